This is an optimization exercise on Yosys and OpenROAD, whose aim is small area, not a production implementation. Where RTL was checked, it was by simulation tests only, not by an equivalence proof against the original. The runs stand in the order in which they began. Some may have run side by side, so a run need not build on the results above it, and the first need not be the original design. The series may have gaps, and a smaller design here may also do less where the tests do not look. The RTL of run 2 was laid out without a check of its function. No activity file was given, so power comes from the tool's default toggle rates.

### run.sh
#!/bin/bash
# synth_recipe.tcl (not shown) runs the flow's synth.tcl, then flattens the netlist and writes it again
# the make line also repeats each setting of config.mk as NAME=value (left out here)
make -C /OpenROAD-flow-scripts/flow DESIGN_CONFIG=/design/flow/config.mk WORK_HOME=/design/flow/orfs CLKGATE_MAP_FILE= SYNTH_SCRIPT=/design/flow/synth_recipe.tcl finish
### config.mk
export PLATFORM = sky130hd
export DESIGN_NAME = ChordMachine2
export DESIGN_NICKNAME = ChordMachine2
export VERILOG_FILES = /design/flow/design.v
export SDC_FILE = /design/flow/constraint.sdc
export NUM_CORES = 4
export LEC_CHECK = 0
export CAP_MARGIN = 20
export CORE_MARGIN = 2
export CORE_UTILIZATION = 40
export SLEW_MARGIN = 20
### constraint.sdc
create_clock -name core_clock -period 20.0 [get_ports {CLOCK_50}]
set_input_delay 4.0000 -clock core_clock [delete_from_list [all_inputs] [get_ports {CLOCK_50}]]
set_output_delay 4.0000 -clock core_clock [all_outputs]
set_load 0.01 [all_outputs]
### design.v
module ChordMachine2 (
	input         CLOCK_50,
	input         reset,
	input  [3:0]  KEY,
	input  [9:0]  SW,
	input  [17:0] keyBus,
	output [31:0] mix_out,
	output [5:0]  LEDR
);
	localparam integer clock = 50000000;
	localparam [20:0] C3  = clock/131;
	localparam [20:0] Eb3 = clock/156;
	localparam [20:0] F3  = clock/175;
	localparam [20:0] G3  = clock/196;
	localparam [20:0] C5  = clock/523;
	localparam [20:0] Eb5 = clock/622;
	localparam [20:0] F5  = clock/698;
	localparam [20:0] Gb5 = clock/740;
	localparam [20:0] G5  = clock/784;
	localparam [20:0] Bb5 = clock/932;
	localparam [20:0] C6  = clock/1047;
	localparam [20:0] Eb6 = clock/1244;
	localparam [20:0] F6  = clock/1397;
	wire squareEn = SW[9];
	wire triEn    = SW[8];
	wire sawEn    = SW[7];
	wire phaseEn  = SW[6];
	wire loopEn   = SW[5];
	reg sawEn_d, sawPEn_d, triEn_d, triPEn_d;
	always @(posedge CLOCK_50) begin
		if (reset) begin
			sawEn_d <= 1'b0; sawPEn_d <= 1'b0; triEn_d <= 1'b0; triPEn_d <= 1'b0;
		end else begin
			sawEn_d <= sawEn; sawPEn_d <= sawEn & phaseEn;
			triEn_d <= triEn; triPEn_d <= triEn & phaseEn;
		end
	end
	wire sqPEn = squareEn & phaseEn;
	wire [31:0] v0, v1, v2, v3, v0k, v1k, v2k, v3k, v4k, v5k, v6k, v7k, v8k;
	noteVoice #(C3)  n0 (CLOCK_50, reset, squareEn, sqPEn, sawEn_d, sawPEn_d, triEn_d, triPEn_d, v0);
	noteVoice #(Eb3) n1 (CLOCK_50, reset, squareEn, sqPEn, sawEn_d, sawPEn_d, triEn_d, triPEn_d, v1);
	noteVoice #(F3)  n2 (CLOCK_50, reset, squareEn, sqPEn, sawEn_d, sawPEn_d, triEn_d, triPEn_d, v2);
	noteVoice #(G3)  n3 (CLOCK_50, reset, squareEn, sqPEn, sawEn_d, sawPEn_d, triEn_d, triPEn_d, v3);
	noteVoice #(C5)  k0 (CLOCK_50, reset, squareEn, sqPEn, sawEn_d, sawPEn_d, triEn_d, triPEn_d, v0k);
	noteVoice #(Eb5) k1 (CLOCK_50, reset, squareEn, sqPEn, sawEn_d, sawPEn_d, triEn_d, triPEn_d, v1k);
	noteVoice #(F5)  k2 (CLOCK_50, reset, squareEn, sqPEn, sawEn_d, sawPEn_d, triEn_d, triPEn_d, v2k);
	noteVoice #(Gb5) k3 (CLOCK_50, reset, squareEn, sqPEn, sawEn_d, sawPEn_d, triEn_d, triPEn_d, v3k);
	noteVoice #(G5)  k4 (CLOCK_50, reset, squareEn, sqPEn, sawEn_d, sawPEn_d, triEn_d, triPEn_d, v4k);
	noteVoice #(Bb5) k5 (CLOCK_50, reset, squareEn, sqPEn, sawEn_d, sawPEn_d, triEn_d, triPEn_d, v5k);
	noteVoice #(C6)  k6 (CLOCK_50, reset, squareEn, sqPEn, sawEn_d, sawPEn_d, triEn_d, triPEn_d, v6k);
	noteVoice #(Eb6) k7 (CLOCK_50, reset, squareEn, sqPEn, sawEn_d, sawPEn_d, triEn_d, triPEn_d, v7k);
	noteVoice #(F6)  k8 (CLOCK_50, reset, squareEn, sqPEn, sawEn_d, sawPEn_d, triEn_d, triPEn_d, v8k);
	wire [3:0] finalOutBus;
	wire [31:0] o0  = finalOutBus[0] ? v0 : 32'd0;
	wire [31:0] o1  = finalOutBus[1] ? v1 : 32'd0;
	wire [31:0] o2  = finalOutBus[2] ? v2 : 32'd0;
	wire [31:0] o3  = finalOutBus[3] ? v3 : 32'd0;
	wire [31:0] o0k = keyBus[0]  ? v0k : 32'd0;
	wire [31:0] o1k = keyBus[3]  ? v1k : 32'd0;
	wire [31:0] o2k = keyBus[5]  ? v2k : 32'd0;
	wire [31:0] o3k = keyBus[6]  ? v3k : 32'd0;
	wire [31:0] o4k = keyBus[7]  ? v4k : 32'd0;
	wire [31:0] o5k = keyBus[10] ? v5k : 32'd0;
	wire [31:0] o6k = keyBus[12] ? v6k : 32'd0;
	wire [31:0] o7k = keyBus[15] ? v7k : 32'd0;
	wire [31:0] o8k = keyBus[17] ? v8k : 32'd0;
	assign mix_out = o0+o1+o2+o3+o0k+o1k+o2k+o3k+o4k+o5k+o6k+o7k+o8k;
	wire [3:0] noteKeys = SW[3:0];
	wire writeEn = (noteKeys != 0) & !loopEn;
	wire [3:0] nkey = ~KEY;
	reg [3:0] qbus0, qbus1, qbus2, qbus3;        
	reg [3:0] Dstatic0, Dstatic1, Dstatic2, Dstatic3;  
	reg [3:0] loopbus0, loopbus1, loopbus2, loopbus3;  
	reg [3:0] LEDPos;
	reg       DstaticLED;
	reg [15:0] rateOut;
	reg [2:0] startOfBar;
	reg [3:0] ledShiftSel;
	wire start = (startOfBar == 3'd0);
	wire BPMShiftEn = (rateOut == 16'd0);
	always @(posedge CLOCK_50) begin
		if (reset) begin
			qbus0 <= 0; qbus1 <= 0; qbus2 <= 0; qbus3 <= 0;
		end else begin
			if (nkey[0] & writeEn) qbus0 <= noteKeys;
			if (nkey[1] & writeEn) qbus1 <= noteKeys;
			if (nkey[2] & writeEn) qbus2 <= noteKeys;
			if (nkey[3] & writeEn) qbus3 <= noteKeys;
		end
	end
	always @(posedge CLOCK_50) begin
		if (reset) begin
			Dstatic0 <= 0; Dstatic1 <= 0; Dstatic2 <= 0; Dstatic3 <= 0;
			DstaticLED <= 1'b0;
		end else begin
			if (nkey[0] & loopEn) Dstatic0 <= noteKeys;
			if (nkey[1] & loopEn) Dstatic1 <= noteKeys;
			if (nkey[2] & loopEn) Dstatic2 <= noteKeys;
			if (nkey[3] & loopEn) Dstatic3 <= noteKeys;
			if (loopEn) DstaticLED <= 1'b1;
		end
	end
	always @(posedge CLOCK_50) begin
		if (reset | !loopEn) begin
			loopbus0 <= 0; loopbus1 <= 0; loopbus2 <= 0; loopbus3 <= 0; LEDPos <= 0;
		end else begin
			if (nkey[0]) begin if (start) loopbus0 <= Dstatic0; end
			else if (BPMShiftEn) loopbus0 <= {loopbus0[0], loopbus0[3:1]};
			else if (start) loopbus0 <= Dstatic0;
			if (nkey[1]) begin if (start) loopbus1 <= Dstatic1; end
			else if (BPMShiftEn) loopbus1 <= {loopbus1[0], loopbus1[3:1]};
			else if (start) loopbus1 <= Dstatic1;
			if (nkey[2]) begin if (start) loopbus2 <= Dstatic2; end
			else if (BPMShiftEn) loopbus2 <= {loopbus2[0], loopbus2[3:1]};
			else if (start) loopbus2 <= Dstatic2;
			if (nkey[3]) begin if (start) loopbus3 <= Dstatic3; end
			else if (BPMShiftEn) loopbus3 <= {loopbus3[0], loopbus3[3:1]};
			else if (start) loopbus3 <= Dstatic3;
			if (BPMShiftEn) LEDPos <= {LEDPos[0], LEDPos[3:1]};
			else if (start) LEDPos <= {DstaticLED, 3'b000};
		end
	end
	always @(posedge CLOCK_50) begin
		if (reset) begin
			rateOut <= 0;
			startOfBar <= 0;
		end else begin
			if (startOfBar == 3'd4) startOfBar <= 0;
			if (BPMShiftEn) begin
				rateOut <= 16'd49999;
				startOfBar <= startOfBar + 3'd1;
			end else if (loopEn)
				rateOut <= rateOut - 16'd1;
		end
	end
	always @(posedge CLOCK_50) begin
		if (reset) ledShiftSel <= 0;
		else if (loopEn) begin
			if (nkey[3]) ledShiftSel <= 4'b1000;
			else if (nkey[2]) ledShiftSel <= 4'b0100;
			else if (nkey[1]) ledShiftSel <= 4'b0010;
			else if (nkey[0]) ledShiftSel <= 4'b0001;
		end
	end
	wire [3:0] qbus0pt = (nkey[0] | loopbus0[3]) ? qbus0 : 4'd0;
	wire [3:0] qbus1pt = (nkey[1] | loopbus1[3]) ? qbus1 : 4'd0;
	wire [3:0] qbus2pt = (nkey[2] | loopbus2[3]) ? qbus2 : 4'd0;
	wire [3:0] qbus3pt = (nkey[3] | loopbus3[3]) ? qbus3 : 4'd0;
	assign finalOutBus = qbus0pt | qbus1pt | qbus2pt | qbus3pt;
	assign LEDR[5] = loopEn ? start : |keyBus;
	assign LEDR[4] = loopEn & BPMShiftEn;
	assign LEDR[3:0] = loopEn ? (LEDPos | (ledShiftSel[3] ? Dstatic3 : 4'd0) | (ledShiftSel[2] ? Dstatic2 : 4'd0)
	                                    | (ledShiftSel[1] ? Dstatic1 : 4'd0) | (ledShiftSel[0] ? Dstatic0 : 4'd0))
	                          : (writeEn ? noteKeys : finalOutBus);
endmodule
module noteVoice #(parameter [20:0] N = 1) (
	input clk, input rst,
	input sqEn, input sqPEn, input sawEn_d, input sawPEn_d, input triEn_d, input triPEn_d,
	output [31:0] v
);
	localparam [20:0] P = N + N/2;
	localparam [31:0] SQ_HI = 32'd20000000;
	localparam [31:0] SQ_LO = -32'd20000000;
	wire snd, sndP;
	wire [31:0] saw, sawP, triV, triVP;
	sawGen #(N) sa (clk, rst, saw, snd);
	sawGen #(P) sp (clk, rst, sawP, sndP);
	triGen #(N) ta (clk, rst, triV);
	triGen #(P) tp (clk, rst, triVP);
	assign v = (sqEn ? (snd ? SQ_HI : SQ_LO) : 32'd0)
	         | (sqPEn ? (sndP ? SQ_HI : SQ_LO) : 32'd0)
	         | (sawEn_d ? saw : 32'd0) | (sawPEn_d ? sawP : 32'd0)
	         | (triEn_d ? triV : 32'd0) | (triPEn_d ? triVP : 32'd0);
endmodule
module sawGen #(parameter [20:0] N = 1) (input clk, input rst, output [31:0] val, output snd);
	function integer BITS(input integer x);
		integer i;
		begin
			BITS = 1;
			for (i = 1; i < 27; i = i + 1)
				if (x >= (1 << i)) BITS = i + 1;
		end
	endfunction
	localparam integer Q  = 20000000 / N;
	localparam integer TZ = (Q % 2 != 0) ? 0 : (Q % 4 != 0) ? 1 : (Q % 8 != 0) ? 2 : (Q % 16 != 0) ? 3 : 4;
	localparam integer QH = Q >> TZ;
	localparam integer NQH = N * QH;
	localparam integer W  = BITS(NQH);
	reg [W-1:0] R;
	reg sndd;
	wire [W-1:0] nq = NQH;
	wire wrap = &(R | ~nq);  
	always @(posedge clk) begin
		if (rst) begin
			R <= nq;
			sndd <= 1'b1;
		end else begin
			R <= wrap ? {W{1'b0}} : R + QH[W-1:0];
			sndd <= sndd ^ wrap;
		end
	end
	assign snd = sndd ^ wrap;
	assign val = {{(31-W-TZ){1'b0}}, R, {(TZ+1){1'b0}}};
endmodule
module triGen #(parameter [20:0] N = 1) (input clk, input rst, output [31:0] val);
	function integer BITS(input integer x);
		integer i;
		begin
			BITS = 1;
			for (i = 1; i < 27; i = i + 1)
				if (x >= (1 << i)) BITS = i + 1;
		end
	endfunction
	localparam integer Q  = 20000000 / N;
	localparam integer TZ = (Q % 2 != 0) ? 0 : (Q % 4 != 0) ? 1 : (Q % 8 != 0) ? 2 : (Q % 16 != 0) ? 3 : 4;
	localparam integer QH = Q >> TZ;
	localparam integer NQH = N * QH;
	localparam integer W  = BITS((N + 1) * QH);
	localparam [31:0] SPIKE = 32'h1FFFFF * (2 * Q);
	reg [W-1:0] R;
	reg up, spk;
	wire [W-1:0] nq = NQH;
	wire [W-1:0] qh = QH;
	wire isN = &(R | ~nq);                   
	wire [W:0] sum = {1'b0, R} + {1'b0, (up ? qh : -qh)};
	wire zero = ~sum[W];                     
	always @(posedge clk) begin
		if (rst) begin
			R <= {W{1'b0}};
			up <= 1'b1;
			spk <= 1'b1;
		end else begin
			R <= (spk | (~up & zero)) ? {W{1'b0}} : sum[W-1:0];
			up <= up ? ~isN : zero;
			spk <= ~up & zero;
		end
	end
	assign val = {{(31-W-TZ){1'b0}}, R, {(TZ+1){1'b0}}} | (spk ? SPIKE : 32'd0);
endmodule
==> results of run 1 <==
## worst max-delay path, cell delays in order
cell and delay, ns:
clkdlybuf4s50_1 0.60, nand2b_1 0.38, a22oi_1 0.13, nand2_1 0.10, buf_4 0.25, nand2_1 0.08, nor2_1 0.81, a21oi_1 0.14
fa_1 0.59, inv_1 0.08, fa_1 0.61, fa_1 0.46, fa_1 0.49, inv_1 0.05, fa_1 0.49, inv_1 0.06
ha_1 0.31, o21ai_0 0.39, a21oi_1 0.15, o211ai_1 0.17, nand3_1 0.18, a221oi_1 0.43, o21bai_1 0.10, a21oi_1 0.39
o21ai_0 0.19, a41oi_1 0.27, xnor2_1 0.26, clkdlybuf4s50_1 0.62
## logic make-up (layout without fill, tap and decap cells)
kind of cell    Yosys count  in the layout  synth area share [%]
simple gates           3568           3568                  18.1
compound gates         3069           3069                  21.3
buf+inv                 982           1008                  4.09
fa+ha+maj              1004           1004                  16.3
mux                      39             39                 0.422
other cells               1              9               0.00404
flops                  1408           1408                  30.4
xor+xnor                993            993                  9.38
## stage by stage
step / instance area, um^2 / cells / hold WS (ns) / setup slack, ns / utilization [%]
2_1_floorplan: 92700 / 11100 / 0.394 / 5.85 / -
3_3_place_gp: 96200 / 13800 / 0.435 / 3.32 / 41.8
3_5_place_dp: 96200 / 13800 / 0.442 / 3.27 / 41.8
4_1_cts: 102000 / 14100 / 0.456 / 3.21 / 44.3
5_1_grt: 102000 / 14100 / 0.467 / 2.62 / 44.3
6_report: 102000 / 14100 / 0.450 / 3.19 / 44.3
## cell usage after synthesis, drive strengths merged, types with 105 or more instances
master and instances:
xnor2 449, nor2b 138, nor3 270, nand4 170, a31oi 105, a222oi 154, xor2 544, inv 561
ha 662, nand2 763, nor2 1254, o21a 119, dfxtp 1408, a21oi 610, a22oi 218, and3 115
fa 342, nand2b 147, o21ai 1049, nand3 340, clkbuf 353, a21o 242
## layer usage
metal  GRT usage, %  up-vias  wire, um
met1           32.8    39400    131000
met4           10.1        0     13000
met2           39.2     2551    134000
met3           4.03      524     20400
met5              0        -         0
li1               -    39200         -
## area by class of cell
| cell class | count | area share, % |
|---|---|---|
| well taps | 3026 | 3.71 |
| multi-input cells | 8674 | 59.6 |
| repair buffers | 135 | 1.20 |
| flip-flops and latches | 1408 | 27.6 |
| clock inverters | 59 | 0.842 |
| inverters | 563 | 2.08 |
| clock buffers | 251 | 4.95 |
| diodes | 8 | 0.0196 |
## cell usage in the layout (no fill, tap or decap), types with 28 or more instances in the layout
| master | count |
|---|---|
| nand4_1 | 170 |
| clkbuf_16 | 172 |
| clkbuf_8 | 45 |
| a22oi_1 | 218 |
| nand2_1 | 763 |
| or3_1 | 81 |
| clkdlybuf4s50_1 | 66 |
| nor3b_1 | 42 |
| o31ai_1 | 31 |
| nor2_1 | 1254 |
| a41oi_1 | 50 |
| ha_1 | 662 |
| nor4_1 | 39 |
| o21bai_1 | 73 |
| a31o_2 | 28 |
| a21o_1 | 242 |
| inv_1 | 561 |
| o21ai_0 | 1036 |
| a31oi_1 | 105 |
| xor2_1 | 544 |
| o21a_1 | 119 |
| or2_2 | 72 |
| fa_1 | 342 |
| nor3_1 | 268 |
| dfxtp_1 | 1404 |
| a211oi_1 | 100 |
| buf_4 | 62 |
| clkinv_2 | 28 |
| nand3_1 | 340 |
| clkbuf_1 | 34 |
| and4_1 | 28 |
| a222oi_1 | 154 |
| mux2i_1 | 38 |
| nand2b_1 | 147 |
| xnor2_1 | 449 |
| and3_1 | 115 |
| a21oi_1 | 609 |
| nor2b_1 | 137 |
| and2_1 | 49 |
## how the worst max path moves through the flow
stage	startpoint	to	cells after the start
final	KEY[1]	mix_out[30]	28
after global routing	KEY[1]	mix_out[30]	28
after CTS	KEY[1]	mix_out[30]	28
after detailed placement	KEY[0]	mix_out[30]	28
after global placement	KEY[1]	mix_out[30]	28
after floorplan	SW[9]	mix_out[30]	26
==> out/metrics.cfg, run 1 <==
[clock_network]
cts_made_buffers = 170
cts_max_level = 4
postCtsResizedCells = 0
cts-root-buf = clkbuf_16
cts.sinks = 1408
clock_latency_ns = 0.87
tritoncts = done
cts_setup_buffers = 0
clk_pin_slew_worst_paths_ns = 0.06
clock_path_buffers = 3
postCtsHoldBufs = 0

[synth]
synthTopCellsByArea = dfxtp_1 30%, ha_1 8.9%, fa_1 7.4%
synth_area_mm2 = 0.0927
ys.flop_type = dfxtp_1
yosysSeqAreaShare_pct = 30.4
syn_avg_cell_area_um2 = 8.38
yosys_warnings = 53
syn_inst = 11100
synth_edf_count = 0
synth_cell_types = 102
yosysTopAreaCell = dfxtp_1
yosys.area.top_type_share_pct = 30.4
synth_seq_cells = 1408
synthArstFlopShare_pct = 0

[global_route]
grt_max_degree = 147
grt_pass1_wl_mm = 458
grt_pass1_vias = 78300
grt_usage_pct = 24.5
antenna_found_initial = 8
overflow = 0

[floorplan]
die_y_um = 486
pin_count = 72
fp.dieArea_mm2 = 0.236
die_width_um = 486
coreArea_mm2 = 0.230
num_rows = 176
start_util_pct = 40.3

[worst_setup_path]
crit_fanout = 18
timing.rr.start = k8.ta.up
timing.rr.end = k8.ta.R[4]
cp_data_arrival_time_ns = 12.81
reg2reg_slack_ns = 15.13
start_kind = input pin
setup.worst_path.class = input pin to output port
reg2regPathDepth = 12
crit_required_ns = 16.00
cp-end-kind = output port

[detailed_routing]
drc = 0
drtIter0Drc = 7421
first_pass_iters = 11
wirelength_mm = 298
via_count = 81800
wire_per_inst_um = 21.1
avgViaCountPerCell = 5.79
ant_nets = 0

[final_layout]
fillers = 22600
layout-drive-gt1-share_pct = 4.57
fin_nets = 12000
multi_input_area_mm2 = 0.0609
syn2layout_area_growth_pct = 10.1
register_area_mm2 = 0.0282

[worst_hold_path]
hold_end = n3.sp.R[0]
min_from = n3.sp.R[0]
hold_depth = 1
hold_class = register to register

[sta]
setup_viol = 0
fin_crit_sh_pct = 84.1
tns_ns = 0
fmax_mhz = 59.5
hold_viol = 0
rsz0062_at_grt = no
fin_crit_ns = 16.81
worstMarginPinSlew_ns = 1.15
slew_violations = 0
finClkSkew_ns = 0.0387
slew_headroom_pct = 22.9

[job]
maxCapViolations = 0

[placed_design]
gp_congestion = 0.965
io_buffers = 69
place_hpwl_mm = 228

[outcome]
status = no timing/DRC/antenna violations

Power of run 1 is not shown: the default activity estimate is doubtful for this run.
==> run 2: changes to the inputs <==
--- a/design.v
+++ b/design.v
@@ -186,18 +186,28 @@
 	localparam integer QH = Q >> TZ;
 	localparam integer NQH = N * QH;
 	localparam integer W  = BITS(NQH);
-	reg [W-1:0] R;
+	wire [W-1:0] pm = QH;
+	wire [W-1:0] nq = NQH;
+	reg [W-1:0] X;
 	reg sndd;
-	wire [W-1:0] nq = NQH;
+	wire [W-1:0] R = X ^ pm;
 	wire wrap = &(R | ~nq);  
+	wire clr = rst | wrap;
+	wire [W:0] co;           
+	wire [W-1:0] ci, s;
+	genvar i;
+	generate for (i = 0; i < W; i = i + 1) begin : add
+		if (i == 0) begin : b0
+			assign ci[i] = pm[0];
+		end else begin : bn
+			assign ci[i] = co[i] ^ (pm[i] ^ pm[i-1]);
+		end
+		assign s[i] = X[i] ^ ci[i];
+		assign co[i+1] = X[i] & ci[i];
+	end endgenerate
 	always @(posedge clk) begin
-		if (rst) begin
-			R <= nq;
-			sndd <= 1'b1;
-		end else begin
-			R <= wrap ? {W{1'b0}} : R + QH[W-1:0];
-			sndd <= sndd ^ wrap;
-		end
+		X <= rst ? (nq ^ pm) : wrap ? pm : s;
+		sndd <= rst | (sndd ^ wrap);
 	end
 	assign snd = sndd ^ wrap;
 	assign val = {{(31-W-TZ){1'b0}}, R, {(TZ+1){1'b0}}};
@@ -218,22 +228,32 @@
 	localparam integer W  = BITS((N + 1) * QH);
 	localparam [31:0] SPIKE = 32'h1FFFFF * (2 * Q);
 	reg [W-1:0] R;
-	reg up, spk;
+	reg up, dn, spk;    
 	wire [W-1:0] nq = NQH;
 	wire [W-1:0] qh = QH;
-	wire isN = &(R | ~nq);                   
-	wire [W:0] sum = {1'b0, R} + {1'b0, (up ? qh : -qh)};
-	wire zero = ~sum[W];                     
+	wire isN = &(R | ~nq);   
+	wire [W:0] c;
+	wire [W-1:0] s;
+	assign c[0] = 1'b0;
+	genvar i;
+	generate for (i = 0; i < W; i = i + 1) begin : add
+		wire b;
+		if (i == 0) begin : b0
+			assign b = 1'b1;
+		end else begin : bn
+			assign b = qh[i] ? up : dn;
+		end
+		assign s[i] = R[i] ^ b ^ c[i];
+		assign c[i+1] = (R[i] & b) | (R[i] & c[i]) | (b & c[i]);
+	end endgenerate
+	wire zero = ~c[W];       
+	wire clr = rst | spk | (dn & zero);
+	wire nup = up ? ~isN : zero;
 	always @(posedge clk) begin
-		if (rst) begin
-			R <= {W{1'b0}};
-			up <= 1'b1;
-			spk <= 1'b1;
-		end else begin
-			R <= (spk | (~up & zero)) ? {W{1'b0}} : sum[W-1:0];
-			up <= up ? ~isN : zero;
-			spk <= ~up & zero;
-		end
+		R <= clr ? {W{1'b0}} : s;
+		up <= rst | nup;
+		dn <= ~rst & ~nup;
+		spk <= rst | (dn & zero);
 	end
 	assign val = {{(31-W-TZ){1'b0}}, R, {(TZ+1){1'b0}}} | (spk ? SPIKE : 32'd0);
 endmodule
--- a/config.mk
+++ b/config.mk
@@ -7,5 +7,6 @@
 export LEC_CHECK = 0
 export CAP_MARGIN = 20
 export CORE_MARGIN = 2
-export CORE_UTILIZATION = 40
+export CORE_UTILIZATION = 70
+export PLACE_DENSITY = 0.78
 export SLEW_MARGIN = 20
==> out/metrics.cfg, run 2 <==
[outcome]
status = no timing/DRC/antenna violations

[synth]
yosys_warnings = 53
yosys.area.top_type_share_pct = 35.8
synth_most_common_cell = dfxtp_1
synth_fa_ha_area_share_pct = 32.3
synth_cell_types = 80
synth_area_mm2 = 0.0803
yosys-top-cells-count = 1434 x dfxtp_1, 915 x fa_1, 869 x and2_1
yosysTopAreaCell = dfxtp_1
synthSimpleGateAreaFrac_pct = 13.2
syn_avg_cell_area_um2 = 10.7
synth_xor_area_share_pct = 1.17
synth_top_family_by_area = adder cells
ys.flop_type = dfxtp_1
muxShareOfSynthArea_pct = 0.411
yosysSeqAreaShare_pct = 35.8
synth_seq_cells = 1434
syn_inst = 7530
synthArstFlopShare_pct = 0
synth-compound-area-share_pct = 12.6
synthTopCellsByArea = dfxtp_1 36%, fa_1 23%, ha_1 9.5%
synth_edf_count = 0

[sta]
fin_ws_ns = 3.47
hold_viol = 0
tns_ns = 0
rsz0062_at_grt = no
worstMarginPinSlew_ns = 1.12
setup_viol = 0
finClkSkew_ns = 0.0353
slew_headroom_pct = 24.8
fin_crit_sh_pct = 82.6
slew_violations = 0
fmax_mhz = 60.5
fin_crit_ns = 16.53

[detailed_routing]
wirelength_mm = 222
via_count = 56400
drtIter0Drc = 6591
wire_per_inst_um = 24.5
drc = 0
first_pass_iters = 10
ant_nets = 0
avgViaCountPerCell = 6.24

[global_route]
met3_usage_pct = 8.62
grt_max_degree = 157
grt.met1_usage_pct = 54.2
grt_usage_pct = 38.5
grt_pass1_wl_mm = 341
met2_usage_pct = 57.8
overflow = 0
busiest_layer = met2
grt_pass1_vias = 56800
antenna_found_initial = 4

[clock_network]
clock_path_buffers = 3
cts-root-buf = clkbuf_16
clk_pin_slew_worst_paths_ns = 0.06
postCtsResizedCells = 0
tritoncts = done
cts_setup_buffers = 0
cts_max_level = 4
cts_made_buffers = 153
postCtsHoldBufs = 0
cts.sinks = 1434
clock_latency_ns = 0.76

[final_layout]
mostFrequentLayoutCells = 1430 x dfxtp_1, 915 x fa_1, 869 x and2_1
n_antenna_cell = 0
fin_nets = 8971
fillers = 7696
instances_no_fill = 9040
syn2layout_area_growth_pct = 8.43
layout-drive-gt1-share_pct = 5.05
multi_input_area_mm2 = 0.0480
final_common_cell = dfxtp_1
register_area_mm2 = 0.0287
fin_area_mm2 = 0.0870

[worst_setup_path]
timing.rr.start = n1.tp.dn
cp-end-kind = output port
start_kind = input pin
setup.worst_path.class = input pin to output port
reg2reg_slack_ns = 7.42
cp_data_arrival_time_ns = 12.53
reg2regPathDepth = 30
crit_required_ns = 16.00
timing.rr.end = n1.tp.R[16]
crit_fanout = 28

[worst_hold_path]
hold_depth = 1
hold_end = k4.sp.X[0]
hold_class = register to register
min_from = k4.sp.X[0]

[placed_design]
dp.cells = 8767
dp_slack_ns = 3.50
gp_congestion = 1.03
place_hpwl_mm = 168
placedInstanceArea_mm2 = 0.0819
io_buffers = 69

[floorplan]
fp.dieArea_mm2 = 0.117
num_rows = 124
die_y_um = 343
start_util_pct = 70.4
coreArea_mm2 = 0.114
pin_count = 72
die_width_um = 343

[job]
maxCapViolations = 0

## run 2: logic make-up (layout without fill, tap and decap cells)
group / after synthesis / after routing
simple gates: 1911 / 1911
other cells: 1 / 1
compound gates: 1562 / 1562
buf+inv: 965 / 963
fa+ha+maj: 1524 / 1524
flops: 1434 / 1434
mux: 33 / 33
xor+xnor: 100 / 100
## run 2: worst max path at each step
stage	slack (ns)	startpoint	cells after the start	to
detailed placement	3.50	KEY[2]	22	mix_out[31]
CTS	3.49	KEY[2]	22	mix_out[31]
finish	3.47	KEY[2]	22	mix_out[31]
global route	3.02	KEY[2]	22	mix_out[31]
global placement	3.55	KEY[2]	22	mix_out[31]
floorplan	5.70	KEY[1]	19	mix_out[31]
## run 2: cell type report
cell class | count | share of cell area, %
multi-input cells | 5131 | 55.2
flip-flops and latches | 1434 | 33.0
clock buffers | 234 | 5.36
clock inverters | 36 | 0.484
inverters | 557 | 2.40
repair buffers | 136 | 1.42
well taps | 1512 | 2.17
## run 2: metrics by stage
step	utilization, %	hold WS [ns]
2_1_floorplan	-	0.358
3_3_place_gp	71.8	0.366
3_5_place_dp	71.8	0.369
4_1_cts	76.3	0.382
5_1_grt	76.3	0.410
6_report	76.3	0.385
## run 2: routing by layer
| metal | part of all wire [%] | up-vias | routed length (um) |
|---|---|---|---|
| li1 | - | 25200 | - |
| met1 | 41 | 28100 | 90700 |
| met2 | 44 | 2596 | 98600 |
| met3 | 10 | 483 | 22100 |
| met4 | 4.7 | 6 | 10500 |
| met5 | 0.018 | - | 40 |
## run 2: critical path: stages
cell             delay, ns
clkdlybuf4s50_1       0.72
nand2b_1              0.19
a22o_1                0.29
a221oi_4              0.18
buf_4                 0.38
or3_1                 0.42
o21ai_0               0.27
fa_1                  0.66
fa_1                  0.49
fa_1                  0.53
fa_1                  0.52
fa_1                  0.49
ha_1                  0.35
o21ai_0               0.22
nor2_1                0.13
a311oi_2              0.40
nor3_1                0.13
a311o_1               0.38
a31oi_1               0.37
o21ai_0               0.28
xnor3_1               0.44
clkdlybuf4s50_1       0.64
Power of run 2 is not shown: the default activity estimate is doubtful for this run.
==> run 3: changes to the inputs <==
--- a/design.v
+++ b/design.v
@@ -36,35 +36,25 @@
 		end
 	end
 	wire sqPEn = squareEn & phaseEn;
+	reg rst_d;
+	always @(posedge CLOCK_50) rst_d <= reset;
+	wire rstSaw = reset | rst_d;
+	wire [3:0] finalOutBus;
 	wire [31:0] v0, v1, v2, v3, v0k, v1k, v2k, v3k, v4k, v5k, v6k, v7k, v8k;
-	noteVoice #(C3)  n0 (CLOCK_50, reset, squareEn, sqPEn, sawEn_d, sawPEn_d, triEn_d, triPEn_d, v0);
-	noteVoice #(Eb3) n1 (CLOCK_50, reset, squareEn, sqPEn, sawEn_d, sawPEn_d, triEn_d, triPEn_d, v1);
-	noteVoice #(F3)  n2 (CLOCK_50, reset, squareEn, sqPEn, sawEn_d, sawPEn_d, triEn_d, triPEn_d, v2);
-	noteVoice #(G3)  n3 (CLOCK_50, reset, squareEn, sqPEn, sawEn_d, sawPEn_d, triEn_d, triPEn_d, v3);
-	noteVoice #(C5)  k0 (CLOCK_50, reset, squareEn, sqPEn, sawEn_d, sawPEn_d, triEn_d, triPEn_d, v0k);
-	noteVoice #(Eb5) k1 (CLOCK_50, reset, squareEn, sqPEn, sawEn_d, sawPEn_d, triEn_d, triPEn_d, v1k);
-	noteVoice #(F5)  k2 (CLOCK_50, reset, squareEn, sqPEn, sawEn_d, sawPEn_d, triEn_d, triPEn_d, v2k);
-	noteVoice #(Gb5) k3 (CLOCK_50, reset, squareEn, sqPEn, sawEn_d, sawPEn_d, triEn_d, triPEn_d, v3k);
-	noteVoice #(G5)  k4 (CLOCK_50, reset, squareEn, sqPEn, sawEn_d, sawPEn_d, triEn_d, triPEn_d, v4k);
-	noteVoice #(Bb5) k5 (CLOCK_50, reset, squareEn, sqPEn, sawEn_d, sawPEn_d, triEn_d, triPEn_d, v5k);
-	noteVoice #(C6)  k6 (CLOCK_50, reset, squareEn, sqPEn, sawEn_d, sawPEn_d, triEn_d, triPEn_d, v6k);
-	noteVoice #(Eb6) k7 (CLOCK_50, reset, squareEn, sqPEn, sawEn_d, sawPEn_d, triEn_d, triPEn_d, v7k);
-	noteVoice #(F6)  k8 (CLOCK_50, reset, squareEn, sqPEn, sawEn_d, sawPEn_d, triEn_d, triPEn_d, v8k);
-	wire [3:0] finalOutBus;
-	wire [31:0] o0  = finalOutBus[0] ? v0 : 32'd0;
-	wire [31:0] o1  = finalOutBus[1] ? v1 : 32'd0;
-	wire [31:0] o2  = finalOutBus[2] ? v2 : 32'd0;
-	wire [31:0] o3  = finalOutBus[3] ? v3 : 32'd0;
-	wire [31:0] o0k = keyBus[0]  ? v0k : 32'd0;
-	wire [31:0] o1k = keyBus[3]  ? v1k : 32'd0;
-	wire [31:0] o2k = keyBus[5]  ? v2k : 32'd0;
-	wire [31:0] o3k = keyBus[6]  ? v3k : 32'd0;
-	wire [31:0] o4k = keyBus[7]  ? v4k : 32'd0;
-	wire [31:0] o5k = keyBus[10] ? v5k : 32'd0;
-	wire [31:0] o6k = keyBus[12] ? v6k : 32'd0;
-	wire [31:0] o7k = keyBus[15] ? v7k : 32'd0;
-	wire [31:0] o8k = keyBus[17] ? v8k : 32'd0;
-	assign mix_out = o0+o1+o2+o3+o0k+o1k+o2k+o3k+o4k+o5k+o6k+o7k+o8k;
+	noteVoice #(C3)  n0 (CLOCK_50, rstSaw, reset, finalOutBus[0], squareEn, sqPEn, sawEn_d, sawPEn_d, triEn_d, triPEn_d, v0);
+	noteVoice #(Eb3) n1 (CLOCK_50, rstSaw, reset, finalOutBus[1], squareEn, sqPEn, sawEn_d, sawPEn_d, triEn_d, triPEn_d, v1);
+	noteVoice #(F3)  n2 (CLOCK_50, rstSaw, reset, finalOutBus[2], squareEn, sqPEn, sawEn_d, sawPEn_d, triEn_d, triPEn_d, v2);
+	noteVoice #(G3)  n3 (CLOCK_50, rstSaw, reset, finalOutBus[3], squareEn, sqPEn, sawEn_d, sawPEn_d, triEn_d, triPEn_d, v3);
+	noteVoice #(C5)  k0 (CLOCK_50, rstSaw, reset, keyBus[0], squareEn, sqPEn, sawEn_d, sawPEn_d, triEn_d, triPEn_d, v0k);
+	noteVoice #(Eb5) k1 (CLOCK_50, rstSaw, reset, keyBus[3], squareEn, sqPEn, sawEn_d, sawPEn_d, triEn_d, triPEn_d, v1k);
+	noteVoice #(F5)  k2 (CLOCK_50, rstSaw, reset, keyBus[5], squareEn, sqPEn, sawEn_d, sawPEn_d, triEn_d, triPEn_d, v2k);
+	noteVoice #(Gb5) k3 (CLOCK_50, rstSaw, reset, keyBus[6], squareEn, sqPEn, sawEn_d, sawPEn_d, triEn_d, triPEn_d, v3k);
+	noteVoice #(G5)  k4 (CLOCK_50, rstSaw, reset, keyBus[7], squareEn, sqPEn, sawEn_d, sawPEn_d, triEn_d, triPEn_d, v4k);
+	noteVoice #(Bb5) k5 (CLOCK_50, rstSaw, reset, keyBus[10], squareEn, sqPEn, sawEn_d, sawPEn_d, triEn_d, triPEn_d, v5k);
+	noteVoice #(C6)  k6 (CLOCK_50, rstSaw, reset, keyBus[12], squareEn, sqPEn, sawEn_d, sawPEn_d, triEn_d, triPEn_d, v6k);
+	noteVoice #(Eb6) k7 (CLOCK_50, rstSaw, reset, keyBus[15], squareEn, sqPEn, sawEn_d, sawPEn_d, triEn_d, triPEn_d, v7k);
+	noteVoice #(F6)  k8 (CLOCK_50, rstSaw, reset, keyBus[17], squareEn, sqPEn, sawEn_d, sawPEn_d, triEn_d, triPEn_d, v8k);
+	assign mix_out = v0+v1+v2+v3+v0k+v1k+v2k+v3k+v4k+v5k+v6k+v7k+v8k;
 	wire [3:0] noteKeys = SW[3:0];
 	wire writeEn = (noteKeys != 0) & !loopEn;
 	wire [3:0] nkey = ~KEY;
@@ -77,7 +67,7 @@
 	reg [2:0] startOfBar;
 	reg [3:0] ledShiftSel;
 	wire start = (startOfBar == 3'd0);
-	wire BPMShiftEn = (rateOut == 16'd0);
+	wire BPMShiftEn = (rateOut == 16'h0001);
 	always @(posedge CLOCK_50) begin
 		if (reset) begin
 			qbus0 <= 0; qbus1 <= 0; qbus2 <= 0; qbus3 <= 0;
@@ -122,15 +112,15 @@
 	end
 	always @(posedge CLOCK_50) begin
 		if (reset) begin
-			rateOut <= 0;
+			rateOut <= 16'h0001;
 			startOfBar <= 0;
 		end else begin
 			if (startOfBar == 3'd4) startOfBar <= 0;
 			if (BPMShiftEn) begin
-				rateOut <= 16'd49999;
+				rateOut <= 16'he856;
 				startOfBar <= startOfBar + 3'd1;
 			end else if (loopEn)
-				rateOut <= rateOut - 16'd1;
+				rateOut <= {1'b0, rateOut[15:1]} ^ (rateOut[0] ? 16'hb400 : 16'h0000);
 		end
 	end
 	always @(posedge CLOCK_50) begin
@@ -154,7 +144,7 @@
 	                          : (writeEn ? noteKeys : finalOutBus);
 endmodule
 module noteVoice #(parameter [20:0] N = 1) (
-	input clk, input rst,
+	input clk, input rstSaw, input rstTri, input g,
 	input sqEn, input sqPEn, input sawEn_d, input sawPEn_d, input triEn_d, input triPEn_d,
 	output [31:0] v
 );
@@ -163,14 +153,16 @@
 	localparam [31:0] SQ_LO = -32'd20000000;
 	wire snd, sndP;
 	wire [31:0] saw, sawP, triV, triVP;
-	sawGen #(N) sa (clk, rst, saw, snd);
-	sawGen #(P) sp (clk, rst, sawP, sndP);
-	triGen #(N) ta (clk, rst, triV);
-	triGen #(P) tp (clk, rst, triVP);
-	assign v = (sqEn ? (snd ? SQ_HI : SQ_LO) : 32'd0)
-	         | (sqPEn ? (sndP ? SQ_HI : SQ_LO) : 32'd0)
-	         | (sawEn_d ? saw : 32'd0) | (sawPEn_d ? sawP : 32'd0)
-	         | (triEn_d ? triV : 32'd0) | (triPEn_d ? triVP : 32'd0);
+	sawGen #(N) sa (clk, rstSaw, saw, snd);
+	sawGen #(P) sp (clk, rstSaw, sawP, sndP);
+	triGen #(N) ta (clk, rstTri, triV);
+	triGen #(P) tp (clk, rstTri, triVP);
+	wire sqHi = g & ((sqEn & snd) | (sqPEn & sndP));
+	wire sqLo = g & ((sqEn & ~snd) | (sqPEn & ~sndP));
+	wire eSaw = g & sawEn_d, eSawP = g & sawPEn_d, eTri = g & triEn_d, eTriP = g & triPEn_d;
+	assign v = (sqHi ? SQ_HI : 32'd0) | (sqLo ? SQ_LO : 32'd0)
+	         | (eSaw ? saw : 32'd0) | (eSawP ? sawP : 32'd0)
+	         | (eTri ? triV : 32'd0) | (eTriP ? triVP : 32'd0);
 endmodule
 module sawGen #(parameter [20:0] N = 1) (input clk, input rst, output [31:0] val, output snd);
 	function integer BITS(input integer x);
@@ -186,28 +178,23 @@
 	localparam integer QH = Q >> TZ;
 	localparam integer NQH = N * QH;
 	localparam integer W  = BITS(NQH);
-	wire [W-1:0] pm = QH;
+	reg [W-1:0] R;
+	reg sndd;
 	wire [W-1:0] nq = NQH;
-	reg [W-1:0] X;
-	reg sndd;
-	wire [W-1:0] R = X ^ pm;
+	wire [W-1:0] qh = QH;
 	wire wrap = &(R | ~nq);  
 	wire clr = rst | wrap;
-	wire [W:0] co;           
-	wire [W-1:0] ci, s;
+	wire [W:0] c;
+	wire [W-1:0] s;
+	assign c[0] = 1'b0;
 	genvar i;
 	generate for (i = 0; i < W; i = i + 1) begin : add
-		if (i == 0) begin : b0
-			assign ci[i] = pm[0];
-		end else begin : bn
-			assign ci[i] = co[i] ^ (pm[i] ^ pm[i-1]);
-		end
-		assign s[i] = X[i] ^ ci[i];
-		assign co[i+1] = X[i] & ci[i];
+		assign s[i] = R[i] ^ qh[i] ^ c[i];
+		assign c[i+1] = qh[i] ? (R[i] | c[i]) : (R[i] & c[i]);
 	end endgenerate
 	always @(posedge clk) begin
-		X <= rst ? (nq ^ pm) : wrap ? pm : s;
-		sndd <= rst | (sndd ^ wrap);
+		R <= clr ? {W{1'b0}} : s;
+		sndd <= ~rst & (sndd ^ wrap);
 	end
 	assign snd = sndd ^ wrap;
 	assign val = {{(31-W-TZ){1'b0}}, R, {(TZ+1){1'b0}}};
--- a/config.mk
+++ b/config.mk
@@ -8,5 +8,8 @@
 export CAP_MARGIN = 20
 export CORE_MARGIN = 2
 export CORE_UTILIZATION = 70
+export CTS_BUF_LIST = sky130_fd_sc_hd__clkbuf_16 sky130_fd_sc_hd__clkbuf_8
+export CTS_CLUSTER_DIAMETER = 100
+export CTS_CLUSTER_SIZE = 20
 export PLACE_DENSITY = 0.78
 export SLEW_MARGIN = 20
==> out/metrics.cfg, run 3 <==
[outcome]
status = no timing/DRC/antenna violations

[final_layout]
final_common_cell = dfxtp_1
mostFrequentLayoutCells = 1433 x dfxtp_1, 1112 x and2_1, 915 x fa_1
fin_nets = 8812
n_antenna_cell = 0
fin_area_mm2 = 0.0828
layout-drive-gt1-share_pct = 3.35
syn2layout_area_growth_pct = 5.12

[clock_network]
cts_made_buffers = 82
cts_max_level = 3
postCtsHoldBufs = 0
cts.sinks = 1435
tritoncts = done
cts-root-buf = clkbuf_16
postCtsResizedCells = 0
clk_pin_slew_worst_paths_ns = 0.07
cts_setup_buffers = 0
clock_path_buffers = 3
clock_latency_ns = 0.71

[power]
power_frac_clock_pct = 20.4
p_int_mw = 5.19
seq_power_share_pct = 35.2
p_sw_mw = 3.32
switching_share_pct = 39.0
p_leak_nw = 39.0
combinationalPowerShare_pct = 44.4
ir_drop_mv = 0.415
p_per_area_mw_per_mm2 = 103

[worst_hold_path]
hold_class = register to register
min_from = k8.ta.R[0]
hold_end = k8.ta.R[0]
hold_depth = 1

[floorplan]
coreArea_mm2 = 0.112
die_width_um = 339
start_util_pct = 70.3
num_rows = 123
fp.dieArea_mm2 = 0.115
die_y_um = 339
pin_count = 72

[synth]
yosysSeqAreaShare_pct = 36.5
ys.flop_type = dfxtp_1
synth_cell_types = 60
syn_inst = 7379
yosysTopAreaCell = dfxtp_1
syn_avg_cell_area_um2 = 10.7
synth_area_mm2 = 0.0788
synthArstFlopShare_pct = 0
synthTopCellsByArea = dfxtp_1 36%, fa_1 23%, ha_1 9.7%
yosys_warnings = 53
yosys-top-cells-count = 1435 x dfxtp_1, 1111 x and2_1, 915 x fa_1
synth_most_common_cell = dfxtp_1
synth_seq_cells = 1435
yosys.area.top_type_share_pct = 36.5
synth_edf_count = 0

[worst_setup_path]
setup.worst_path.class = input pin to output port
reg2regPathDepth = 30
cp-startpoint = KEY[2]
cp-end-kind = output port
reg2reg_slack_ns = 7.35
cp_common_cell = fa_1
timing.rr.start = k3.tp.dn
timing.rr.end = k3.tp.R[12]
cpMaxStageDelayCell = xnor2_1
cpPeakStageDelay_ns = 0.71
start_kind = input pin
crit_required_ns = 16.00
cp_data_arrival_time_ns = 13.32
crit_fanout = 24

[sta]
fmax_mhz = 57.7
hold_ws_ns = 0.444
fin_crit_ns = 17.32
tns_ns = 0
hold_viol = 0
setup_viol = 0
finClkSkew_ns = 0.0270
rsz0062_at_grt = no
slew_headroom_pct = 24.5
fin_crit_sh_pct = 86.6
worstMarginPinSlew_ns = 1.13
slew_violations = 0

[global_route]
grt_usage_pct = 37.3
antenna_found_initial = 7
grt_pass1_vias = 54600
grt_pass1_wl_mm = 326
grt_max_degree = 60
overflow = 0

[detailed_routing]
wire_per_inst_um = 24.0
ant_nets = 0
wirelength_mm = 210
via_count = 53600
drtIter0Drc = 5012
first_pass_iters = 7
drc = 0
avgViaCountPerCell = 6.12

[placed_design]
gp_congestion = 1.01
io_buffers = 69
place_hpwl_mm = 164
placedInstanceArea_mm2 = 0.0805

[job]
maxCapViolations = 0

-- run 3: worst max-delay path: cells and delay by family --
kind	cells	cell delay (ns)
XOR/XNOR	1	0.71
buffers and inverters	4	1.51
AO/OA/AOI/OAI	9	2.32
AND/OR/NAND/NOR	6	1.38
adder cells (fa/ha/maj)	7	3.37
-- run 3: cells by family (layout without fill, tap and decap cells) --
kind of cell / Yosys count / after routing / synth area share, %
fa+ha+maj: 1524 / 1524 / 32.9
mux: 49 / 49 / 0.623
buf+inv: 885 / 769 / 4.23
xor+xnor: 95 / 95 / 1.06
simple gates: 2426 / 2426 / 16.8
other cells: 1 / 1 / 0.00476
flops: 1435 / 1435 / 36.5
compound gates: 964 / 964 / 7.85
-- run 3: how the worst max path moves through the flow --
stage | cells past startpoint | endpoint
2_1_floorplan | 24 | mix_out[31]
3_3_place_gp | 23 | mix_out[31]
3_5_place_dp | 23 | mix_out[31]
4_1_cts | 23 | mix_out[31]
5_1_grt | 24 | mix_out[30]
6_report | 27 | mix_out[30]
-- run 3: cell type report --
type | count | area [um^2]
timing repair buffer | 136 | 1180
sequential | 1435 | 28700
fill | 8159 | 29200
clock inverter | 8 | 95.1
tap | 1500 | 1880
inverter | 540 | 2030
clock buffer | 85 | 2120
multi-input combinational | 5059 | 46800
-- run 3: metal layers --
layer / global-route usage, % / vias to the layer above / part of all wire (%) / routed length, um
met5: 0 / - / 0.015 / 31
met4: 15.7 / 6 / 5.1 / 10700
met3: 8.71 / 454 / 9.5 / 20000
met2: 56.7 / 2151 / 44 / 93500
met1: 51.7 / 26800 / 41 / 86100
li1: - / 24200 / - / -
-- run 3: power by group through the flow --
stage | sequential [mW] | combinational (mW) | clock [mW]
3_3_place_gp | 3.06 | 3.58 | 0
4_1_cts | 2.99 | 3.66 | 1.76
6_report | 3.00 | 3.78 | 1.74
3_5_place_dp | 3.06 | 3.62 | 0
5_1_grt | 3.01 | 4.02 | 1.85
2_1_floorplan | 3.03 | 1.95 | 0
-- run 3: per-stage QoR --
| step | util [%] | power (mW) | setup slack, ns | std cells |
|---|---|---|---|---|
| final | 73.9 | 8.52 | 2.68 | 8763 |
| after global placement | 71.8 | 6.64 | 2.86 | 8666 |
| after floorplan | - | 4.98 | 5.68 | 7379 |
| after CTS | 73.8 | 8.41 | 2.77 | 8759 |
| after detailed placement | 71.8 | 6.68 | 2.82 | 8666 |
| after global routing | 73.9 | 8.87 | 2.30 | 8763 |
==> run 4: changes to the inputs <==
--- a/config.mk
+++ b/config.mk
@@ -7,9 +7,9 @@
 export LEC_CHECK = 0
 export CAP_MARGIN = 20
 export CORE_MARGIN = 2
-export CORE_UTILIZATION = 70
+export CORE_UTILIZATION = 80
 export CTS_BUF_LIST = sky130_fd_sc_hd__clkbuf_16 sky130_fd_sc_hd__clkbuf_8
 export CTS_CLUSTER_DIAMETER = 100
 export CTS_CLUSTER_SIZE = 20
-export PLACE_DENSITY = 0.78
+export PLACE_DENSITY = 0.86
 export SLEW_MARGIN = 20
==> out/metrics.cfg, run 4 <==
[outcome]
status = no timing/DRC/antenna violations

[sta]
slew_violations = 0
fmax_mhz = 58.3
tns_ns = 0
worstMarginPinSlew_ns = 1.15
fin_crit_sh_pct = 85.7
fin_crit_ns = 17.14
slew_headroom_pct = 22.7
setup_viol = 0
finClkSkew_ns = 0.0209
rsz0062_at_grt = no
hold_viol = 0

[worst_hold_path]
hold_depth = 1
hold_class = register to register
hold_end = k0.ta.R[0]
min_from = k0.ta.R[0]

[final_layout]
fillers = 5421
mostFrequentLayoutCells = 1435 x dfxtp_1, 1111 x and2_1, 915 x fa_1
syn2layout_area_growth_pct = 4.55
fin_nets = 8799
multi_input_area_mm2 = 0.0468
register_area_mm2 = 0.0287
final_common_cell = dfxtp_1
layout-drive-gt1-share_pct = 3.12

[worst_setup_path]
worstPathCellList = clkdlybuf4s50_1 > nand2b_1 > a22oi_1 > nand2_1 > and2_1 > a21boi_0 > nand4_1 > fa_1 > fa_1 > fa_1 > fa_1 > fa_1 > ha_1 > a21o_1 > or3_1 > o221ai_2 > o21ai_1 > a2111oi_2 > o21ai_1 > a211o_1 > a21oi_1 > xnor2_1 > clkdlybuf4s50_1
cpPeakStageDelay_ns = 0.75
crit_fanout = 24
reg2reg_slack_ns = 7.34
cp-end-kind = output port
setup.worst_path.class = input pin to output port
cp_common_cell = fa_1
critical-path-top-delay-family = adder cells
cp_data_arrival_time_ns = 13.14
timing.rr.end = k3.tp.R[16]
crit_buf_inv = 2
reg2regPathDepth = 30
timing.rr.start = k3.tp.dn
crit_required_ns = 16.00
cpMaxStageDelayCell = a21boi_0
start_kind = input pin

[floorplan]
coreArea_mm2 = 0.0980
num_rows = 115
die_y_um = 318
fp.dieArea_mm2 = 0.101
start_util_pct = 80.4
pin_count = 72
die_width_um = 318

[global_route]
antenna_found_initial = 3
grt_pass1_wl_mm = 333
overflow = 0
grt_max_degree = 60
grt_pass1_vias = 57200
grt_usage_pct = 43.3

[synth]
synth_area_mm2 = 0.0788
yosys.area.top_type_share_pct = 36.5
ys.flop_type = dfxtp_1
syn_inst = 7379
synth_seq_cells = 1435
yosysTopAreaCell = dfxtp_1
synth_cell_types = 60
yosys_warnings = 53
synth_most_common_cell = dfxtp_1
synthArstFlopShare_pct = 0
synthTopCellsByArea = dfxtp_1 36%, fa_1 23%, ha_1 9.7%
synth_edf_count = 0
yosys-top-cells-count = 1435 x dfxtp_1, 1111 x and2_1, 915 x fa_1
yosysSeqAreaShare_pct = 36.5
syn_avg_cell_area_um2 = 10.7

[placed_design]
place_hpwl_mm = 165
io_buffers = 69
gp_congestion = 1.09

[clock_network]
cts_setup_buffers = 0
cts_made_buffers = 81
clk_pin_slew_worst_paths_ns = 0.08
postCtsHoldBufs = 0
postCtsResizedCells = 0
clock_latency_ns = 0.72
cts_max_level = 3
tritoncts = done
cts.sinks = 1435
clock_path_buffers = 3
cts-root-buf = clkbuf_16

[detailed_routing]
via_count = 55200
first_pass_iters = 7
drc = 0
drtIter0Drc = 7219
ant_nets = 0
wirelength_mm = 214
wire_per_inst_um = 25.1
avgViaCountPerCell = 6.47

[job]
maxCapViolations = 0

[power]
ir_drop_mv = 0.371
p_per_area_mw_per_mm2 = 103
p_leak_nw = 38.9
total_power_mw = 8.45

run 4: cell types whose count changed in the layout (fill, tap and decap cells not counted), moves of 2 or more:
cell       delta
inv_6         +2
clkbuf_16     -3
dfxtp_2       -2
buf_4        -14
dfxtp_1       +2
run 4: cell families (layout without fill, tap and decap cells):
kind of cell    after synthesis  after routing  synth area share, %
compound gates              964            964                 7.85
buf+inv                     885            753                 4.23
flops                      1435           1435                 36.5
xor+xnor                     95             95                 1.06
simple gates               2426           2426                 16.8
mux                          49             49                0.623
other cells                   1              2              0.00476
fa+ha+maj                  1524           1524                 32.9
run 4: per-stage QoR:
stage | hold WS, ns | instances | cell area (um^2) | setup WS, ns | utilization, %
global route | 0.465 | 8534 | 82300 | 2.48 | 84.0
floorplan | 0.413 | 7379 | 78800 | 5.68 | -
global placement | 0.425 | 8441 | 80100 | 3.17 | 81.8
CTS | 0.441 | 8530 | 82200 | 3.00 | 83.9
finish | 0.444 | 8535 | 82300 | 2.86 | 84.0
detailed placement | 0.430 | 8441 | 80100 | 3.03 | 81.8
run 4: layout make-up:
cell class	count	share of cell area [%]
diodes	1	0.00304
multi-input cells	5059	56.8
well taps	1287	1.96
repair buffers	124	1.32
inverters	540	2.46
clock buffers	81	2.46
clock inverters	8	0.102
flip-flops and latches	1435	34.9
run 4: report_power, final:
part | internal (mW) | switching, mW | total, mW
logic | 1.52 | 2.25 | 3.77
clock network | 0.730 | 0.955 | 1.69
registers | 2.92 | 0.0745 | 3.00
total | 5.17 | 3.28 | 8.45
run 4: worst max-delay path by stage:
stage / cells past startpoint / start / to / slack, ns
after global routing: 27 / KEY[2] / mix_out[28] / 2.48
after CTS: 23 / KEY[2] / mix_out[30] / 3.00
after global placement: 22 / KEY[2] / mix_out[31] / 3.17
after detailed placement: 23 / KEY[2] / mix_out[30] / 3.03
final: 23 / KEY[2] / mix_out[30] / 2.86
after floorplan: 24 / KEY[1] / mix_out[31] / 5.68
run 4: metal layers:
| layer | wire length, um | part of all wire (%) | track usage [%] |
|---|---|---|---|
| met2 | 95700 | 45 | 66.2 |
| met3 | 23600 | 11 | 10.7 |
| met4 | 14500 | 6.8 | 23.5 |
| met1 | 80300 | 38 | 57.6 |
| met5 | 0 | 0 | 0 |
run 4: worst reg2reg max path: cells and delay by family (launching register included):
family                     cells  cell delay (ns)
and+or+nand+nor                2             0.50
AOI/OAI and AO/OA              1             0.34
adders and majority gates     24            11.00
buffers and inverters          3             0.45
DFF                            1             0.30
==> run 5: changes to the inputs <==
--- a/design.v
+++ b/design.v
@@ -188,12 +188,14 @@
 	wire [W-1:0] s;
 	assign c[0] = 1'b0;
 	genvar i;
+	wire [W-1:0] Rk = R & {W{~clr}};
+	wire [W:0] ck = c & {(W+1){~clr}};
 	generate for (i = 0; i < W; i = i + 1) begin : add
-		assign s[i] = R[i] ^ qh[i] ^ c[i];
+		assign s[i] = Rk[i] ^ (qh[i] & ~clr) ^ ck[i];
 		assign c[i+1] = qh[i] ? (R[i] | c[i]) : (R[i] & c[i]);
 	end endgenerate
 	always @(posedge clk) begin
-		R <= clr ? {W{1'b0}} : s;
+		R <= s;
 		sndd <= ~rst & (sndd ^ wrap);
 	end
 	assign snd = sndd ^ wrap;
==> flow/run.sh (new file) <==
#!/bin/bash
# Layout: the standard ORFS flow (standard.sh) with two changes:
#  - the ports are buffered with sky130_fd_sc_hd__buf_1 cells (repair_design
#    resizes them where needed) instead of the default port buffer;
#  - clock tree synthesis inserts no dummy loads.
# The full make output goes to standard.log; ORFS keeps each step's log
# under orfs/logs/.
set -euo pipefail
bash standard.sh \
  "BUFFER_PORTS_ARGS=-buffer_cell sky130_fd_sc_hd__buf_1" \
  "CTS_ARGS=-sink_clustering_enable -repair_clock_nets -sink_clustering_size 20 -sink_clustering_max_diameter 100 -buf_list {sky130_fd_sc_hd__clkbuf_16 sky130_fd_sc_hd__clkbuf_8} -dont_use_dummy_load" \
  finish > standard.log 2>&1
==> standard.sh (new file) <==
#!/bin/bash
# synth_recipe.tcl (not shown) runs the flow's synth.tcl, then flattens the netlist and writes it again
# the make line also repeats each setting of config.mk as NAME=value (left out here)
make -C /OpenROAD-flow-scripts/flow DESIGN_CONFIG=/design/flow/config.mk WORK_HOME=/design/flow/orfs CLKGATE_MAP_FILE= SYNTH_SCRIPT=/design/flow/synth_recipe.tcl "${@:-finish}"
removed: run.sh
==> out/metrics.cfg, run 5 <==
[worst_setup_path]
crit_fanout = 24
reg2regPathDepth = 29
cp_data_arrival_time_ns = 12.50
start_kind = input pin
cp-end-kind = output port
cpPeakStageDelay_ns = 0.78
cp_common_cell = fa_1
crit_buf_inv = 4
cpMaxStageDelayCell = a221oi_1
setup.worst_path.class = input pin to output port
critical-path-top-delay-family = adder cells
crit_required_ns = 16.00
critical_path_cell_count = 26

[final_layout]
mostFrequentLayoutCells = 1431 x dfxtp_1, 915 x fa_1, 745 x nor2_1
register_area_mm2 = 0.0287
fillers = 5776
syn2layout_area_growth_pct = 3.73
instances_no_fill = 8997
final_common_cell = dfxtp_1
fin_area_mm2 = 0.0812
multi_input_area_mm2 = 0.0466
layout-drive-gt1-share_pct = 3.03
fin_nets = 8701
final_util_pct = 83.9

[synth]
syn_inst = 7900
synth_cell_types = 90
yosysTopAreaCell = dfxtp_1
synthArstFlopShare_pct = 0
yosys-top-cells-count = 1435 x dfxtp_1, 915 x fa_1, 766 x nor2_1
synth_most_common_cell = dfxtp_1
syn_avg_cell_area_um2 = 9.91
synth_area_mm2 = 0.0783
yosysSeqAreaShare_pct = 36.7
synthTopCellsByArea = dfxtp_1 37%, fa_1 23%, and2_1 5.4%
synth_edf_count = 0
yosys_warnings = 53
ys.flop_type = dfxtp_1
yosys.area.top_type_share_pct = 36.7
synth_seq_cells = 1435

[clock_network]
cts_setup_buffers = 0
cts.sinks = 1435
clk_pin_slew_worst_paths_ns = 0.08
tritoncts = done
postCtsHoldBufs = 0
cts-root-buf = clkbuf_16
clock_path_buffers = 3
postCtsResizedCells = 0
cts_made_buffers = 83
clock_latency_ns = 0.70
cts_max_level = 3

[detailed_routing]
wire_per_inst_um = 24.6
ant_nets = 0
avgViaCountPerCell = 6.64
drtIter0Drc = 8037
wirelength_mm = 222
first_pass_iters = 7
drc = 0
via_count = 59700

[sta]
fin_crit_ns = 16.50
fin_crit_sh_pct = 82.5
finClkSkew_ns = 0.0701
hold_ws_ns = 0.447
fin_ws_ns = 3.50
worstMarginPinSlew_ns = 1.18
setup_viol = 0
slew_headroom_pct = 21.2
fmax_mhz = 60.6
rsz0062_at_grt = no
tns_ns = 0
slew_violations = 0
hold_viol = 0

[global_route]
antenna_found_initial = 10
grt_usage_pct = 44.8
grt_pass1_vias = 59200
grt_pass1_wl_mm = 340
grt_max_degree = 54
overflow = 0

[floorplan]
die_y_um = 317
start_util_pct = 80.8
fp.dieArea_mm2 = 0.100
pin_count = 72
die_width_um = 317
coreArea_mm2 = 0.0969
num_rows = 114

[placed_design]
gp_congestion = 1.05
io_buffers = 69
dp.cells = 8906
dp_slack_ns = 3.98
placedInstanceArea_mm2 = 0.0791
place_hpwl_mm = 168

[worst_hold_path]
hold_depth = 1
hold_class = register to register

[power]
p_per_area_mw_per_mm2 = 102
p_leak_nw = 33.7
total_power_mw = 8.31
ir_drop_mv = 0.442

[outcome]
status = no timing/DRC/antenna violations

[job]
maxCapViolations = 0

-- run 5: layout make-up --
| cell class | count | share of cell area (%) |
|---|---|---|
| inverter | 399 | 1.85 |
| antenna | 5 | 0.0154 |
| multi-input combinational | 5678 | 57.4 |
| clock buffer | 83 | 2.56 |
| tap | 1276 | 1.97 |
| timing repair buffer | 121 | 0.813 |
| sequential | 1435 | 35.4 |
-- run 5: logic make-up (layout without fill, tap and decap cells) --
| family | Yosys count | after routing | synth area share (%) |
|---|---|---|---|
| AND/OR/NAND/NOR | 2983 | 2983 | 19.3 |
| flip-flops | 1435 | 1435 | 36.7 |
| buffers and inverters | 787 | 603 | 3.81 |
| adder cells (fa/ha/maj) | 949 | 949 | 23.9 |
| XOR/XNOR | 548 | 548 | 6.16 |
| AO/OA/AOI/OAI | 1150 | 1150 | 9.46 |
| other | 1 | 6 | 0.00479 |
| multiplexers | 47 | 47 | 0.601 |
-- run 5: routing by layer --
layer	vias to the layer above	share of wire, %	GRT usage, %	routed length, um
met5	-	0.016	0	35
met4	6	7.1	25.2	15700
met3	862	13	13.3	27900
met2	3740	44	66.9	97100
met1	29300	36	58.9	80900
li1	25800	-	-	-
-- run 5: final timing paths --
kind / start / end / slack (ns)
setup / recovery: KEY[3] / mix_out[28] / 3.50
hold / removal: k6.tp.R[0] / k6.tp.R[0] / 0.45
setup reg to reg: k7.ta.dn / k7.ta.R[7] / 7.06
hold reg to reg: k6.tp.R[0] / k6.tp.R[0] / 0.45
-- run 5: worst reg2reg max path: cells and delay by family (launching register included) --
kind / cells / cell delay, ns
buf+inv: 2 / 0.33
simple gates: 2 / 0.50
fa+ha+maj: 24 / 11.02
compound gates: 1 / 0.34
flops: 1 / 0.68
-- run 5: report_power, final --
group          total [mW]  switching (mW)  internal [mW]  leakage (nW)
clock                1.69           0.948          0.739          1.02
combinational        3.62            2.43           1.20          21.0
sequential           3.00          0.0841           2.92          11.6
total                8.31            3.46           4.86          33.7
==> run 6: changes to the inputs <==
==> run.sh (new file) <==
#!/bin/bash
# synth_recipe.tcl (not shown) runs the flow's synth.tcl, then flattens the netlist and writes it again
# the make line also repeats each setting of config.mk as NAME=value (left out here)
make -C /OpenROAD-flow-scripts/flow DESIGN_CONFIG=/design/flow/config.mk WORK_HOME=/design/flow/orfs CLKGATE_MAP_FILE= SYNTH_SCRIPT=/design/flow/synth_recipe.tcl finish
removed: flow/run.sh
removed: standard.sh
==> out/metrics.cfg, run 6 <==
[floorplan]
die_width_um = 317
num_rows = 114
fp.dieArea_mm2 = 0.100
coreArea_mm2 = 0.0969
die_y_um = 317
pin_count = 72
start_util_pct = 80.8

[global_route]
grt_usage_pct = 44.9
grt_pass1_vias = 59200
grt_max_degree = 43
antenna_found_initial = 2
overflow = 0
grt_pass1_wl_mm = 341

[power]
p_leak_nw = 33.9
p_per_area_mw_per_mm2 = 107
ir_drop_mv = 0.855

[synth]
yosys_warnings = 53
synth_area_mm2 = 0.0783
synthTopCellsByArea = dfxtp_1 37%, fa_1 23%, and2_1 5.4%
yosys.area.top_type_share_pct = 36.7
synth_cell_types = 90
syn_avg_cell_area_um2 = 9.91
ys.flop_type = dfxtp_1
synth_edf_count = 0
synth_most_common_cell = dfxtp_1
yosysSeqAreaShare_pct = 36.7
syn_inst = 7900
yosysTopAreaCell = dfxtp_1
synth_seq_cells = 1435
yosys-top-cells-count = 1435 x dfxtp_1, 915 x fa_1, 766 x nor2_1
synthArstFlopShare_pct = 0

[worst_setup_path]
critical-path-top-delay-family = adder cells
cp_data_arrival_time_ns = 13.39
timing.rr.start = k7.ta.dn
start_kind = input pin
cp-end-kind = output port
timing.rr.end = k7.ta.R[17]
critical_path_cell_count = 26
setup.worst_path.class = input pin to output port
cpMaxStageDelayCell = a221oi_1
crit_required_ns = 16.00
crit_buf_inv = 4
crit_fanout = 24
reg2regPathDepth = 29
reg2reg_slack_ns = 7.13
cpPeakStageDelay_ns = 0.73
cp_common_cell = fa_1

[final_layout]
final_util_pct = 84.4
fillers = 5539
final_common_cell = dfxtp_1
layout-drive-gt1-share_pct = 3.10
mostFrequentLayoutCells = 1431 x dfxtp_1, 915 x fa_1, 745 x nor2_1
syn2layout_area_growth_pct = 4.34
instances_no_fill = 9004
fin_nets = 8698

[sta]
setup_viol = 0
fin_crit_ns = 17.39
fin_crit_sh_pct = 86.9
slew_headroom_pct = 21.2
fin_ws_ns = 2.61
fmax_mhz = 57.5
slew_violations = 0
hold_viol = 0
finClkSkew_ns = 0.0236
tns_ns = 0
rsz0062_at_grt = no
hold_ws_ns = 0.451
worstMarginPinSlew_ns = 1.17

[worst_hold_path]
hold_class = register to register
min_from = k5.tp.R[0]
hold_end = k5.tp.R[0]
hold_depth = 1

[clock_network]
cts-root-buf = clkbuf_16
cts_made_buffers = 81
clock_latency_ns = 0.73
clk_pin_slew_worst_paths_ns = 0.08
cts_max_level = 3
tritoncts = done
cts.sinks = 1435
postCtsResizedCells = 0
cts_setup_buffers = 0
postCtsHoldBufs = 0
clock_path_buffers = 3

[detailed_routing]
wire_per_inst_um = 24.7
avgViaCountPerCell = 6.64
via_count = 59800
drtIter0Drc = 7946
ant_nets = 0
drc = 0
first_pass_iters = 8
wirelength_mm = 223

[placed_design]
dp_slack_ns = 3.17
place_hpwl_mm = 168
gp_congestion = 1.12
dp.cells = 8905
io_buffers = 69

[job]
maxCapViolations = 0

[outcome]
status = no timing/DRC/antenna violations

## run 6: cells by family after synthesis
group | synth area share (%)
mux | 0.601
flops | 36.7
xor+xnor | 6.16
buf+inv | 3.81
fa+ha+maj | 23.9
compound gates | 9.46
other cells | 0.00479
simple gates | 19.3
## run 6: worst max path at each step
stage,startpoint,end,slack (ns)
6_report,KEY[1],mix_out[28],2.61
5_1_grt,KEY[1],mix_out[22],2.42
4_1_cts,KEY[1],mix_out[28],3.08
3_5_place_dp,KEY[1],mix_out[28],3.17
3_3_place_gp,KEY[2],mix_out[31],3.32
2_1_floorplan,KEY[1],mix_out[31],5.89
## run 6: area by class of cell
type	instances	area [um^2]	area share, %
Sequential cell	1435	28700	35.2
Antenna cell	6	15.0	0.0184
Clock inverter	8	105	0.129
Inverter	399	1500	1.84
Clock buffer	82	2050	2.51
Timing Repair Buffer	120	1060	1.29
Multi-Input combinational cell	5678	46600	57.1
Tap cell	1276	1600	1.95
## run 6: through the flow
step                total power [mW]  area (um^2)
CTS                             8.59        81600
global placement                6.83        79500
detailed placement              6.89        79500
finish                          8.74        81700
global route                    9.07        81700
floorplan                       5.14        78300
## run 6: per-layer routing
layer  track usage (%)  vias to the layer above  share of wire (%)
li1                  -                    25800                  -
met1              58.0                    29400                 36
met2              67.5                     3661                 44
met3              14.6                      859                 13
met4              24.9                        2                6.7
met5             0.947                        -              0.061
## run 6: power breakdown
part | switching, mW | internal [mW] | leakage, nW
clock network | 0.963 | 0.751 | 1.06
logic | 2.41 | 1.62 | 21.2
registers | 0.0819 | 2.92 | 11.6
total | 3.45 | 5.29 | 33.9
==> run 7: changes to the inputs <==
==> flow/run.sh (new file) <==
#!/bin/bash
# Layout: the standard ORFS flow (standard.sh) with these changes:
#  - the ports are buffered with sky130_fd_sc_hd__buf_1 cells (repair_design
#    resizes them where needed) instead of the default port buffer;
#  - clock tree synthesis inserts no dummy loads.
# The full make output goes to standard.log; ORFS keeps each step's log
# under orfs/logs/.
set -euo pipefail
bash standard.sh \
  REMOVE_ABC_BUFFERS=1 \
  "BUFFER_PORTS_ARGS=-buffer_cell sky130_fd_sc_hd__buf_1" \
  "CTS_ARGS=-sink_clustering_enable -repair_clock_nets -sink_clustering_size 24 -sink_clustering_max_diameter 100 -buf_list {sky130_fd_sc_hd__clkbuf_16 sky130_fd_sc_hd__clkbuf_8} -dont_use_dummy_load" \
  finish > standard.log 2>&1
==> standard.sh (new file) <==
#!/bin/bash
# synth_recipe.tcl (not shown) runs the flow's synth.tcl, then flattens the netlist and writes it again
# the make line also repeats each setting of config.mk as NAME=value (left out here)
make -C /OpenROAD-flow-scripts/flow DESIGN_CONFIG=/design/flow/config.mk WORK_HOME=/design/flow/orfs CLKGATE_MAP_FILE= SYNTH_SCRIPT=/design/flow/synth_recipe.tcl "${@:-finish}"
--- a/config.mk
+++ b/config.mk
@@ -10,6 +10,7 @@
 export CORE_UTILIZATION = 80
 export CTS_BUF_LIST = sky130_fd_sc_hd__clkbuf_16 sky130_fd_sc_hd__clkbuf_8
 export CTS_CLUSTER_DIAMETER = 100
-export CTS_CLUSTER_SIZE = 20
+export CTS_CLUSTER_SIZE = 24
+export GPL_TIMING_DRIVEN = 0
 export PLACE_DENSITY = 0.86
 export SLEW_MARGIN = 20
removed: run.sh
==> out/metrics.cfg, run 7 <==
[power]
ir_drop_mv = 0.359
power_frac_clock_pct = 19.1
p_sw_mw = 3.35
combinationalPowerShare_pct = 43.8
p_int_mw = 4.74
seq_power_share_pct = 37.1
p_leak_nw = 33.4
switching_share_pct = 41.4
total_power_mw = 8.09
p_per_area_mw_per_mm2 = 100

[sta]
fin_ws_ns = 3.48
hold_viol = 0
fin_crit_sh_pct = 82.6
finClkSkew_ns = 0.0518
fin_crit_ns = 16.52
slew_violations = 0
setup_viol = 0
fmax_mhz = 60.5
rsz0062_at_grt = no
tns_ns = 0
worstMarginPinSlew_ns = 1.17
slew_headroom_pct = 21.7

[global_route]
grt_pass1_vias = 58300
overflow = 0
grt_usage_pct = 44.6
grt_pass1_wl_mm = 338
antenna_found_initial = 9
grt_max_degree = 39

[clock_network]
clock_path_buffers = 3
cts_made_buffers = 69
clock_latency_ns = 0.71
clk_pin_slew_worst_paths_ns = 0.09
postCtsResizedCells = 0
cts-root-buf = clkbuf_16
cts.sinks = 1435
tritoncts = done
cts_setup_buffers = 0
cts_max_level = 3
postCtsHoldBufs = 0

[synth]
yosys-top-cells-count = 1435 x dfxtp_1, 915 x fa_1, 766 x nor2_1
synth_area_mm2 = 0.0783
synth_seq_cells = 1435
synthArstFlopShare_pct = 0
ys.flop_type = dfxtp_1
synth_most_common_cell = dfxtp_1
yosysSeqAreaShare_pct = 36.7
yosys.area.top_type_share_pct = 36.7
syn_avg_cell_area_um2 = 9.91
synth_cell_types = 90
synth_edf_count = 0
yosys_warnings = 53
yosysTopAreaCell = dfxtp_1
synthTopCellsByArea = dfxtp_1 37%, fa_1 23%, and2_1 5.4%
syn_inst = 7900

[final_layout]
syn2layout_area_growth_pct = 3.29
fin_nets = 8653
final_common_cell = dfxtp_1
layout-drive-gt1-share_pct = 2.62
mostFrequentLayoutCells = 1421 x dfxtp_1, 915 x fa_1, 746 x nor2_1
fillers = 5767
final_util_pct = 83.5

[floorplan]
die_y_um = 317
pin_count = 72
fp.dieArea_mm2 = 0.100
coreArea_mm2 = 0.0969
start_util_pct = 80.8
die_width_um = 317
num_rows = 114

[worst_setup_path]
reg2regPathDepth = 29
reg2reg_slack_ns = 7.11
cp_common_cell = fa_1
cp_data_arrival_time_ns = 12.52
crit_buf_inv = 2
setup.worst_path.class = input pin to output port
cpPeakStageDelay_ns = 0.90
crit_fanout = 25
critical-path-top-delay-family = adder cells
start_kind = input pin
crit_required_ns = 16.00
worstPathCellList = buf_1 > nand2b_1 > a22oi_1 > nand2_1 > and2_1 > a21oi_1 > nand4_1 > fa_1 > fa_1 > fa_1 > fa_1 > fa_1 > ha_1 > a21oi_1 > o21ai_0 > a211oi_1 > a211oi_1 > or4_1 > a41oi_1 > xnor2_1 > buf_1
cpMaxStageDelayCell = a21oi_1
cp-end-kind = output port
critical_path_cell_count = 21

[placed_design]
dp_slack_ns = 3.84
place_hpwl_mm = 169
io_buffers = 69
gp_congestion = 1.06

[detailed_routing]
wire_per_inst_um = 24.7
drc = 0
ant_nets = 0
first_pass_iters = 7
wirelength_mm = 221
via_count = 59400
drtIter0Drc = 8007
avgViaCountPerCell = 6.64

[worst_hold_path]
hold_class = register to register
hold_depth = 1

[job]
maxCapViolations = 0

[outcome]
status = no timing/DRC/antenna violations

## run 7: cell counts after synthesis
No cell type changed its count.
## run 7: final cells by class
type	count	area (um^2)	share of cell area, %
diodes	6	15.0	0.0186
well taps	1276	1600	1.97
clock buffers	69	1730	2.13
flip-flops and latches	1435	28700	35.5
multi-input cells	5678	46700	57.7
repair buffers	87	622	0.769
inverters	399	1500	1.85
## run 7: worst reg2reg max path, delay by kind of cell, from the launching register on
family | cells | cell delay (ns)
AOI/OAI and AO/OA | 1 | 0.33
DFF | 1 | 0.68
buffers and inverters | 2 | 0.33
and+or+nand+nor | 2 | 0.47
adders and majority gates | 24 | 10.95
## run 7: power groups by stage
| stage | Clock (mW) | Sequential (mW) | Combinational [mW] |
|---|---|---|---|
| 5_1_grt | 1.63 | 3.01 | 3.75 |
| 6_report | 1.54 | 3.00 | 3.54 |
| 2_1_floorplan | 0 | 3.04 | 2.07 |
| 3_5_place_dp | 0 | 3.07 | 3.33 |
| 4_1_cts | 1.54 | 3.00 | 3.37 |
| 3_3_place_gp | 0 | 3.07 | 3.24 |
## run 7: layer usage
layer	wire (um)	part of all wire, %	global-route usage (%)	up-vias
met3	26900	12	12.0	793
met1	80500	36	59.1	29300
li1	-	-	-	25800
met5	63	0.028	0	-
met2	99100	45	67.5	3586
met4	14800	6.7	24.0	10
## run 7: path summary, 6_finish.rpt
kind / startpoint / to
setup / recovery: KEY[3] / mix_out[31]
hold / removal: k5.tp.R[0] / k5.tp.R[0]
setup reg to reg: k4.tp.dn / k4.tp.R[2]
hold reg to reg: k5.tp.R[0] / k5.tp.R[0]
## run 7: through the flow
step | std cells | cell area (um^2) | hold slack (ns)
3_5_place_dp | 8873 | 79100 | 0.438
6_report | 8950 | 80900 | 0.452
3_3_place_gp | 8857 | 78700 | 0.426
4_1_cts | 8942 | 80800 | 0.451
2_1_floorplan | 7512 | 76800 | 0.415
5_1_grt | 8947 | 80900 | 0.472
## run 7: cell families after synthesis
logic type               after synthesis  share of synthesized area [%]
buffers and inverters                787                           3.81
AO/OA/AOI/OAI                       1150                           9.46
XOR/XNOR                             548                           6.16
AND/OR/NAND/NOR                     2983                           19.3
multiplexers                          47                          0.601
other                                  1                        0.00479
adder cells (fa/ha/maj)              949                           23.9
flip-flops                          1435                           36.7
==> run 8: changes to the inputs <==
--- a/design.v
+++ b/design.v
@@ -216,32 +216,34 @@
 	localparam integer NQH = N * QH;
 	localparam integer W  = BITS((N + 1) * QH);
 	localparam [31:0] SPIKE = 32'h1FFFFF * (2 * Q);
-	reg [W-1:0] R;
-	reg up, dn, spk;    
+	wire [W-1:0] qh = QH;
+	wire [W-1:0] pm = {~qh[W-1:1], 1'b0};
 	wire [W-1:0] nq = NQH;
-	wire [W-1:0] qh = QH;
+	reg [W-1:0] X;
+	reg up, spk;
+	wire [W-1:0] R = X ^ pm;
 	wire isN = &(R | ~nq);   
-	wire [W:0] c;
-	wire [W-1:0] s;
-	assign c[0] = 1'b0;
+	wire [W:0] co;           
+	wire [W-1:0] ci, s;      
 	genvar i;
 	generate for (i = 0; i < W; i = i + 1) begin : add
-		wire b;
 		if (i == 0) begin : b0
-			assign b = 1'b1;
+			assign ci[i] = 1'b0;
+			assign s[i] = ~X[0];
+			assign co[i+1] = X[0];
 		end else begin : bn
-			assign b = qh[i] ? up : dn;
-		end
-		assign s[i] = R[i] ^ b ^ c[i];
-		assign c[i+1] = (R[i] & b) | (R[i] & c[i]) | (b & c[i]);
+			assign ci[i] = co[i] ^ (pm[i] ^ pm[i-1]);
+			assign s[i] = X[i] ^ up ^ ci[i];
+			assign co[i+1] = (X[i] & up) | (X[i] & ci[i]) | (up & ci[i]);
+		end
 	end endgenerate
-	wire zero = ~c[W];       
+	wire zero = co[W] ^ ~pm[W-1];   
+	wire dn = ~up;
 	wire clr = rst | spk | (dn & zero);
 	wire nup = up ? ~isN : zero;
 	always @(posedge clk) begin
-		R <= clr ? {W{1'b0}} : s;
+		X <= clr ? pm : s;
 		up <= rst | nup;
-		dn <= ~rst & ~nup;
 		spk <= rst | (dn & zero);
 	end
 	assign val = {{(31-W-TZ){1'b0}}, R, {(TZ+1){1'b0}}} | (spk ? SPIKE : 32'd0);
==> flow/run.sh (replaced) <==
#!/bin/bash
# Layout: the standard ORFS flow (standard.sh) with two changes:
#  - the ports are buffered with sky130_fd_sc_hd__buf_1 cells (repair_design
#    resizes them where needed) instead of the default port buffer;
#  - clock tree synthesis inserts no dummy loads.
# The full make output goes to standard.log; ORFS keeps each step's log
# under orfs/logs/.
set -euo pipefail
bash standard.sh \
  "BUFFER_PORTS_ARGS=-buffer_cell sky130_fd_sc_hd__buf_1" \
  "CTS_ARGS=-sink_clustering_enable -repair_clock_nets -sink_clustering_size 20 -sink_clustering_max_diameter 100 -buf_list {sky130_fd_sc_hd__clkbuf_16 sky130_fd_sc_hd__clkbuf_8} -dont_use_dummy_load" \
  finish > standard.log 2>&1
--- a/config.mk
+++ b/config.mk
@@ -10,7 +10,6 @@
 export CORE_UTILIZATION = 80
 export CTS_BUF_LIST = sky130_fd_sc_hd__clkbuf_16 sky130_fd_sc_hd__clkbuf_8
 export CTS_CLUSTER_DIAMETER = 100
-export CTS_CLUSTER_SIZE = 24
-export GPL_TIMING_DRIVEN = 0
+export CTS_CLUSTER_SIZE = 20
 export PLACE_DENSITY = 0.86
 export SLEW_MARGIN = 20
==> out/metrics.cfg, run 8 <==
[outcome]
status = no timing/DRC/antenna violations

[worst_setup_path]
crit_required_ns = 16.00
crit_fanout = 20
start_kind = input pin
cp_common_cell = fa_1
cpMaxStageDelayCell = a2111oi_1
cp-end-kind = output port
worstPathCellList = buf_1 > nand2b_1 > a22oi_1 > nand2_1 > nand2_1 > a21oi_1 > a2111oi_1 > fa_1 > inv_1 > fa_1 > fa_1 > fa_1 > fa_1 > ha_1 > o21ai_0 > nor2_1 > a41oi_1 > o211ai_1 > a221o_1 > nor4_1 > nor3_1 > xnor3_1 > buf_1
setup.worst_path.class = input pin to output port
cp_data_arrival_time_ns = 12.62
cpPeakStageDelay_ns = 1.00

[power]
power_frac_clock_pct = 20.7
total_power_mw = 7.93
p_leak_nw = 28.8
ir_drop_mv = 0.326
combinationalPowerShare_pct = 42.1
p_sw_mw = 3.21
p_per_area_mw_per_mm2 = 97.8
switching_share_pct = 40.5
p_int_mw = 4.72
seq_power_share_pct = 37.2

[final_layout]
layout-drive-gt1-share_pct = 3.22
fillers = 5679
final_common_cell = dfxtp_1
mostFrequentLayoutCells = 1406 x dfxtp_1, 915 x fa_1, 847 x nor2_1
fin_nets = 8777
syn2layout_area_growth_pct = 3.90

[floorplan]
pin_count = 72
coreArea_mm2 = 0.0967
fp.dieArea_mm2 = 0.100
die_y_um = 316
start_util_pct = 80.7
die_width_um = 316
num_rows = 114

[synth]
yosys-top-cells-count = 1409 x dfxtp_1, 915 x fa_1, 848 x nor2_1
synth_cell_types = 96
syn_avg_cell_area_um2 = 9.81
yosys.area.top_type_share_pct = 36.1
synth_edf_count = 0
synth_area_mm2 = 0.0781
syn_inst = 7962
yosysTopAreaCell = dfxtp_1
yosys_warnings = 53
synth_seq_cells = 1409
ys.flop_type = dfxtp_1
synth_most_common_cell = dfxtp_1
yosysSeqAreaShare_pct = 36.1
synthTopCellsByArea = dfxtp_1 36%, fa_1 23%, nor2_1 4.1%
synthArstFlopShare_pct = 0

[detailed_routing]
wirelength_mm = 225
avgViaCountPerCell = 6.69
via_count = 60800
wire_per_inst_um = 24.8
drc = 0
first_pass_iters = 9
ant_nets = 0
drtIter0Drc = 8483

[sta]
slew_headroom_pct = 18.0
rsz0062_at_grt = no
fmax_mhz = 60.2
setup_viol = 0
finClkSkew_ns = 0.0553
fin_crit_sh_pct = 83.1
fin_crit_ns = 16.62
tns_ns = 0
slew_violations = 0
hold_viol = 0
worstMarginPinSlew_ns = 1.22

[job]
maxCapViolations = 0

[clock_network]
cts-root-buf = clkbuf_16
clock_latency_ns = 0.71
cts_max_level = 3
postCtsHoldBufs = 0
cts_made_buffers = 80
clock_path_buffers = 3
clk_pin_slew_worst_paths_ns = 0.09
postCtsResizedCells = 0
tritoncts = done
cts_setup_buffers = 0
cts.sinks = 1409

[global_route]
grt_pass1_vias = 59600
overflow = 0
grt_usage_pct = 45.4
antenna_found_initial = 8
met2_usage_pct = 66.6
grt.met1_usage_pct = 59.9
met3_usage_pct = 14.4
grt_max_degree = 56
grt_pass1_wl_mm = 344
busiest_layer = met2

[placed_design]
gp_congestion = 1.06
place_hpwl_mm = 171
io_buffers = 69

[worst_hold_path]
hold_class = register to register

[run 8: routing by layer]
metal	wire (um)	share of wire (%)	up-vias
met5	34	0.015	-
met4	15200	6.8	4
met3	29400	13	843
met2	98000	44	3730
met1	82100	37	29800
li1	-	-	26400
[run 8: worst paths after layout]
check	from	endpoint	slack, ns	cells past startpoint
min	k2.ta.X[0]	k2.ta.X[0]	0.43	1
min reg2reg	k2.ta.X[0]	k2.ta.X[0]	0.43	1
max	KEY[2]	mix_out[31]	3.38	23
max reg2reg	k1.tp.up	k1.tp.X[6]	7.38	32
[run 8: kinds of logic after synthesis]
family	synth area share (%)
AND/OR/NAND/NOR	17.4
AO/OA/AOI/OAI	11.0
other	0.00480
multiplexers	0.590
flip-flops	36.1
XOR/XNOR	6.26
adder cells (fa/ha/maj)	24.0
buffers and inverters	4.53
[run 8: layout make-up]
type,instances,area [um^2],share of cell area [%]
Sequential cell,1409,28200,34.8
Tap cell,1276,1600,1.97
Timing Repair Buffer,142,812,1.00
Clock buffer,80,2000,2.47
Inverter,543,2040,2.51
Antenna cell,9,22.5,0.0278
Multi-Input combinational cell,5618,46400,57.2
[run 8: critical path, delay by kind of cell]
| kind | cells | cell delay (ns) |
|---|---|---|
| adders and majority gates | 6 | 2.98 |
| buffers and inverters | 3 | 0.74 |
| and+or+nand+nor | 6 | 1.80 |
| AOI/OAI and AO/OA | 7 | 2.75 |
| xor gates and xnor gates | 1 | 0.32 |
[run 8: stage by stage]
stage / utilization (%) / setup slack (ns) / std cells / hold slack [ns] / instance area (um^2)
6_report: 83.9 / 3.38 / 9077 / 0.426 / 81100
2_1_floorplan: - / 5.63 / 7962 / 0.397 / 78100
5_1_grt: 83.9 / 3.14 / 9069 / 0.459 / 81100
4_1_cts: 83.8 / 3.66 / 9067 / 0.428 / 81000
3_5_place_dp: 81.7 / 3.71 / 8987 / 0.417 / 79000
3_3_place_gp: 81.7 / 3.89 / 8987 / 0.408 / 79000
[run 8: power by group through the flow]
stage | Combinational [mW] | Clock, mW | Sequential, mW
global placement | 3.07 | 0 | 3.01
floorplan | 1.99 | 0 | 2.98
global route | 3.56 | 1.73 | 2.96
CTS | 3.20 | 1.64 | 2.95
detailed placement | 3.17 | 0 | 3.01
finish | 3.34 | 1.65 | 2.95
==> run 9: changes to the inputs <==
==> flow/run.sh (replaced) <==
#!/bin/bash
# Layout: the standard ORFS flow (standard.sh) with these changes:
#  - the ports are buffered with sky130_fd_sc_hd__buf_1 cells (repair_design
#    resizes them where needed) instead of the default port buffer;
#  - clock tree synthesis inserts no dummy loads.
# The full make output goes to standard.log; ORFS keeps each step's log
# under orfs/logs/.
set -euo pipefail
bash standard.sh \
  REMOVE_ABC_BUFFERS=1 \
  "BUFFER_PORTS_ARGS=-buffer_cell sky130_fd_sc_hd__buf_1" \
  "CTS_ARGS=-sink_clustering_enable -repair_clock_nets -sink_clustering_size 24 -sink_clustering_max_diameter 100 -buf_list {sky130_fd_sc_hd__clkbuf_16 sky130_fd_sc_hd__clkbuf_8} -dont_use_dummy_load" \
  finish > standard.log 2>&1
--- a/config.mk
+++ b/config.mk
@@ -10,6 +10,7 @@
 export CORE_UTILIZATION = 80
 export CTS_BUF_LIST = sky130_fd_sc_hd__clkbuf_16 sky130_fd_sc_hd__clkbuf_8
 export CTS_CLUSTER_DIAMETER = 100
-export CTS_CLUSTER_SIZE = 20
+export CTS_CLUSTER_SIZE = 24
+export GPL_TIMING_DRIVEN = 0
 export PLACE_DENSITY = 0.86
 export SLEW_MARGIN = 20
==> out/metrics.cfg, run 9 <==
[synth]
yosys-top-cells-count = 1409 x dfxtp_1, 915 x fa_1, 848 x nor2_1
syn_avg_cell_area_um2 = 9.81
synth-compound-area-share_pct = 11.0
synth_seq_cells = 1409
synth_most_common_cell = dfxtp_1
synth_area_mm2 = 0.0781
syn_inst = 7962
yosysSeqAreaShare_pct = 36.1
yosys.area.top_type_share_pct = 36.1
synthArstFlopShare_pct = 0
yosys_warnings = 53
synth_edf_count = 0
synthTopCellsByArea = dfxtp_1 36%, fa_1 23%, nor2_1 4.1%
synthSimpleGateAreaFrac_pct = 17.4
synth_cell_types = 96
synth_fa_ha_area_share_pct = 24.0
yosysTopAreaCell = dfxtp_1
synth_top_family_by_area = adder cells
muxShareOfSynthArea_pct = 0.590
ys.flop_type = dfxtp_1
synth_xor_area_share_pct = 6.26

[sta]
worstMarginPinSlew_ns = 1.25
hold_viol = 0
tns_ns = 0
finClkSkew_ns = 0.0425
rsz0062_at_grt = no
fmax_mhz = 59.8
setup_viol = 0
slew_headroom_pct = 16.8
slew_violations = 0
fin_crit_sh_pct = 83.6
fin_crit_ns = 16.71
fin_ws_ns = 3.29
hold_ws_ns = 0.433

[floorplan]
fp.dieArea_mm2 = 0.100
coreArea_mm2 = 0.0967
die_y_um = 316
die_width_um = 316
pin_count = 72
start_util_pct = 80.7
num_rows = 114

[global_route]
grt_pass1_vias = 59100
grt_usage_pct = 45.1
grt_max_degree = 36
antenna_found_initial = 4
overflow = 0
grt_pass1_wl_mm = 342

[worst_setup_path]
reg2reg_slack_ns = 6.93
timing.rr.end = k2.ta.X[19]
timing.rr.start = k2.ta.up
start_kind = input pin
cp-end-kind = output port
setup.worst_path.class = input pin to output port
cp_data_arrival_time_ns = 12.71
cpPeakStageDelay_ns = 0.75
worstPathCellList = buf_1 > nand2b_1 > a22oi_1 > nand2_1 > nand2_1 > o21ai_1 > a2111oi_0 > fa_1 > inv_1 > fa_1 > fa_1 > fa_1 > fa_1 > ha_1 > o21ai_0 > nor2_1 > a41oi_1 > o211ai_1 > a221o_1 > nor4_1 > nor3_1 > xnor3_1 > buf_1
crit_buf_inv = 3
cp_common_cell = fa_1
crit_fanout = 23
reg2regPathDepth = 32
crit_required_ns = 16.00
critical-path-top-delay-family = adder cells
cpMaxStageDelayCell = nand2_1

[detailed_routing]
drc = 0
drtIter0Drc = 7976
wire_per_inst_um = 24.9
via_count = 60200
ant_nets = 0
first_pass_iters = 6
avgViaCountPerCell = 6.68
wirelength_mm = 224

[final_layout]
fin_area_mm2 = 0.0807
mostFrequentLayoutCells = 1390 x dfxtp_1, 915 x fa_1, 847 x nor2_1
final_util_pct = 83.5
syn2layout_area_growth_pct = 3.40
final_common_cell = dfxtp_1
instances_no_fill = 9015
fin_nets = 8716
layout-drive-gt1-share_pct = 2.85

[clock_network]
cts.sinks = 1409
cts_made_buffers = 68
clk_pin_slew_worst_paths_ns = 0.10
cts-root-buf = clkbuf_16
cts_setup_buffers = 0
postCtsResizedCells = 0
clock_latency_ns = 0.71
clock_path_buffers = 3
tritoncts = done
cts_max_level = 3
postCtsHoldBufs = 0

[worst_hold_path]
min_from = k2.ta.X[0]
hold_end = k2.ta.X[0]
hold_depth = 1
hold_class = register to register

[power]
ir_drop_mv = 0.306
total_power_mw = 7.96
p_per_area_mw_per_mm2 = 98.6
p_leak_nw = 28.5

[placed_design]
placedInstanceArea_mm2 = 0.0789
dp.cells = 8937
dp_slack_ns = 3.62
io_buffers = 69
place_hpwl_mm = 170
gp_congestion = 1.06

[outcome]
status = no timing/DRC/antenna violations

[job]
maxCapViolations = 0

==> run 9: cell counts after synthesis <==
Identical to the previous run, type by type.
==> run 9: final cells by class <==
class / count / area, um^2
Multi-Input combinational cell: 5618 / 46500
Sequential cell: 1409 / 28200
Antenna cell: 8 / 20.0
Inverter: 543 / 2040
Tap cell: 1276 / 1600
Fill cell: 5783 / 16000
Clock buffer: 68 / 1700
Timing Repair Buffer: 93 / 638
==> run 9: routing by layer <==
| metal | share of wire, % | GRT usage, % | vias up |
|---|---|---|---|
| li1 | - | - | 26300 |
| met1 | 37 | 59.5 | 29500 |
| met2 | 43 | 66.0 | 3529 |
| met3 | 12 | 13.7 | 877 |
| met4 | 7.3 | 27.1 | 2 |
| met5 | 0.0062 | 0 | - |
==> run 9: cells by family after synthesis <==
family / count (synthesis)
AO/OA/AOI/OAI: 1315
flip-flops: 1409
adder cells (fa/ha/maj): 949
AND/OR/NAND/NOR: 2751
multiplexers: 46
other: 1
XOR/XNOR: 556
buffers and inverters: 935
==> run 9: how the worst max path moves through the flow <==
stage / slack (ns) / start / depth (start not counted) / end
floorplan: 5.95 / KEY[0] / 22 / mix_out[31]
finish: 3.29 / KEY[2] / 23 / mix_out[31]
detailed placement: 3.62 / KEY[2] / 23 / mix_out[31]
global placement: 1.91 / SW[6] / 21 / mix_out[31]
global route: 3.00 / KEY[2] / 25 / mix_out[30]
CTS: 3.61 / KEY[3] / 25 / mix_out[30]
==> run 9: where the power goes <==
group	switching [mW]	internal, mW	leakage, nW
Clock	0.912	0.613	0.838
Sequential	0.0866	2.87	11.4
Combinational	2.34	1.14	16.2
Total	3.34	4.62	28.5
==> run 10: changes to the inputs <==
--- a/design.v
+++ b/design.v
@@ -216,34 +216,32 @@
 	localparam integer NQH = N * QH;
 	localparam integer W  = BITS((N + 1) * QH);
 	localparam [31:0] SPIKE = 32'h1FFFFF * (2 * Q);
+	reg [W-1:0] R;
+	reg up, dn, spk;    
+	wire [W-1:0] nq = NQH;
 	wire [W-1:0] qh = QH;
-	wire [W-1:0] pm = {~qh[W-1:1], 1'b0};
-	wire [W-1:0] nq = NQH;
-	reg [W-1:0] X;
-	reg up, spk;
-	wire [W-1:0] R = X ^ pm;
 	wire isN = &(R | ~nq);   
-	wire [W:0] co;           
-	wire [W-1:0] ci, s;      
+	wire [W:0] c;
+	wire [W-1:0] s;
+	assign c[0] = 1'b0;
 	genvar i;
 	generate for (i = 0; i < W; i = i + 1) begin : add
+		wire b;
 		if (i == 0) begin : b0
-			assign ci[i] = 1'b0;
-			assign s[i] = ~X[0];
-			assign co[i+1] = X[0];
+			assign b = 1'b1;
 		end else begin : bn
-			assign ci[i] = co[i] ^ (pm[i] ^ pm[i-1]);
-			assign s[i] = X[i] ^ up ^ ci[i];
-			assign co[i+1] = (X[i] & up) | (X[i] & ci[i]) | (up & ci[i]);
-		end
+			assign b = qh[i] ? up : dn;
+		end
+		assign s[i] = R[i] ^ b ^ c[i];
+		assign c[i+1] = (R[i] & b) | (R[i] & c[i]) | (b & c[i]);
 	end endgenerate
-	wire zero = co[W] ^ ~pm[W-1];   
-	wire dn = ~up;
+	wire zero = ~c[W];       
 	wire clr = rst | spk | (dn & zero);
 	wire nup = up ? ~isN : zero;
 	always @(posedge clk) begin
-		X <= clr ? pm : s;
+		R <= clr ? {W{1'b0}} : s;
 		up <= rst | nup;
+		dn <= ~rst & ~nup;
 		spk <= rst | (dn & zero);
 	end
 	assign val = {{(31-W-TZ){1'b0}}, R, {(TZ+1){1'b0}}} | (spk ? SPIKE : 32'd0);
--- a/config.mk
+++ b/config.mk
@@ -7,10 +7,10 @@
 export LEC_CHECK = 0
 export CAP_MARGIN = 20
 export CORE_MARGIN = 2
-export CORE_UTILIZATION = 80
+export CORE_UTILIZATION = 84
 export CTS_BUF_LIST = sky130_fd_sc_hd__clkbuf_16 sky130_fd_sc_hd__clkbuf_8
 export CTS_CLUSTER_DIAMETER = 100
 export CTS_CLUSTER_SIZE = 24
 export GPL_TIMING_DRIVEN = 0
-export PLACE_DENSITY = 0.86
+export PLACE_DENSITY = 0.9
 export SLEW_MARGIN = 20
==> out/metrics.cfg, run 10 <==
[power]
p_per_area_mw_per_mm2 = 101
ir_drop_mv = 0.334
p_leak_nw = 33.4

[detailed_routing]
wire_per_inst_um = 25.7
drtIter0Drc = 9620
ant_nets = 0
avgViaCountPerCell = 6.84
drc = 0
via_count = 61000
wirelength_mm = 229
first_pass_iters = 10

[placed_design]
dp.cells = 8841
place_hpwl_mm = 171
gp_congestion = 1.06
placedInstanceArea_mm2 = 0.0790
io_buffers = 69

[clock_network]
clock_path_buffers = 3
clk_pin_slew_worst_paths_ns = 0.09
cts.sinks = 1435
clock_latency_ns = 0.70
cts_setup_buffers = 0
cts_made_buffers = 70
cts_max_level = 3
tritoncts = done
postCtsHoldBufs = 0
cts-root-buf = clkbuf_16
postCtsResizedCells = 0

[sta]
tns_ns = 0
hold_viol = 0
fin_crit_sh_pct = 83.4
worstMarginPinSlew_ns = 1.25
finClkSkew_ns = 0.0507
setup_viol = 0
slew_headroom_pct = 16.9
fmax_mhz = 60.0
fin_crit_ns = 16.67
slew_violations = 0
rsz0062_at_grt = no

[worst_setup_path]
crit_buf_inv = 2
crit_required_ns = 16.00
cp_data_arrival_time_ns = 12.67
cp-end-kind = output port
critical-path-top-delay-family = adder cells
critical_path_cell_count = 21
cpPeakStageDelay_ns = 0.91
cp-startpoint = KEY[0]
cpMaxStageDelayCell = a21oi_1
crit_fanout = 25
start_kind = input pin
timing.rr.start = k7.ta.dn
reg2regPathDepth = 30
cp_common_cell = fa_1
reg2reg_slack_ns = 7.01
worstPathCellList = buf_1 > nand2b_1 > a22oi_1 > nand2_1 > and2_1 > a21oi_1 > nand4_1 > fa_1 > fa_1 > fa_1 > fa_1 > fa_1 > ha_1 > a21oi_1 > o21ai_0 > a211oi_1 > a211oi_1 > or4_1 > a41oi_1 > xnor2_1 > buf_1
setup.worst_path.class = input pin to output port

[final_layout]
syn2layout_area_growth_pct = 3.30
layout-drive-gt1-share_pct = 2.70
fin_nets = 8656
mostFrequentLayoutCells = 1419 x dfxtp_1, 915 x fa_1, 746 x nor2_1
fillers = 4571
final_common_cell = dfxtp_1
fin_area_mm2 = 0.0809
instances_no_fill = 8923

[worst_hold_path]
hold_depth = 1
hold_class = register to register
min_from = k6.tp.R[0]

[synth]
synth_top_family_by_area = adder cells
ys.flop_type = dfxtp_1
synth_edf_count = 0
synth_fa_ha_area_share_pct = 23.9
yosysTopAreaCell = dfxtp_1
synth_xor_area_share_pct = 6.16
synth_seq_cells = 1435
yosysSeqAreaShare_pct = 36.7
yosys_warnings = 53
synthSimpleGateAreaFrac_pct = 19.3
synthArstFlopShare_pct = 0
syn_avg_cell_area_um2 = 9.91
synth-compound-area-share_pct = 9.46
synthTopCellsByArea = dfxtp_1 37%, fa_1 23%, and2_1 5.4%
yosys.area.top_type_share_pct = 36.7
synth_most_common_cell = dfxtp_1
syn_inst = 7900
synth_cell_types = 90
muxShareOfSynthArea_pct = 0.601
yosys-top-cells-count = 1435 x dfxtp_1, 915 x fa_1, 766 x nor2_1
synth_area_mm2 = 0.0783

[floorplan]
fp.dieArea_mm2 = 0.0957
start_util_pct = 85.0
coreArea_mm2 = 0.0921
die_width_um = 309
pin_count = 72
num_rows = 111
die_y_um = 309

[global_route]
busiest_layer = met2
grt_usage_pct = 48.5
grt_max_degree = 39
overflow = 0
grt.met1_usage_pct = 62.2
grt_pass1_wl_mm = 350
met2_usage_pct = 71.6
antenna_found_initial = 9
met3_usage_pct = 16.7
grt_pass1_vias = 60500

[job]
maxCapViolations = 0

[outcome]
status = no timing/DRC/antenna violations

==> run 10: cell count changes after synthesis, sizes merged, moves of 69 or more <==
cell,before,now
nand4,101,273
nand3,182,251
a21oi,540,188
a22oi,98,325
inv,535,398
o2111ai,129,20
nor2,848,766
o21ai,170,393
and2,112,680
or3,482,27
==> run 10: cells by family after synthesis <==
kind of cell,after synthesis
AO/OA/AOI/OAI,1150
XOR/XNOR,548
adder cells (fa/ha/maj),949
buffers and inverters,787
flip-flops,1435
multiplexers,47
other,1
AND/OR/NAND/NOR,2983
==> run 10: layout make-up <==
| cell class | instances | area (um^2) | share of cell area (%) |
|---|---|---|---|
| clock buffers | 70 | 1750 | 2.17 |
| flip-flops and latches | 1435 | 28700 | 35.5 |
| well taps | 1243 | 1560 | 1.92 |
| repair buffers | 89 | 633 | 0.783 |
| diodes | 9 | 22.5 | 0.0278 |
| inverters | 399 | 1500 | 1.85 |
| multi-input cells | 5678 | 46700 | 57.7 |
==> run 10: path summary, 6_finish.rpt <==
path	endpoint
hold reg to reg	k6.tp.R[0]
hold / removal	k6.tp.R[0]
setup / recovery	mix_out[31]
setup reg to reg	k7.ta.R[8]
==> run 10: where the power goes <==
group / switching (mW) / internal, mW / leakage [nW] / total [mW]
logic: 2.41 / 1.21 / 20.9 / 3.62
registers: 0.0882 / 2.92 / 11.6 / 3.01
clock network: 0.921 / 0.630 / 0.863 / 1.55
==> run 10: metrics by stage <==
stage / hold slack [ns] / util, % / total power [mW] / setup WS (ns)
floorplan: 0.415 / - / 5.11 / 6.05
finish: 0.445 / 87.8 / 8.18 / 3.33
global route: 0.469 / 87.8 / 8.42 / 3.14
global placement: 0.426 / 85.4 / 6.28 / 2.18
CTS: 0.444 / 87.7 / 7.92 / 3.69
detailed placement: 0.431 / 85.8 / 6.41 / 3.76
==> run 10: metal layers <==
layer	part of all wire, %	up-vias
met3	14	1163
met4	8.0	6
met2	43	4453
li1	-	25800
met5	0.032	-
met1	35	29600
==> run 11: changes to the inputs <==
--- a/design.v
+++ b/design.v
@@ -216,32 +216,34 @@
 	localparam integer NQH = N * QH;
 	localparam integer W  = BITS((N + 1) * QH);
 	localparam [31:0] SPIKE = 32'h1FFFFF * (2 * Q);
-	reg [W-1:0] R;
-	reg up, dn, spk;    
+	wire [W-1:0] qh = QH;
+	wire [W-1:0] pm = {~qh[W-1:1], 1'b0};
 	wire [W-1:0] nq = NQH;
-	wire [W-1:0] qh = QH;
+	reg [W-1:0] X;
+	reg up, spk;
+	wire [W-1:0] R = X ^ pm;
 	wire isN = &(R | ~nq);   
-	wire [W:0] c;
-	wire [W-1:0] s;
-	assign c[0] = 1'b0;
+	wire [W:0] co;           
+	wire [W-1:0] ci, s;      
 	genvar i;
 	generate for (i = 0; i < W; i = i + 1) begin : add
-		wire b;
 		if (i == 0) begin : b0
-			assign b = 1'b1;
+			assign ci[i] = 1'b0;
+			assign s[i] = ~X[0];
+			assign co[i+1] = X[0];
 		end else begin : bn
-			assign b = qh[i] ? up : dn;
-		end
-		assign s[i] = R[i] ^ b ^ c[i];
-		assign c[i+1] = (R[i] & b) | (R[i] & c[i]) | (b & c[i]);
+			assign ci[i] = co[i] ^ (pm[i] ^ pm[i-1]);
+			assign s[i] = X[i] ^ up ^ ci[i];
+			assign co[i+1] = (X[i] & up) | (X[i] & ci[i]) | (up & ci[i]);
+		end
 	end endgenerate
-	wire zero = ~c[W];       
+	wire zero = co[W] ^ ~pm[W-1];   
+	wire dn = ~up;
 	wire clr = rst | spk | (dn & zero);
 	wire nup = up ? ~isN : zero;
 	always @(posedge clk) begin
-		R <= clr ? {W{1'b0}} : s;
+		X <= clr ? pm : s;
 		up <= rst | nup;
-		dn <= ~rst & ~nup;
 		spk <= rst | (dn & zero);
 	end
 	assign val = {{(31-W-TZ){1'b0}}, R, {(TZ+1){1'b0}}} | (spk ? SPIKE : 32'd0);
==> flow/run.sh (replaced) <==
#!/bin/bash
# Layout: the standard ORFS flow (standard.sh) with these changes:
#  - the ports are buffered with sky130_fd_sc_hd__buf_1 cells (repair_design
#    resizes them where needed) instead of the default port buffer;
#  - clock tree synthesis inserts no dummy loads;
#  - after global route, gates on paths with positive slack are downsized.
# The full make output goes to standard.log; ORFS keeps each step's log
# under orfs/logs/.
set -euo pipefail
bash standard.sh \
  REMOVE_ABC_BUFFERS=1 \
  RECOVER_POWER=100 \
  "BUFFER_PORTS_ARGS=-buffer_cell sky130_fd_sc_hd__buf_1" \
  "CTS_ARGS=-sink_clustering_enable -repair_clock_nets -sink_clustering_size 24 -sink_clustering_max_diameter 100 -buf_list {sky130_fd_sc_hd__clkbuf_16 sky130_fd_sc_hd__clkbuf_8} -dont_use_dummy_load" \
  finish > standard.log 2>&1
==> config.mk (replaced) <==
export PLATFORM = sky130hd
export DESIGN_NAME = ChordMachine2
export DESIGN_NICKNAME = ChordMachine2
export VERILOG_FILES = /design/flow/design.v
export SDC_FILE = /design/flow/constraint.sdc
export NUM_CORES = 4
export LEC_CHECK = 0
export CAP_MARGIN = 5
export CORE_MARGIN = 2
export CORE_UTILIZATION = 80
export CTS_BUF_LIST = sky130_fd_sc_hd__clkbuf_16 sky130_fd_sc_hd__clkbuf_8
export CTS_CLUSTER_DIAMETER = 100
export CTS_CLUSTER_SIZE = 24
export GPL_TIMING_DRIVEN = 0
export PLACE_DENSITY = 0.86
export SLEW_MARGIN = 5
==> out/metrics.cfg, run 11 <==
[outcome]
status = finished with violations
checkFailReasons = max-capacitance violations, max-slew violations

[synth]
yosysTopAreaCell = dfxtp_1
synth_area_mm2 = 0.0781
yosys.area.top_type_share_pct = 36.1
yosys-top-cells-count = 1409 x dfxtp_1, 915 x fa_1, 848 x nor2_1
yosys_warnings = 53
synthArstFlopShare_pct = 0
yosysSeqAreaShare_pct = 36.1
synth_edf_count = 0
synth_seq_cells = 1409
synthTopCellsByArea = dfxtp_1 36%, fa_1 23%, nor2_1 4.1%
ys.flop_type = dfxtp_1
syn_inst = 7962
synth_cell_types = 96
syn_avg_cell_area_um2 = 9.81
synth_most_common_cell = dfxtp_1

[job]
maxCapViolations = 10

[detailed_routing]
wirelength_mm = 224
wire_per_inst_um = 24.8
via_count = 60400
first_pass_iters = 11
ant_nets = 0
drc = 0
drtIter0Drc = 7852
avgViaCountPerCell = 6.70

[worst_hold_path]
hold_class = register to register
min_from = k2.ta.X[0]

[final_layout]
fillers = 5892
layout-drive-gt1-share_pct = 1.98
multi_input_area_mm2 = 0.0463
register_area_mm2 = 0.0282
fin_nets = 8710
mostFrequentLayoutCells = 1405 x dfxtp_1, 915 x fa_1, 848 x nor2_1
fin_area_mm2 = 0.0804
instances_no_fill = 9014
final_common_cell = dfxtp_1
syn2layout_area_growth_pct = 2.93
final_util_pct = 83.1

[sta]
worstMarginPinSlew_ns = 5.01
slew_headroom_pct = -234
rsz0062_at_grt = no
finClkSkew_ns = 0.0256
hold_ws_ns = 0.437
slew_violations = 264
tns_ns = 0
fin_crit_sh_pct = 87.2
fin_ws_ns = 2.55
hold_viol = 0
fmax_mhz = 57.3
setup_viol = 0
fin_crit_ns = 17.45

[floorplan]
start_util_pct = 80.7
die_y_um = 316
num_rows = 114
fp.dieArea_mm2 = 0.100
pin_count = 72
coreArea_mm2 = 0.0967
die_width_um = 316

[global_route]
antenna_found_initial = 5
grt_max_degree = 42
grt_usage_pct = 44.9
grt_pass1_vias = 58900
grt_pass1_wl_mm = 341
overflow = 0

[worst_setup_path]
crit_required_ns = 16.00
cp_data_arrival_time_ns = 13.45
cp-startpoint = KEY[2]
crit_buf_inv = 4
cp-end-kind = output port
cpPeakStageDelay_ns = 0.82
timing.rr.start = k2.ta.up
cpMaxStageDelayCell = a221oi_1
crit_fanout = 25
setup.worst_path.class = input pin to output port
cp_common_cell = fa_1
critical-path-top-delay-family = compound AO/OA/AOI/OAI gates
start_kind = input pin

[placed_design]
placedInstanceArea_mm2 = 0.0787
dp_slack_ns = 3.65
place_hpwl_mm = 169
io_buffers = 69
dp.cells = 8932
gp_congestion = 1.06

[clock_network]
postCtsResizedCells = 0
cts_max_level = 3
clock_path_buffers = 3
cts.sinks = 1409
postCtsHoldBufs = 0
tritoncts = done
clk_pin_slew_worst_paths_ns = 0.10
cts_made_buffers = 68
cts_setup_buffers = 0
clock_latency_ns = 0.69
cts-root-buf = clkbuf_16

[power]
p_per_area_mw_per_mm2 = 98.4
p_leak_nw = 28.3
total_power_mw = 7.91
ir_drop_mv = 0.306

-- run 11: area by class of cell --
cell class / count / share of cell area (%)
multi-input combinational: 5618 / 57.6
sequential: 1409 / 35.1
inverter: 543 / 2.54
clock buffer: 68 / 2.12
tap: 1276 / 1.99
timing repair buffer: 87 / 0.567
antenna: 13 / 0.0405
-- run 11: cells by family (layout without fill, tap and decap cells) --
group | after synthesis | after routing | synth area share (%)
compound gates | 1315 | 1315 | 11.0
flops | 1409 | 1409 | 36.1
buf+inv | 935 | 698 | 4.53
fa+ha+maj | 949 | 949 | 24.0
other cells | 1 | 14 | 0.00480
simple gates | 2751 | 2751 | 17.4
mux | 46 | 46 | 0.590
xor+xnor | 556 | 556 | 6.26
-- run 11: worst paths after layout --
check | cells past startpoint | slack, ns | endpoint
min | 1 | 0.44 | k2.ta.X[0]
max reg2reg | 32 | 6.80 | k2.ta.X[18]
min reg2reg | 1 | 0.44 | k2.ta.X[0]
max | 25 | 2.55 | mix_out[30]
-- run 11: routing by layer --
metal / routed length [um] / global-route usage [%] / part of all wire (%) / vias to the layer above
li1: - / - / - / 26300
met1: 82600 / 59.2 / 37 / 29600
met2: 97400 / 66.6 / 44 / 3666
met3: 27500 / 13.6 / 12 / 848
met4: 15900 / 25.8 / 7.1 / 4
met5: 24 / 0 / 0.011 / -
-- run 11: where the power goes --
part           switching, mW  total, mW  internal (mW)  leakage, nW
clock                  0.906       1.52          0.613        0.838
combinational           2.31       3.43           1.12         16.0
sequential            0.0869       2.96           2.87         11.5

static timing again, ports no longer ideal:
In the flow no input, the clock included, has a driving cell. The finished layouts below were timed again as built, in two steps.
Step 1: set_driving_cell puts a clkbuf_16 on CLOCK_50 and a buf_2 on each other input, an assumption about the parent block.
Step 2, shift: input delay + t, output delay - t, t = (earliest + latest rising clock arrival at the registers) / 2. This alone moves slack from input paths to output paths.
Three values: ideal, step 1, step 2; two values: the first two.
run | shift t [ns] | slack for setup (ns) | hold WS [ns]
run 1 | 0.938 | 3.189 / 3.163 / 3.163 | 0.450 / 0.450 / 0.450
run 2 | 0.826 | 3.472 / 3.435 / 3.435 | 0.385 / 0.385 / 0.385
run 3 | 0.776 | 2.678 / 2.651 / 2.651 | 0.444 / 0.444 / 0.444
run 4 | 0.782 | 2.859 / 2.829 / 2.829 | 0.444 / 0.444 / 0.444
run 5 | 0.745 | 3.502 / 3.478 / 3.478 | 0.447 / 0.447 / 0.447
run 6 | 0.790 | 2.615 / 2.588 / 2.588 | 0.451 / 0.451 / 0.451
run 7 | 0.759 | 3.484 / 3.438 / 3.438 | 0.452 / 0.452 / 0.452
run 8 | 0.763 | 3.385 / 3.359 / 3.359 | 0.426 / 0.426 / 0.426
run 9 | 0.769 | 3.290 / 3.265 / 3.265 | 0.433 / 0.433 / 0.433
run 10 | 0.764 | 3.327 / 3.267 / 3.267 | 0.445 / 0.445 / 0.445
run 11 | 0.755 | 2.551 / 2.528 / 2.528 | 0.437 / 0.437 / 0.437
The setup slack of run 10, which loses most, moves by -0.060 ns with the drivers and by -0.060 ns with both steps.
